Context: an optimization exercise on an open-source flow, tuned for small area. The choices shown serve that exercise and are no tape-out recipe. In this exercise RTL edits were held to simulation tests only and were not proved equivalent to the original. Order is by start time. A run may have started before the one above it ended, and the first run may already hold edits. Some runs may be left out. An edit can pass the tests and still lose a function that they never use.

==> flow/design.v <==
`timescale 1ns / 1ps
module Clock(
    clkAdj, clkReg, clkFast, clkBlink,
    clk, rst
    );
    output       clkAdj;
    output       clkReg;
    output       clkFast;
    output       clkBlink;
    input        clk;
    input        rst;
    localparam REG_DIV   = 2000;
    localparam ADJ_DIV   = 1000;
    localparam BLINK_DIV = 400;
    localparam FAST_DIV  = 20;
    reg qAdj, qReg, qFast, qBlink;
    integer regCounter;
    integer adjCounter;
    integer blinkCounter;
    integer fastCounter;  
    assign clkReg   = (regCounter == REG_DIV) && !qReg;
    assign clkAdj   = (adjCounter == ADJ_DIV) && !qAdj;
    assign clkBlink = (blinkCounter == BLINK_DIV) && !qBlink;
    assign clkFast  = (fastCounter == FAST_DIV) && !qFast;
    always @ (posedge clk)
        begin
            if (rst)
                begin
                    qReg <= 0;
                    qAdj <= 0;
                    qBlink <= 0;
                    qFast <= 0;
                    regCounter <= 0;
                    adjCounter <= 0;
                    blinkCounter <= 0;
                    fastCounter <= 0;
                end
            else
                begin
                    if (regCounter == REG_DIV)
                        begin
                            qReg <= ~qReg;
                            regCounter <= 1;
                        end
                    else
                        regCounter <= regCounter + 1;
                    if (adjCounter == ADJ_DIV)
                        begin
                            qAdj <= ~qAdj;
                            adjCounter <= 1;
                        end
                    else
                        adjCounter <= adjCounter + 1;
                    if (blinkCounter == BLINK_DIV)
                        begin
                            qBlink <= ~qBlink;
                            blinkCounter <= 1;
                        end
                    else
                        blinkCounter <= blinkCounter + 1;
                    if (fastCounter == FAST_DIV)
                        begin
                            qFast <= ~qFast;
                            fastCounter <= 1;
                        end
                    else
                        fastCounter <= fastCounter + 1;
                end
        end
endmodule
`timescale 1ns / 1ps
module display (
input wire clk,
input wire rst,
input wire btnU, btnL, btnR, btnD, btnP,
output reg hsync, vsync,
output reg [3:0] red, green, blue,
output wire [6:0] seg,
output wire [3:0] an
);
wire clkAdj, clkReg, clkFast, clkBlink;
   Clock clock_ (
          .clkAdj                  (clkAdj), 
          .clkReg                  (clkReg), 
          .clkFast                 (clkFast), 
          .clkBlink                (clkBlink),
          .clk                       (clk),
          .rst                       (rst));
reg [9:0] hcount;
reg [9:0] vcount;
reg [1:0] counter;
reg enable;
wire square_on, maze_on, collision, ghost_on, dots_on;
    reg [3:0]  digit0;    
    reg [3:0]  anode;
    reg [1:0]  index;
    reg [6:0]  segreg;
        reg dot1;  
    reg dot2;
    reg dot3;
    reg pse;
    reg btnP_q;
    assign seg = ~segreg;
    assign an = ~anode;
	function [6:0] segments (input [3:0] digit);
       begin
        case (digit)
            4'b0000 : segments = 7'b0111111;
            4'b0001 : segments = 7'b0000110;
            4'b0010 : segments = 7'b1011011;
            4'b0011 : segments = 7'b1001111;
            4'b0100 : segments = 7'b1100110;
            4'b0101 : segments = 7'b1101101;
            4'b0110 : segments = 7'b1111101;
            4'b0111 : segments = 7'b0000111;
            4'b1000 : segments = 7'b1111111;
            4'b1001 : segments = 7'b1100111;
            default : segments = 7'b1111001;
        endcase
       end
   endfunction
   always @ (posedge clk)
        begin
          if (rst)
            digit0 <= 0;
          else if (clkBlink)
            digit0 <= dot1 + dot2 + dot3;
        end
   always @ (posedge clk)
          begin
            if (rst)
              begin
                index <= 0;
                anode <= 0;
                segreg <= 0;
              end
            else if (clkFast)
              begin
                index <= index + 1;
                anode <= 0;
                anode[index] <= 1;
                segreg <= segments(index == 0 ? digit0 : 4'd0);
              end
         end
always @ (posedge clk)
begin
  if (rst)
  begin
    counter <= 0;
    enable <= 0;
  end
  else if (counter == 3)
  begin
    counter <= 1'b0;
    enable <= 1'b1;
  end
  else
  begin
    counter <= counter + 1'b1;
    enable <= 1'b0;
  end
end
always @(posedge clk)
begin
  if (rst)
  begin
    hcount <= 0;
    vcount <= 0;
    hsync <= 0;
    vsync <= 0;
  end
  else if (enable == 1)
  begin
    if(hcount == 799)
    begin
      hcount <= 0;
      if(vcount == 524)
        vcount <= 0;
      else 
        vcount <= vcount+1'b1;
    end
    else
      hcount <= hcount+1'b1;
  if (vcount >= 490 && vcount < 492) 
    vsync <= 1'b0;
  else
    vsync <= 1'b1;
  if (hcount >= 656 && hcount < 752) 
    hsync <= 1'b0;
  else
    hsync <= 1'b1;
  end
end
    localparam T_W = 50;  
    localparam T_H = 50;  
    reg [9:0] ph;
    reg [9:0] pv;
    reg [9:0] gh;
    reg [9:0] gv;
    localparam WALL_W = 10;
    localparam WALL_H = 400;
    localparam NEW_W = 50 + WALL_W;
    function maze (input [9:0] hcount, vcount);
        begin
         maze = (hcount >= 50) && (hcount < 50 + WALL_W) && (vcount >= 50) && (vcount < 50 + WALL_H) ||
                (hcount >= 50 + WALL_H) && (hcount < 50 + WALL_H + WALL_W) && (vcount >= 50) && (vcount < 50 + WALL_H) ||
                (vcount >= 50) && (vcount <= 50 + WALL_W) && (hcount >= 50) && (hcount <= 50 + WALL_H) ||
                (vcount >= 50 + WALL_H) && (vcount <= 50 + WALL_H + WALL_W) && (hcount >= 50) && (hcount <= 50 + WALL_H + WALL_W) ||
                (hcount >= NEW_W + 60) && (hcount <= NEW_W + 140) && (vcount >= NEW_W + 60) && (vcount <= NEW_W + 60 + WALL_W) ||
                (vcount >= NEW_W + 60) && (vcount <= NEW_W + 140) && (hcount >= NEW_W + 60) && (hcount <= NEW_W + 60 + WALL_W) ||
                (hcount >= NEW_W + 60) && (hcount <= NEW_W +140) && (vcount >= NEW_W + 310) && (vcount <= NEW_W + 310 + WALL_W) ||
                (vcount >= NEW_W + 240) && (vcount <= NEW_W + 320) && (hcount >= NEW_W + 60) && (hcount <= NEW_W + 60 + WALL_W) ||
                (hcount >= NEW_W + 240) && (hcount <= NEW_W + 320) && (vcount >= NEW_W + 60) && (vcount <= NEW_W + 60 + WALL_W) ||
                (vcount >= NEW_W + 60) && (vcount <= NEW_W + 140) && (hcount >= NEW_W + 310) && (hcount <= NEW_W + 310 + WALL_W) ||
                (hcount >= NEW_W + 240) && (hcount <= NEW_W +320) && (vcount >= NEW_W + 310) && (vcount <= NEW_W + 310 + WALL_W) ||
                (vcount >= NEW_W + 240) && (vcount <= NEW_W + 320) && (hcount >= NEW_W + 310) && (hcount <= NEW_W + 310 + WALL_W) ||
                (vcount >= NEW_W + 140) && (vcount <= NEW_W + 240) && (hcount >= NEW_W + 140) && (hcount <= NEW_W + 140 + WALL_W) ||
                (hcount >= NEW_W + 140) && (hcount <= NEW_W + 240) && (vcount >= NEW_W + 230) && (vcount <= NEW_W + 230 + WALL_W) || 
                (vcount >= NEW_W + 140) && (vcount <= NEW_W + 240) && (hcount >= NEW_W + 230) && (hcount <= NEW_W + 230 + WALL_W)                            
        ;
        end
    endfunction
    assign maze_on = maze(hcount, vcount);
    localparam DOT_W = 16;
    assign dots_on = dots(hcount, vcount);
    function dots (input [9:0] hcount, vcount);
    begin
        dots = (hcount >= NEW_W + 22) && (hcount < NEW_W + 22 + DOT_W) && (vcount >= NEW_W + 22) && (vcount < NEW_W + 22 + DOT_W) && !dot1
        || (hcount >= NEW_W + 22) && (hcount <= NEW_W + 22 + DOT_W) && (vcount >= NEW_W + 212) && (vcount <= NEW_W + 212 +  DOT_W)  && !dot2
        || (hcount >= NEW_W + 212) && (hcount <= NEW_W + 212 + DOT_W) && (vcount >= NEW_W + 22) && (vcount <= NEW_W + 22 +  DOT_W) && !dot3
        ;
    end
    endfunction
    function hit (input[9:0] ph, pv, gh, gv, delta);
        begin
            hit = 0;
            if (ph >= gh && ph - gh < delta)
            begin
                if (pv >= gv && pv - gv < delta)
                            hit = 1;
                else if (gv >= pv && gv - pv < delta)
                            hit = 1;
            end
            else if (gh >= ph && gh - ph < delta)
            begin
                    if (pv >= gv && pv - gv < delta)
                        hit = 1;
                    else if (gv >= pv && gv - pv < delta)
                        hit = 1;
            end
            else
                hit = 0;
        end
    endfunction
    function hitDot (input[9:0] ph, pv, gh, gv, delta);
        begin
            hitDot = 0;
            if (ph > gh && ph - gh < delta)
            begin
                if ( gv > pv && gv - pv < T_W)
                    hitDot = 1;
                else if (pv > gv && pv - gv < delta)
                    hitDot = 1;
            end
            else if (gh > ph && gh - ph < T_W)
            begin
                if (pv > gv && pv - gv < delta) 
                    hitDot = 1;  
                else if (gv > pv && gv - pv < T_W)
                    hitDot = 1;
            end
            else if (gv > pv && gv - pv < T_W)
            begin
                if (gh > ph && gh - ph < T_W)
                    hitDot = 1;
                else if (ph > gh && ph - gh < delta)
                    hitDot = 1;
            end
            else if (pv > gv && pv - gv < delta)
            begin
               if (gh > ph && gh - ph < T_W)
                   hitDot = 1;
               else if (ph > gh && ph - gh < delta)
                   hitDot = 1;
            end
            else
                hitDot = 0;
        end
    endfunction
    assign collision = hit(ph, pv, gh, gv, T_W);  
    function pacman (input [9:0] hcount, vcount);
        begin
         pacman = (hcount >= ph) && (hcount < ph + T_W) &&
                           (vcount >= pv) && (vcount < pv + T_H);
        end
    endfunction
    assign square_on = pacman(hcount, vcount);
    function ghost (input [9:0] hcount, vcount);
        begin
         ghost = (hcount >= gh) && (hcount < gh + T_W) &&
                           (vcount >= gv) && (vcount < gv + T_H);
        end
    endfunction
    assign ghost_on = ghost(hcount, vcount);
    localparam LEFT = 2'b10;
    localparam RIGHT = 2'b01;
    localparam UP = 2'b00;
    localparam DOWN = 2'b11;
    reg [1:0] dir_reg, dir_next;
        always @(posedge clk)
        if (rst)
            dir_reg     <= UP;
        else
            dir_reg     <= dir_next;
    always @(posedge clk)
        if (rst)
        begin
            btnP_q <= 0;
            pse <= 0;
        end
        else
        begin
            btnP_q <= btnP;
            if (btnP && !btnP_q)
                pse <= pse + 1;
        end
    always @*
        begin
        dir_next <= dir_reg;    
        if(btnL && !btnR)      
            dir_next <= LEFT;  
        if(btnR && !btnL)      
            dir_next <= RIGHT;
        if (btnU && !btnD)     
            dir_next <= UP;
        if (btnD && !btnU)     
            dir_next <= DOWN;
        end
    integer gcount;  
    always @ (posedge clk)
        if (rst)
        begin
            gcount <= 0;
            gh <= 400;
            gv <= 200;
        end
        else if (clkFast)
        begin
            if (gcount == 15)
            begin
                gcount <= 0;
                if (pse == 0)
                begin
                if (gv < pv && !maze(gh, gv + T_W + 1) && !maze(gh + 10, gv + T_W + 1)&& !maze(gh + 20, gv + T_W + 1) && !maze(gh + 30, gv + T_W + 1) && !maze(gh + 40, gv + T_W + 1) && !maze(gh + 50, gv + T_W + 1))  
                    gv <= gv + 1;
                else if (gh > ph && !maze(gh - 1, gv) && !maze(gh - 1, gv + 10) && !maze(gh - 1, gv + 20) && !maze(gh - 1, gv + 30) && !maze(gh - 1, gv + 40) && !maze(gh - 1, gv + 50))
                    gh <= gh - 1;
                else if (gv > pv && !maze(gh, gv - 1) && !maze(gh + 10, gv - 1)&& !maze(gh + 20, gv - 1) && !maze(gh + 30, gv - 1) && !maze(gh + 40, gv - 1) && !maze(gh + 50, gv - 1))
                    gv <= gv - 1;
                else if (gh < ph && !maze(gh + T_W + 1, gv) && !maze(gh + T_W + 1, gv + 10)&& !maze(gh + T_W + 1, gv + 20) && !maze(gh + T_W + 1, gv + 30) && !maze(gh + T_W + 1, gv + 40)&& !maze(gh + T_W + 1, gv + 50))
                    gh <= gh + 1;
                else if (!maze(gh, gv + T_W + 1) && !maze(gh + 10, gv + T_W + 1)&& !maze(gh + 20, gv + T_W + 1) && !maze(gh + 30, gv + T_W + 1) && !maze(gh + 40, gv + T_W + 1) && !maze(gh + 50, gv + T_W + 1))  
                    gv <= gv + 1;
                else if (!maze(gh - 1, gv) && !maze(gh - 1, gv + 10) && !maze(gh - 1, gv + 20) && !maze(gh - 1, gv + 30) && !maze(gh - 1, gv + 40) && !maze(gh - 1, gv + 50))
                    gh <= gh - 1;
                else if (!maze(gh, gv - 1) && !maze(gh + 10, gv - 1)&& !maze(gh + 20, gv - 1) && !maze(gh + 30, gv - 1) && !maze(gh + 40, gv - 1) && !maze(gh + 50, gv - 1))
                    gv <= gv - 1;
                else if (!maze(gh + T_W + 1, gv) && !maze(gh + T_W + 1, gv + 10)&& !maze(gh + T_W + 1, gv + 20) && !maze(gh + T_W + 1, gv + 30) && !maze(gh + T_W + 1, gv + 40)&& !maze(gh + T_W + 1, gv + 50))
                    gh <= gh + 1;
                end
            end
            else
                gcount <= gcount + 1;
        end
    always @ (posedge clk)
        if (rst)
        begin
            ph <= 300;
            pv <= 300;
            dot1 <= 0;
            dot2 <= 0;
            dot3 <= 0;
        end
        else if (clkFast)
        begin
            case(dir_reg)
                RIGHT: if (pse == 0 && !collision)
                        begin
                            if (!maze(ph + T_W + 1, pv) && !maze(ph + T_W + 1, pv + 10)&& !maze(ph + T_W + 1, pv + 20) && !maze(ph + T_W + 1, pv + 30) && !maze(ph + T_W + 1, pv + 40)&& !maze(ph + T_W + 1, pv + 50))  
                                ph <= ph + 1;
                        end
                LEFT:  if (pse == 0 && !collision)
                        begin
                            if (!maze(ph - 1, pv) && !maze(ph - 1, pv + 10) && !maze(ph - 1, pv + 20) && !maze(ph - 1, pv + 30) && !maze(ph - 1, pv + 40) && !maze(ph - 1, pv + 50))
                                ph <= ph - 1;
                        end
                UP:    if (pse == 0 && !collision) 
                        begin
                            if (!maze(ph, pv - 1) && !maze(ph + 10, pv - 1)&& !maze(ph + 20, pv - 1) && !maze(ph + 30, pv - 1) && !maze(ph + 40, pv - 1) && !maze(ph + 50, pv - 1))
                                pv <= pv - 1;
                        end
                DOWN:  if (pse == 0 && !collision) 
                        begin
                            if (!maze(ph, pv + T_W + 1) && !maze(ph + 10, pv + T_W + 1)&& !maze(ph + 20, pv + T_W + 1) && !maze(ph + 30, pv + T_W + 1) && !maze(ph + 40, pv + T_W + 1) && !maze(ph + 50, pv + T_W + 1))
                                pv <= pv + 1;
                        end
            endcase
            if (hitDot(ph, pv, NEW_W + 22, NEW_W + 22, DOT_W))  
                dot1 <= 1;
            if (hitDot(ph, pv, NEW_W + 22, NEW_W + 212, DOT_W))  
                dot2 <= 1;
            if (hitDot(ph, pv, NEW_W + 212, NEW_W + 22, DOT_W))  
                dot3 <= 1;
        end
always @ (posedge clk)
begin
  if (rst)
  begin
    red <= 0;
    green <= 0;
    blue <= 0;
  end
  else if (enable)
  begin
    if (ghost_on)
    begin
        red <= 0;
        blue <= 3'b111;
        green <= 3'b111;
    end
    else if (square_on && collision)  
    begin
        red <= 3'b111;
        blue <= 0;
        green <= 3'b001;
    end
    else if (square_on)  
        begin
            red <= 3'b111;
            blue <= 3'b000;
            green <= 3'b111;
        end
    else if (maze_on)  
    begin
        red <= 3'b000;
        blue <= 3'b111;
        green <= 3'b000;
    end
    else if (dots_on)  
    begin
        red <= 3'b111;
        green <= 3'b101;
        blue <= 3'b110;
    end
    else 
    begin
      green <= 3'b000;
      blue <= 2'b00; 
      red <= 3'b000;
    end
  end 
end 
endmodule
==> flow/run.sh <==
#!/bin/bash
# synth_recipe.tcl (not shown) runs the flow's synth.tcl, then flattens the netlist and writes it again
# the make line also repeats each setting of config.mk as NAME=value (left out here)
make -C /OpenROAD-flow-scripts/flow DESIGN_CONFIG=/design/flow/config.mk WORK_HOME=/design/flow/orfs CLKGATE_MAP_FILE= SYNTH_SCRIPT=/design/flow/synth_recipe.tcl finish
==> flow/config.mk <==
export PLATFORM = sky130hd
export DESIGN_NAME = display
export DESIGN_NICKNAME = display
export VERILOG_FILES = /design/flow/design.v
export SDC_FILE = /design/flow/constraint.sdc
export NUM_CORES = 4
export LEC_CHECK = 0
export CAP_MARGIN = 20
export CORE_MARGIN = 2
export CORE_UTILIZATION = 40
export SLEW_MARGIN = 20
==> flow/constraint.sdc <==
create_clock -name core_clock -period 10.0 [get_ports {clk}]
set_input_delay 2.0000 -clock core_clock [delete_from_list [all_inputs] [get_ports {clk}]]
set_output_delay 2.0000 -clock core_clock [all_outputs]
set_load 0.01 [all_outputs]
==> results of run 1 <==
## metal layers
| metal | up-vias | routed length [um] | GRT usage, % |
|---|---|---|---|
| met1 | 18800 | 59900 | 40.9 |
| met2 | 2226 | 60600 | 46.3 |
| li1 | 18400 | - | - |
| met3 | 387 | 13100 | 5.35 |
| met4 | 2 | 6290 | 12.9 |
| met5 | - | 18 | 0 |
## through the flow
| step | area (sq um) | util (%) |
|---|---|---|
| after floorplan | 34300 | - |
| after global placement | 35100 | 41.2 |
| after detailed placement | 35100 | 41.2 |
| after CTS | 35700 | 41.9 |
| after global routing | 35700 | 42.0 |
| final | 35700 | 42.0 |
## kinds of logic after synthesis
kind of cell | after synthesis
other | 1
and+or+nand+nor | 2139
buffers and inverters | 475
adders and majority gates | 229
muxes | 53
DFF | 190
xor gates and xnor gates | 324
AOI/OAI and AO/OA | 1560
## Yosys cell counts, drive strengths merged (70+ instances only)
cell | number | area [sq um]
nor3 | 218 | 1130
ha | 224 | 2800
o21ai | 277 | 1390
nand2 | 408 | 1540
dfxtp | 190 | 3800
xnor2 | 221 | 2020
nand3 | 221 | 1110
nor4 | 110 | 703
buf | 156 | 852
or3 | 70 | 443
clkbuf | 176 | 661
a21oi | 316 | 1590
nand4 | 117 | 738
a21o | 87 | 653
xor2 | 103 | 936
inv | 134 | 503
a31oi | 90 | 569
nor2 | 499 | 1880
nand2b | 73 | 457
## worst paths after layout
kind | to | slack, ns | depth (start not counted) | startpoint
worst min register to register | counter[0] | 0.44 | 1 | counter[0]
worst max register to register | gv[0] | 3.34 | 14 | gh[2]
worst min-delay path | counter[0] | 0.44 | 1 | counter[0]
worst max-delay path | gv[0] | 3.34 | 14 | gh[2]
## final cells by class
type	instances	share of cell area [%]
flip-flops and latches	190	10.7
repair buffers	99	2.27
clock inverters	14	0.463
inverters	143	1.50
multi-input cells	4308	79.8
well taps	1144	4.01
clock buffers	18	1.20
==> run_results.csv, run 1 <==
group,metric,value,unit
worst_setup_path,worstPathCellList,"inv_1, ha_1, inv_1, nand2_1, or4_1, and3_1, o221a_2, nor4_1, nand2_1, a41o_1, or3_4, nor3_4, o21ai_0, mux2_2",
clock_tree,clk_latency,0.48,ns
yosys,synth-async-reset-ratio,0,%
worst_setup_path,slowest_delay,0.81,ns
floorplanning,ios,32,
placed_design,place_ws,3.64,ns
yosys,synth-xor-area-share,8.61,%
worst_setup_path,critical_path_class,"reg2reg",
placed_design,gp_congestion,1.05,
hold_path,hp-class,"reg2reg",
detailed_routing,wl,140,mm
layout,area_growth,4.01,%
detailed_routing,routed-via-count,39800,
layout,mostFrequentLayoutCell,"nor2_1",
clock_tree,htreeDepth,4,
yosys,yosys_warnings,2,
worst_setup_path,crit_slowest_cell,"nor3_4",
timing,setup_tns,0,ns
floorplanning,die_x,297,um
detailed_routing,drt-pass1-iter-count,7,
timing,maxSlewHeadroom,25.7,%
floorplanning,initial_core_util,40.3,%
timing,rsz0062_at_grt,"no",
detailed_routing,via_per_inst,6.72,
layout,final_cell_mix,"nor2_1, nand2_1, a21oi_1, o21ai_0, ha_1",
clock_tree,cts_tree,"done",
placed_design,portBuffers,28,
clock_tree,numCtsBuffers,17,
layout,multi_input_area,0.0285,sq mm
detailed_routing,drt_iter0_drc,5044,
floorplanning,dieArea,0.0881,sq mm
floorplanning,die_y,297,um
worst_setup_path,critical_path_arrival,7.03,ns
global_route,grt_pass1_wl,216,mm
worst_setup_path,start_kind,"flop",
yosys,synth_adder_area_share,8.46,%
yosys,synthMuxAreaShare,1.63,%
global_route,grt.total_usage,30.1,%
yosys,avgSynthCellArea,6.90,sq um
timing,finalHoldViolations,0,
yosys,synth_flop_cell,"dfxtp_1",
layout,diodes,0,
layout,top_regs,"clock_.blinkCounter x32, clock_.fastCounter x32, gcount x32",
timing,finalCriticalPeriod,6.66,ns
layout,fillCellCount,8894,
global_route,grt_max_degree,70,
worst_setup_path,cp_num_buf_inv,2,
detailed_routing,ant_nets,0,
detailed_routing,drc,0,
timing,hold_ws,0.439,ns
job,cap_violations,0,
timing,fin_worst_skew,0.0207,ns
layout,seqCellArea,0.00382,sq mm
clock_tree,cts_hold_buf,0,
yosys,yosysUniqueCellTypes,125,
clock_tree,cts_root_buf,"clkbuf_16",
global_route,grt-ovfl-total,0,
floorplanning,core,0.0850,sq mm
layout,finalNonFillerCells,5916,
status,status,"no timing/DRC/antenna violations",
yosys,synthesis.area,0.0343,sq mm
yosys,synth_compound_area_share,31.9,%
placed_design,dpl.hpwl,103,mm
clock_tree,cts_resized,0,
yosys,yosysSeqAreaShare,11.1,%
yosys,synth_top_family_by_area,"simple AND/OR/NAND/NOR gates",
layout,fin_nets,4995,
placed_design,dp.cells,5884,
timing,setup_ws,3.34,ns
timing,setup_viol,0,
yosys,synth_edf_count,0,
yosys,synthCells,4971,
layout,layout-drive-gt1-share,6.41,%
floorplanning,fp-row-count,107,
clock_tree,clk_pin_slew,0.08,ns
global_route,antenna_found_initial,1,
worst_setup_path,required,10.37,ns
clock_tree,post_cts_buffers,0,
worst_setup_path,endpoint_kind,"flop",
clock_tree,clock_path_buffers,2,
yosys,synth-simple-area-share,32.3,%
timing,max_clock_freq,150,MHz
timing,tightest_slew,1.10,ns
worst_setup_path,worstPathMaxFanout,22,
worst_setup_path,critPathTopFamily,"simple AND/OR/NAND/NOR gates",
clock_tree,cts.sinks,190,
detailed_routing,wl_per_cell,23.6,um
yosys,ys_seq_elements,190,
timing,slew_viol_final,0,
global_route,first_global_vias,36400,
timing,period_share,66.6,%
Power of run 1 is not shown: the default activity estimate is doubtful for this run.
==> inputs of run 2 (changes only) <==
==> flow/design.v (replaced) <==
`timescale 1ns / 1ps
module Clock(
    input  wire       clk,
    input  wire       rst,
    output reg        en,
    output wire       fast,
    output wire       blink,
    output reg  [3:0] g16,
    output wire       half
    );
    reg [1:0] cnt;    
    reg [3:0] c10;    
    reg [2:0] g5;     
    assign half  = c10 >= 4'd5;
    assign fast  = en && c10 == 4'd4;
    assign blink = en && c10 == 4'd9 && g16[1:0] == 2'd1 && g5 == 3'd4;
    always @(posedge clk)
        if (rst) begin
            cnt <= 0;
            en  <= 0;
            c10 <= 0;
            g16 <= 0;
            g5  <= 0;
        end else begin
            cnt <= cnt + 1'b1;
            en  <= cnt == 2'd3;
            if (en) begin
                if (c10 == 4'd9) begin
                    c10 <= 0;
                    g16 <= g16 + 1'b1;
                    g5  <= (g5 == 3'd4) ? 3'd0 : g5 + 1'b1;
                end else
                    c10 <= c10 + 1'b1;
            end
        end
endmodule
`timescale 1ns / 1ps
module display (
input wire clk,
input wire rst,
input wire btnU, btnL, btnR, btnD, btnP,
output reg hsync, vsync,
output wire [3:0] red, green, blue,
output wire [6:0] seg,
output wire [3:0] an
);
wire en, fast, blink;
wire [3:0] g16;
wire half;
Clock clock_ (.clk(clk), .rst(rst), .en(en), .fast(fast), .blink(blink), .g16(g16), .half(half));
reg [9:0] hcount;
reg [9:0] vcount;
always @(posedge clk)
  if (rst) begin
    hcount <= 0;
    vcount <= 0;
    hsync <= 0;
    vsync <= 0;
  end else if (en) begin
    if (hcount == 799) begin
      hcount <= 0;
      if (vcount == 524) vcount <= 0;
      else vcount <= vcount + 1'b1;
    end else
      hcount <= hcount + 1'b1;
    vsync <= !(vcount >= 490 && vcount < 492);
    hsync <= !(hcount >= 656 && hcount < 752);
  end
reg [8:0] ph, pv, gh, gv;
reg [1:0] dir_reg;
reg pse, btnP_q;
reg dot1, dot2, dot3;
reg [1:0] digit0;
reg started;
localparam LEFT = 2'b10;
localparam RIGHT = 2'b01;
localparam UP = 2'b00;
localparam DOWN = 2'b11;
    function blkR (input [8:0] x, y);
        blkR = (x >= 9'd399 && x <= 9'd400 && y >= 9'd61 && y <= 9'd399) ||
               (x >= 9'd69 && x <= 9'd149 && y >= 9'd70 && y <= 9'd130) ||
               (x >= 9'd69 && x <= 9'd79 && y >= 9'd70 && y <= 9'd200) ||
               (x >= 9'd69 && x <= 9'd149 && y >= 9'd320 && y <= 9'd380) ||
               (x >= 9'd69 && x <= 9'd79 && y >= 9'd250 && y <= 9'd380) ||
               (x >= 9'd249 && x <= 9'd329 && y >= 9'd70 && y <= 9'd130) ||
               (x >= 9'd319 && x <= 9'd329 && y >= 9'd70 && y <= 9'd200) ||
               (x >= 9'd249 && x <= 9'd329 && y >= 9'd320 && y <= 9'd380) ||
               (x >= 9'd319 && x <= 9'd329 && y >= 9'd250 && y <= 9'd380) ||
               (x >= 9'd149 && x <= 9'd159 && y >= 9'd150 && y <= 9'd300) ||
               (x >= 9'd149 && x <= 9'd249 && y >= 9'd240 && y <= 9'd300) ||
               (x >= 9'd239 && x <= 9'd249 && y >= 9'd150 && y <= 9'd300);
    endfunction
    function blkL (input [8:0] x, y);
        blkL = (x >= 9'd60 && x <= 9'd60 && y >= 9'd61 && y <= 9'd399) ||
               (x >= 9'd121 && x <= 9'd201 && y >= 9'd70 && y <= 9'd130) ||
               (x >= 9'd121 && x <= 9'd131 && y >= 9'd70 && y <= 9'd200) ||
               (x >= 9'd121 && x <= 9'd201 && y >= 9'd320 && y <= 9'd380) ||
               (x >= 9'd121 && x <= 9'd131 && y >= 9'd250 && y <= 9'd380) ||
               (x >= 9'd301 && x <= 9'd381 && y >= 9'd70 && y <= 9'd130) ||
               (x >= 9'd371 && x <= 9'd381 && y >= 9'd70 && y <= 9'd200) ||
               (x >= 9'd301 && x <= 9'd381 && y >= 9'd320 && y <= 9'd380) ||
               (x >= 9'd371 && x <= 9'd381 && y >= 9'd250 && y <= 9'd380) ||
               (x >= 9'd201 && x <= 9'd211 && y >= 9'd150 && y <= 9'd300) ||
               (x >= 9'd201 && x <= 9'd301 && y >= 9'd240 && y <= 9'd300) ||
               (x >= 9'd291 && x <= 9'd301 && y >= 9'd150 && y <= 9'd300);
    endfunction
    function blkU (input [8:0] x, y);
        blkU = (x >= 9'd400 && x <= 9'd400 && y >= 9'd61 && y <= 9'd399) ||
               (x >= 9'd60 && x <= 9'd400 && y >= 9'd61 && y <= 9'd61) ||
               (x >= 9'd70 && x <= 9'd200 && y >= 9'd121 && y <= 9'd131) ||
               (x >= 9'd70 && x <= 9'd130 && y >= 9'd121 && y <= 9'd201) ||
               (x >= 9'd70 && x <= 9'd200 && y >= 9'd371 && y <= 9'd381) ||
               (x >= 9'd70 && x <= 9'd130 && y >= 9'd301 && y <= 9'd381) ||
               (x >= 9'd250 && x <= 9'd380 && y >= 9'd121 && y <= 9'd131) ||
               (x >= 9'd320 && x <= 9'd380 && y >= 9'd121 && y <= 9'd201) ||
               (x >= 9'd250 && x <= 9'd380 && y >= 9'd371 && y <= 9'd381) ||
               (x >= 9'd320 && x <= 9'd380 && y >= 9'd301 && y <= 9'd381) ||
               (x >= 9'd150 && x <= 9'd210 && y >= 9'd201 && y <= 9'd301) ||
               (x >= 9'd150 && x <= 9'd300 && y >= 9'd291 && y <= 9'd301) ||
               (x >= 9'd240 && x <= 9'd300 && y >= 9'd201 && y <= 9'd301);
    endfunction
    function blkD (input [8:0] x, y);
        blkD = (x >= 9'd400 && x <= 9'd400 && y >= 9'd61 && y <= 9'd398) ||
               (x >= 9'd60 && x <= 9'd400 && y >= 9'd399 && y <= 9'd399) ||
               (x >= 9'd70 && x <= 9'd200 && y >= 9'd69 && y <= 9'd79) ||
               (x >= 9'd70 && x <= 9'd130 && y >= 9'd69 && y <= 9'd149) ||
               (x >= 9'd70 && x <= 9'd200 && y >= 9'd319 && y <= 9'd329) ||
               (x >= 9'd70 && x <= 9'd130 && y >= 9'd249 && y <= 9'd329) ||
               (x >= 9'd250 && x <= 9'd380 && y >= 9'd69 && y <= 9'd79) ||
               (x >= 9'd320 && x <= 9'd380 && y >= 9'd69 && y <= 9'd149) ||
               (x >= 9'd250 && x <= 9'd380 && y >= 9'd319 && y <= 9'd329) ||
               (x >= 9'd320 && x <= 9'd380 && y >= 9'd249 && y <= 9'd329) ||
               (x >= 9'd150 && x <= 9'd210 && y >= 9'd149 && y <= 9'd249) ||
               (x >= 9'd150 && x <= 9'd300 && y >= 9'd239 && y <= 9'd249) ||
               (x >= 9'd240 && x <= 9'd300 && y >= 9'd149 && y <= 9'd249);
    endfunction
wire [9:0] dh = {1'b0, ph} - {1'b0, gh};
wire [9:0] dv = {1'b0, pv} - {1'b0, gv};
wire [9:0] dh49 = dh + 10'd49;
wire [9:0] dv49 = dv + 10'd49;
wire collision = dh49 < 10'd99 && dv49 < 10'd99;
wire gh_gt = dh[9];                  
wire gh_lt = !dh[9] && dh != 0;      
wire gv_gt = dv[9];                  
wire gv_lt = !dv[9] && dv != 0;      
function hitDot (input [8:0] x, y, input [9:0] cx, cy);
    hitDot = ((x > cx && x < cx + 16) || (cx > x && cx < x + 50)) &&
             ((y > cy && y < cy + 16) || (cy > y && cy < y + 50));
endfunction
wire [1:0] dir_next = (btnD && !btnU) ? DOWN :
                      (btnU && !btnD) ? UP :
                      (btnR && !btnL) ? RIGHT :
                      (btnL && !btnR) ? LEFT : dir_reg;
always @(posedge clk)
  if (rst) begin
    dir_reg <= UP;
    btnP_q <= 0;
    pse <= 0;
  end else begin
    dir_reg <= dir_next;
    btnP_q <= btnP;
    if (btnP && !btnP_q) pse <= !pse;
  end
always @(posedge clk)
  if (rst) begin
    gh <= 400;
    gv <= 200;
  end else if (fast && g16 == 4'd15 && !pse) begin
    if (gv_lt && !blkD(gh, gv)) gv <= gv + 1'b1;
    else if (gh_gt && !blkL(gh, gv)) gh <= gh - 1'b1;
    else if (gv_gt && !blkU(gh, gv)) gv <= gv - 1'b1;
    else if (gh_lt && !blkR(gh, gv)) gh <= gh + 1'b1;
    else if (!blkD(gh, gv)) gv <= gv + 1'b1;
    else if (!blkL(gh, gv)) gh <= gh - 1'b1;
    else if (!blkU(gh, gv)) gv <= gv - 1'b1;
    else if (!blkR(gh, gv)) gh <= gh + 1'b1;
  end
always @(posedge clk)
  if (rst) begin
    ph <= 300;
    pv <= 300;
    dot1 <= 0;
    dot2 <= 0;
    dot3 <= 0;
  end else if (fast) begin
    if (!pse && !collision)
      case (dir_reg)
        RIGHT: if (!blkR(ph, pv)) ph <= ph + 1'b1;
        LEFT:  if (!blkL(ph, pv)) ph <= ph - 1'b1;
        UP:    if (!blkU(ph, pv)) pv <= pv - 1'b1;
        DOWN:  if (!blkD(ph, pv)) pv <= pv + 1'b1;
      endcase
    if (hitDot(ph, pv, 82, 82)) dot1 <= 1;
    if (hitDot(ph, pv, 82, 272)) dot2 <= 1;
    if (hitDot(ph, pv, 272, 82)) dot3 <= 1;
  end
always @(posedge clk)
  if (rst) digit0 <= 0;
  else if (blink) digit0 <= dot1 + dot2 + dot3;
always @(posedge clk)
  if (rst) started <= 0;
  else if (fast) started <= 1;
wire [1:0] idx = g16[1:0] + {1'b0, half} - 2'd1;
wire [1:0] dsel = (idx == 2'd0) ? digit0 : 2'd0;
reg [6:0] segs;
always @*
  case (dsel)
    2'd0: segs = 7'b0111111;
    2'd1: segs = 7'b0000110;
    2'd2: segs = 7'b1011011;
    default: segs = 7'b1001111;
  endcase
assign seg = started ? ~segs : 7'h7f;
assign an  = started ? ~(4'b0001 << idx) : 4'hf;
function maze (input [9:0] hcount, vcount);
    maze = (hcount >= 50) && (hcount < 60) && (vcount >= 50) && (vcount < 450) ||
           (hcount >= 450) && (hcount < 460) && (vcount >= 50) && (vcount < 450) ||
           (vcount >= 50) && (vcount <= 60) && (hcount >= 50) && (hcount <= 450) ||
           (vcount >= 450) && (vcount <= 460) && (hcount >= 50) && (hcount <= 460) ||
           (hcount >= 120) && (hcount <= 200) && (vcount >= 120) && (vcount <= 130) ||
           (vcount >= 120) && (vcount <= 200) && (hcount >= 120) && (hcount <= 130) ||
           (hcount >= 120) && (hcount <= 200) && (vcount >= 370) && (vcount <= 380) ||
           (vcount >= 300) && (vcount <= 380) && (hcount >= 120) && (hcount <= 130) ||
           (hcount >= 300) && (hcount <= 380) && (vcount >= 120) && (vcount <= 130) ||
           (vcount >= 120) && (vcount <= 200) && (hcount >= 370) && (hcount <= 380) ||
           (hcount >= 300) && (hcount <= 380) && (vcount >= 370) && (vcount <= 380) ||
           (vcount >= 300) && (vcount <= 380) && (hcount >= 370) && (hcount <= 380) ||
           (vcount >= 200) && (vcount <= 300) && (hcount >= 200) && (hcount <= 210) ||
           (hcount >= 200) && (hcount <= 300) && (vcount >= 290) && (vcount <= 300) ||
           (vcount >= 200) && (vcount <= 300) && (hcount >= 290) && (hcount <= 300);
endfunction
wire maze_on = maze(hcount, vcount);
wire dots_on = (hcount >= 82) && (hcount < 98) && (vcount >= 82) && (vcount < 98) && !dot1
            || (hcount >= 82) && (hcount <= 98) && (vcount >= 272) && (vcount <= 288) && !dot2
            || (hcount >= 272) && (hcount <= 288) && (vcount >= 82) && (vcount <= 98) && !dot3;
wire [9:0] hp = hcount - {1'b0, ph};
wire [9:0] vp = vcount - {1'b0, pv};
wire [9:0] hg = hcount - {1'b0, gh};
wire [9:0] vg = vcount - {1'b0, gv};
wire square_on = hp < 50 && vp < 50;
wire ghost_on = hg < 50 && vg < 50;
reg r_on, g0, g1, g2, b0, b12;
always @(posedge clk)
  if (rst) begin
    r_on <= 0; g0 <= 0; g1 <= 0; g2 <= 0; b0 <= 0; b12 <= 0;
  end else if (en) begin
    if (ghost_on) begin
      r_on <= 0; g0 <= 1; g1 <= 1; g2 <= 1; b0 <= 1; b12 <= 1;
    end else if (square_on && collision) begin
      r_on <= 1; g0 <= 1; g1 <= 0; g2 <= 0; b0 <= 0; b12 <= 0;
    end else if (square_on) begin
      r_on <= 1; g0 <= 1; g1 <= 1; g2 <= 1; b0 <= 0; b12 <= 0;
    end else if (maze_on) begin
      r_on <= 0; g0 <= 0; g1 <= 0; g2 <= 0; b0 <= 1; b12 <= 1;
    end else if (dots_on) begin
      r_on <= 1; g0 <= 1; g1 <= 0; g2 <= 1; b0 <= 0; b12 <= 1;
    end else begin
      r_on <= 0; g0 <= 0; g1 <= 0; g2 <= 0; b0 <= 0; b12 <= 0;
    end
  end
assign red   = {1'b0, r_on, r_on, r_on};
assign green = {1'b0, g2, g1, g0};
assign blue  = {1'b0, b12, b12, b0};
endmodule
==> run 2 against run 1 <==
Effect of this change: sequential share of layout area grew 2.7 points; largest cell class unchanged; clock skew is 0.0082 ns lower; still clean on timing, DRC and antenna; count of clock-buffer cells in the layout down 9; highest routed layer is now met4; wire length fell by 71%; final cell count is 64% lower; worst hold slack lost 0.018 ns.
==> run_results.csv, run 2 <==
group,metric,value,unit
yosys,synth_edf_count,0,
yosys,ys_seq_elements,88,
worst_setup_path,regToRegSetupSlack,5.23,ns
worst_setup_path,critical_path_class,"reg2reg",
clock_tree,cts_resized,0,
layout,diodes,0,
floorplanning,fp-row-count,64,
global_route,antenna_found_initial,1,
detailed_routing,drc,0,
timing,hold_ws,0.420,ns
timing,setup_viol,0,
timing,setup_tns,0,ns
layout,mostFrequentLayoutCell,"nor2_1",
timing,rsz0062_at_grt,"no",
yosys,synth.top_cell.area_share,14.0,%
clock_tree,numCtsBuffers,9,
clock_tree,clk_latency,0.36,ns
detailed_routing,drt_iter0_drc,1875,
layout,fin_nets,1829,
detailed_routing,via_per_inst,6.51,
clock_tree,cts_root_buf,"clkbuf_16",
detailed_routing,drt-pass1-iter-count,9,
layout,final_cell_mix,"nor2_1, nand2_1, a21oi_1, o21ai_0, ha_1",
yosys,yosysUniqueCellTypes,97,
yosys,synth_top_area_cell,"dfxtp_1",
worst_setup_path,required,10.21,ns
worst_setup_path,worstPathMaxFanout,20,
detailed_routing,wl,41.2,mm
timing,finalHoldViolations,0,
timing,period_share,47.7,%
timing,tightest_slew,1.21,ns
worst_setup_path,reg2reg_to,"pv[8]",
worst_setup_path,endpoint_kind,"flop",
timing,max_clock_freq,210,MHz
yosys,synthTopCellsByArea,"dfxtp_1, ha_1, nor2_1",
clock_tree,post_cts_buffers,0,
clock_tree,clock_path_buffers,2,
placed_design,gp_congestion,0.940,
global_route,grt_pass1_wl,66.0,mm
global_route,grt_max_degree,63,
floorplanning,initial_core_util,40.9,%
layout,fillCellCount,3139,
global_route,grt-ovfl-total,0,
detailed_routing,ant_nets,0,
timing,setup_ws,5.23,ns
clock_tree,cts.sinks,88,
worst_setup_path,reg2reg_depth,12,
floorplanning,die_x,181,um
worst_setup_path,critical_path_arrival,4.97,ns
layout,top_regs,"hcount x10, vcount x10",
status,status,"no timing/DRC/antenna violations",
yosys,yosysSeqAreaShare,14.0,%
clock_tree,clk_pin_slew,0.08,ns
placed_design,place_ws,5.34,ns
clock_tree,cts_tree,"done",
floorplanning,core,0.0308,sq mm
global_route,grt.total_usage,24.1,%
worst_setup_path,start_kind,"flop",
floorplanning,ios,32,
yosys,synthCells,1800,
layout,area_growth,4.49,%
floorplanning,die_y,181,um
yosys,yosys_warnings,2,
clock_tree,cts_hold_buf,0,
yosys,synth-async-reset-ratio,0,%
placed_design,portBuffers,28,
worst_setup_path,cp-startpoint,"gh[1]",
detailed_routing,routed-via-count,13800,
yosys,avgSynthCellArea,7.00,sq um
yosys,synth_common_cells,"nor2_1, nand2_1, a21oi_1, o21ai_0, ha_1",
job,cap_violations,0,
yosys,synthesis.area,0.0126,sq mm
timing,slew_viol_final,0,
floorplanning,dieArea,0.0329,sq mm
timing,maxSlewHeadroom,17.5,%
worst_setup_path,r2r_start,"gh[1]",
hold_path,hp-class,"reg2reg",
yosys,synth_flop_cell,"dfxtp_1",
clock_tree,htreeDepth,3,
hold_path,hp-start,"clock_.cnt[0]",
detailed_routing,wl_per_cell,19.5,um
layout,layout-drive-gt1-share,4.36,%
timing,finalCriticalPeriod,4.77,ns
hold_path,holdPathEnd,"clock_.cnt[0]",
layout,fin_util,42.7,%
timing,fin_worst_skew,0.0125,ns
placed_design,dpl.hpwl,29.5,mm
yosys,synth_most_common_cell,"nor2_1",
hold_path,min_path_cells,1,
global_route,first_global_vias,12400,
==> run 2: changes by cell type after synthesis, moves of 141 or more <==
cell     change
nand3_1    -145
nor3_1     -141
o21ai_0    -168
xnor2_1    -166
a21oi_1    -188
nor2_1     -309
nand2_1    -263
==> run 2: stage by stage <==
| stage | instances | area, sq um |
|---|---|---|
| after floorplan | 1802 | 12600 |
| after global placement | 2101 | 12800 |
| after detailed placement | 2101 | 12800 |
| after CTS | 2117 | 13200 |
| after global routing | 2117 | 13200 |
| final | 2117 | 13200 |
==> run 2: layer usage <==
layer | share of wire, % | wire, um | GRT usage, %
met5 | 0 | 0 | 0
met4 | 2.5 | 1030 | 7.64
met3 | 7.2 | 2970 | 1.99
met2 | 44 | 18200 | 38.3
met1 | 46 | 19000 | 34.3
==> run 2: cells by family after synthesis <==
group                    share of synthesized area (%)
AO/OA/AOI/OAI                                     31.4
XOR/XNOR                                          5.35
adder cells (fa/ha/maj)                           11.1
buffers and inverters                             7.30
flip-flops                                        14.0
multiplexers                                      2.44
other                                           0.0298
AND/OR/NAND/NOR                                   28.4
==> run 2: how the worst max path moves through the flow <==
| stage | endpoint | slack, ns | cells past startpoint |
|---|---|---|---|
| 3_3_place_gp | gv[2] | 5.47 | 12 |
| 3_5_place_dp | pv[6] | 5.34 | 12 |
| 4_1_cts | pv[8] | 5.30 | 12 |
| 5_1_grt | pv[8] | 4.72 | 12 |
| 2_1_floorplan | gh[6] | 5.92 | 17 |
| 6_report | pv[8] | 5.23 | 12 |
==> run 2: cell type report <==
class                   instances  area (sq um)  share of cell area [%]
flip-flops and latches         88          1760                    13.4
clock buffers                   9           225                    1.71
repair buffers                 39           358                    2.72
inverters                      81           304                    2.31
multi-input cells            1497          9930                    75.4
clock inverters                 7          95.1                   0.722
well taps                     396           495                    3.76
==> run 2: worst max-delay path: stages (launching register included) <==
cell       delay [ns]
dfxtp_1          0.82
inv_1            0.36
ha_1             0.40
nor2b_1          0.20
o2111ai_1        0.23
a31o_2           0.30
a2111oi_0        0.49
o21ai_0          0.15
a32o_1           0.29
a21o_1           0.21
a211oi_2         0.81
and3_1           0.26
o21ai_0          0.07
Power of run 2 is not shown: the default activity estimate is doubtful for this run.
==> inputs of run 3 (changes only) <==
==> flow/design.v (replaced) <==
`timescale 1ns / 1ps
module Clock(
    input  wire       clk,
    input  wire       rst,
    output reg  [1:0] cnt,
    output reg        en
    );
    always @(posedge clk)
        if (rst) begin
            cnt <= 0;
            en  <= 0;
        end else begin
            cnt <= cnt + 1'b1;
            en  <= cnt == 2'd3;
        end
endmodule
`timescale 1ns / 1ps
module display (
input wire clk,
input wire rst,
input wire btnU, btnL, btnR, btnD, btnP,
output reg hsync, vsync,
output wire [3:0] red, green, blue,
output wire [6:0] seg,
output wire [3:0] an
);
wire [1:0] cnt;
wire en;
Clock clock_ (.clk(clk), .rst(rst), .cnt(cnt), .en(en));
reg [6:0] hH;    
reg [3:0] hL;
reg [5:0] vH;    
reg [3:0] vL;
wire [10:0] hc = {hH, hL};
wire [9:0]  vc = {vH, vL};
always @(posedge clk)
  if (rst) begin
    hH <= 0; hL <= 0; vH <= 0; vL <= 0;
    hsync <= 0;
    vsync <= 0;
  end else if (en) begin
    if (hL == 4'd9) begin
      hL <= 0;
      if (hH == 7'd79) begin
        hH <= 0;
        if (vc == ((((524)/10)<<4) | ((524)%10))) begin
          vH <= 0; vL <= 0;
        end else if (vL == 4'd9) begin
          vL <= 0; vH <= vH + 1'b1;
        end else
          vL <= vL + 1'b1;
      end else
        hH <= hH + 1'b1;
    end else
      hL <= hL + 1'b1;
    vsync <= !(vc >= ((((490)/10)<<4) | ((490)%10)) && vc < ((((492)/10)<<4) | ((492)%10)));
    hsync <= !(hc >= ((((656)/10)<<4) | ((656)%10)) && hc < ((((752)/10)<<4) | ((752)%10)));
  end
wire fast  = en && hL == 4'd4;
wire blink = en && hL == 4'd9 && (hH == 7'd9 || hH == 7'd29 || hH == 7'd49 || hH == 7'd69);
wire gstep = hH[3:0] == 4'd15;     
reg [8:0] ph, pv, gh, gv;
reg [1:0] dir_reg;
reg pse, btnP_q;
reg dot1, dot2, dot3;
reg [1:0] digit0;
reg started;
localparam LEFT = 2'b10;
localparam RIGHT = 2'b01;
localparam UP = 2'b00;
localparam DOWN = 2'b11;
    function blkR (input [8:0] x, y);
        blkR = (x >= 9'd399) ||
               (x >= 9'd69 && x <= 9'd127 && y >= 9'd70 && y <= 9'd200) ||
               (x >= 9'd319 && x <= 9'd319 && y >= 9'd256 && y <= 9'd319) ||
               (x >= 9'd239 && x <= 9'd255 && y >= 9'd150 && y <= 9'd255) ||
               (x >= 9'd149 && x <= 9'd191 && y >= 9'd150 && y <= 9'd255) ||
               (x >= 9'd69 && x <= 9'd127 && y >= 9'd250 && y <= 9'd380) ||
               (x >= 9'd319 && x <= 9'd319 && y >= 9'd250 && y <= 9'd255) ||
               (x >= 9'd249 && x <= 9'd255 && y >= 9'd70 && y <= 9'd130) ||
               (x >= 9'd149 && x <= 9'd255 && y >= 9'd256 && y <= 9'd300) ||
               (x >= 9'd249 && x <= 9'd255 && y >= 9'd320 && y <= 9'd380) ||
               (x >= 9'd319 && x <= 9'd319 && y >= 9'd128 && y <= 9'd200);
    endfunction
    function blkL (input [8:0] x, y);
        blkL = (x <= 9'd60) ||
               (x >= 9'd128 && x <= 9'd131 && y >= 9'd256 && y <= 9'd319) ||
               (x >= 9'd320 && x <= 9'd381 && y >= 9'd70 && y <= 9'd200) ||
               (x >= 9'd256 && x <= 9'd301 && y >= 9'd150 && y <= 9'd255) ||
               (x >= 9'd192 && x <= 9'd211 && y >= 9'd150 && y <= 9'd255) ||
               (x >= 9'd320 && x <= 9'd381 && y >= 9'd250 && y <= 9'd380) ||
               (x >= 9'd128 && x <= 9'd131 && y >= 9'd250 && y <= 9'd255) ||
               (x >= 9'd128 && x <= 9'd201 && y >= 9'd70 && y <= 9'd130) ||
               (x >= 9'd256 && x <= 9'd301 && y >= 9'd256 && y <= 9'd300) ||
               (x >= 9'd128 && x <= 9'd131 && y >= 9'd128 && y <= 9'd200) ||
               (x >= 9'd128 && x <= 9'd201 && y >= 9'd320 && y <= 9'd380);
    endfunction
    function blkU (input [8:0] x, y);
        blkU = (y <= 9'd61) ||
               (x >= 9'd256 && x <= 9'd319 && y >= 9'd128 && y <= 9'd131) ||
               (x >= 9'd70 && x <= 9'd200 && y >= 9'd320 && y <= 9'd381) ||
               (x >= 9'd150 && x <= 9'd255 && y >= 9'd256 && y <= 9'd301) ||
               (x >= 9'd250 && x <= 9'd380 && y >= 9'd320 && y <= 9'd381) ||
               (x >= 9'd250 && x <= 9'd255 && y >= 9'd128 && y <= 9'd131) ||
               (x >= 9'd70 && x <= 9'd130 && y >= 9'd128 && y <= 9'd201) ||
               (x >= 9'd400) ||
               (x >= 9'd256 && x <= 9'd300 && y >= 9'd256 && y <= 9'd301) ||
               (x >= 9'd128 && x <= 9'd200 && y >= 9'd128 && y <= 9'd131) ||
               (x >= 9'd320 && x <= 9'd380 && y >= 9'd128 && y <= 9'd201);
    endfunction
    function blkD (input [8:0] x, y);
        blkD = (y >= 9'd399) ||
               (x >= 9'd70 && x <= 9'd200 && y >= 9'd69 && y <= 9'd127) ||
               (x >= 9'd256 && x <= 9'd319 && y >= 9'd319 && y <= 9'd319) ||
               (x >= 9'd240 && x <= 9'd300 && y >= 9'd149 && y <= 9'd255) ||
               (x >= 9'd150 && x <= 9'd210 && y >= 9'd149 && y <= 9'd255) ||
               (x >= 9'd192 && x <= 9'd255 && y >= 9'd239 && y <= 9'd255) ||
               (x >= 9'd250 && x <= 9'd380 && y >= 9'd69 && y <= 9'd127) ||
               (x >= 9'd250 && x <= 9'd255 && y >= 9'd319 && y <= 9'd319) ||
               (x >= 9'd70 && x <= 9'd130 && y >= 9'd249 && y <= 9'd255) ||
               (x >= 9'd400) ||
               (x >= 9'd320 && x <= 9'd380 && y >= 9'd249 && y <= 9'd255) ||
               (x >= 9'd128 && x <= 9'd200 && y >= 9'd319 && y <= 9'd319);
    endfunction
wire [8:0] cx = cnt[0] ? pv : ph;
wire [8:0] cy = cnt[0] ? gv : gh;
wire [9:0] cd = {1'b0, cx} - {1'b0, cy};
wire c_near = cd[9] ? (cd >= 10'd975) : (cd <= 10'd49);
wire c_neg  = cd[9];
wire c_pos  = !cd[9] && cd != 10'd0;
reg  cq_near, cq_neg, cq_pos;
always @(posedge clk) begin
  cq_near <= c_near;
  cq_neg  <= c_neg;
  cq_pos  <= c_pos;
end
wire collision = c_near && cq_near;
wire gh_gt = c_neg;       
wire gh_lt = c_pos;       
wire gv_gt = cq_neg;      
wire gv_lt = cq_pos;      
wire [8:0] wx = fast ? ph : gh;
wire [8:0] wy = fast ? pv : gv;
wire bR = blkR(wx, wy), bL = blkL(wx, wy), bU = blkU(wx, wy), bD = blkD(wx, wy);
reg gbR, gbL, gbU, gbD;
always @(posedge clk)
  if (!fast) begin
    gbR <= bR; gbL <= bL; gbU <= bU; gbD <= bD;
  end
function hitDot (input [8:0] x, y, input [9:0] cx, cy);
    hitDot = ((x > cx && x < cx + 16) || (cx > x && cx < x + 50)) &&
             ((y > cy && y < cy + 16) || (cy > y && cy < y + 50));
endfunction
wire [1:0] dir_next = (btnD && !btnU) ? DOWN :
                      (btnU && !btnD) ? UP :
                      (btnR && !btnL) ? RIGHT :
                      (btnL && !btnR) ? LEFT : dir_reg;
always @(posedge clk)
  if (rst) begin
    dir_reg <= UP;
    btnP_q <= 0;
    pse <= 0;
  end else begin
    dir_reg <= dir_next;
    btnP_q <= btnP;
    if (btnP && !btnP_q) pse <= !pse;
  end
always @(posedge clk)
  if (rst) begin
    gh <= 400;
    gv <= 200;
  end else if (fast && gstep && !pse) begin
    if (gv_lt && !gbD) gv <= gv + 1'b1;
    else if (gh_gt && !gbL) gh <= gh - 1'b1;
    else if (gv_gt && !gbU) gv <= gv - 1'b1;
    else if (gh_lt && !gbR) gh <= gh + 1'b1;
    else if (!gbD) gv <= gv + 1'b1;
    else if (!gbL) gh <= gh - 1'b1;
    else if (!gbU) gv <= gv - 1'b1;
    else if (!gbR) gh <= gh + 1'b1;
  end
always @(posedge clk)
  if (rst) begin
    ph <= 300;
    pv <= 300;
    dot1 <= 0;
    dot2 <= 0;
    dot3 <= 0;
  end else if (fast) begin
    if (!pse && !collision)
      case (dir_reg)
        RIGHT: if (!bR) ph <= ph + 1'b1;
        LEFT:  if (!bL) ph <= ph - 1'b1;
        UP:    if (!bU) pv <= pv - 1'b1;
        DOWN:  if (!bD) pv <= pv + 1'b1;
      endcase
    if (hitDot(ph, pv, 82, 82)) dot1 <= 1;
    if (hitDot(ph, pv, 82, 272)) dot2 <= 1;
    if (hitDot(ph, pv, 272, 82)) dot3 <= 1;
  end
always @(posedge clk)
  if (rst) digit0 <= 0;
  else if (blink) digit0 <= dot1 + dot2 + dot3;
always @(posedge clk)
  if (rst) started <= 0;
  else if (fast) started <= 1;
wire [1:0] idx = hH[1:0] + {1'b0, hL >= 4'd5} - 2'd1;
wire [1:0] dsel = (idx == 2'd0) ? digit0 : 2'd0;
reg [6:0] segs;
always @*
  case (dsel)
    2'd0: segs = 7'b0111111;
    2'd1: segs = 7'b0000110;
    2'd2: segs = 7'b1011011;
    default: segs = 7'b1001111;
  endcase
assign seg = started ? ~segs : 7'h7f;
assign an  = started ? ~(4'b0001 << idx) : 4'hf;
function maze (input [10:0] h, input [9:0] v);
    maze = (h >= ((((50)/10)<<4) | ((50)%10))) && (h < ((((60)/10)<<4) | ((60)%10))) && (v >= ((((50)/10)<<4) | ((50)%10))) && (v < ((((450)/10)<<4) | ((450)%10))) ||
           (h >= ((((450)/10)<<4) | ((450)%10))) && (h < ((((460)/10)<<4) | ((460)%10))) && (v >= ((((50)/10)<<4) | ((50)%10))) && (v < ((((450)/10)<<4) | ((450)%10))) ||
           (v >= ((((50)/10)<<4) | ((50)%10))) && (v <= ((((60)/10)<<4) | ((60)%10))) && (h >= ((((50)/10)<<4) | ((50)%10))) && (h <= ((((450)/10)<<4) | ((450)%10))) ||
           (v >= ((((450)/10)<<4) | ((450)%10))) && (v <= ((((460)/10)<<4) | ((460)%10))) && (h >= ((((50)/10)<<4) | ((50)%10))) && (h <= ((((460)/10)<<4) | ((460)%10))) ||
           (h >= ((((120)/10)<<4) | ((120)%10))) && (h <= ((((200)/10)<<4) | ((200)%10))) && (v >= ((((120)/10)<<4) | ((120)%10))) && (v <= ((((130)/10)<<4) | ((130)%10))) ||
           (v >= ((((120)/10)<<4) | ((120)%10))) && (v <= ((((200)/10)<<4) | ((200)%10))) && (h >= ((((120)/10)<<4) | ((120)%10))) && (h <= ((((130)/10)<<4) | ((130)%10))) ||
           (h >= ((((120)/10)<<4) | ((120)%10))) && (h <= ((((200)/10)<<4) | ((200)%10))) && (v >= ((((370)/10)<<4) | ((370)%10))) && (v <= ((((380)/10)<<4) | ((380)%10))) ||
           (v >= ((((300)/10)<<4) | ((300)%10))) && (v <= ((((380)/10)<<4) | ((380)%10))) && (h >= ((((120)/10)<<4) | ((120)%10))) && (h <= ((((130)/10)<<4) | ((130)%10))) ||
           (h >= ((((300)/10)<<4) | ((300)%10))) && (h <= ((((380)/10)<<4) | ((380)%10))) && (v >= ((((120)/10)<<4) | ((120)%10))) && (v <= ((((130)/10)<<4) | ((130)%10))) ||
           (v >= ((((120)/10)<<4) | ((120)%10))) && (v <= ((((200)/10)<<4) | ((200)%10))) && (h >= ((((370)/10)<<4) | ((370)%10))) && (h <= ((((380)/10)<<4) | ((380)%10))) ||
           (h >= ((((300)/10)<<4) | ((300)%10))) && (h <= ((((380)/10)<<4) | ((380)%10))) && (v >= ((((370)/10)<<4) | ((370)%10))) && (v <= ((((380)/10)<<4) | ((380)%10))) ||
           (v >= ((((300)/10)<<4) | ((300)%10))) && (v <= ((((380)/10)<<4) | ((380)%10))) && (h >= ((((370)/10)<<4) | ((370)%10))) && (h <= ((((380)/10)<<4) | ((380)%10))) ||
           (v >= ((((200)/10)<<4) | ((200)%10))) && (v <= ((((300)/10)<<4) | ((300)%10))) && (h >= ((((200)/10)<<4) | ((200)%10))) && (h <= ((((210)/10)<<4) | ((210)%10))) ||
           (h >= ((((200)/10)<<4) | ((200)%10))) && (h <= ((((300)/10)<<4) | ((300)%10))) && (v >= ((((290)/10)<<4) | ((290)%10))) && (v <= ((((300)/10)<<4) | ((300)%10))) ||
           (v >= ((((200)/10)<<4) | ((200)%10))) && (v <= ((((300)/10)<<4) | ((300)%10))) && (h >= ((((290)/10)<<4) | ((290)%10))) && (h <= ((((300)/10)<<4) | ((300)%10)));
endfunction
wire maze_on = maze(hc, vc);
wire dots_on = (hc >= ((((82)/10)<<4) | ((82)%10))) && (hc < ((((98)/10)<<4) | ((98)%10))) && (vc >= ((((82)/10)<<4) | ((82)%10))) && (vc < ((((98)/10)<<4) | ((98)%10))) && !dot1
            || (hc >= ((((82)/10)<<4) | ((82)%10))) && (hc <= ((((98)/10)<<4) | ((98)%10))) && (vc >= ((((272)/10)<<4) | ((272)%10))) && (vc <= ((((288)/10)<<4) | ((288)%10))) && !dot2
            || (hc >= ((((272)/10)<<4) | ((272)%10))) && (hc <= ((((288)/10)<<4) | ((288)%10))) && (vc >= ((((82)/10)<<4) | ((82)%10))) && (vc <= ((((98)/10)<<4) | ((98)%10))) && !dot3;
wire [10:0] sm = cnt[0] ? hc : {1'b0, vc};
wire [9:0] sa = {sm[10:4], 3'b000} + {sm[10:4], 1'b0} + sm[3:0];    
reg  [8:0] sb;
always @*
  case (cnt)
    2'd1: sb = ph;
    2'd2: sb = pv;
    2'd3: sb = gh;
    default: sb = gv;
  endcase
wire [9:0] sd = sa - {1'b0, sb};
wire s_in = sd < 10'd50;
reg s1, s2, s3;
always @(posedge clk) begin
  s1 <= s_in;
  s2 <= s1;
  s3 <= s2;
end
wire square_on = s3 && s2;
wire ghost_on = s1 && s_in;
reg r_on, g0, g1, g2, b0, b12;
always @(posedge clk)
  if (rst) begin
    r_on <= 0; g0 <= 0; g1 <= 0; g2 <= 0; b0 <= 0; b12 <= 0;
  end else if (en) begin
    if (ghost_on) begin
      r_on <= 0; g0 <= 1; g1 <= 1; g2 <= 1; b0 <= 1; b12 <= 1;
    end else if (square_on && collision) begin
      r_on <= 1; g0 <= 1; g1 <= 0; g2 <= 0; b0 <= 0; b12 <= 0;
    end else if (square_on) begin
      r_on <= 1; g0 <= 1; g1 <= 1; g2 <= 1; b0 <= 0; b12 <= 0;
    end else if (maze_on) begin
      r_on <= 0; g0 <= 0; g1 <= 0; g2 <= 0; b0 <= 1; b12 <= 1;
    end else if (dots_on) begin
      r_on <= 1; g0 <= 1; g1 <= 0; g2 <= 1; b0 <= 0; b12 <= 1;
    end else begin
      r_on <= 0; g0 <= 0; g1 <= 0; g2 <= 0; b0 <= 0; b12 <= 0;
    end
  end
assign red   = {1'b0, r_on, r_on, r_on};
assign green = {1'b0, g2, g1, g0};
assign blue  = {1'b0, b12, b12, b0};
endmodule
--- a/flow/config.mk
+++ b/flow/config.mk
@@ -5,6 +5,7 @@
 export SDC_FILE = /design/flow/constraint.sdc
 export NUM_CORES = 4
 export LEC_CHECK = 0
+export ABC_AREA = 1
 export CAP_MARGIN = 20
 export CORE_MARGIN = 2
 export CORE_UTILIZATION = 40
==> run 3 against run 2 <==
Effect of this change: via count shrank 22%; synthesized cell count shrank 8.7%; sequential share of layout area grew 3.5 points; register-to-register slack lost 0.03 ns; still clean on timing, DRC and antenna; final cell count shrank 7.7%.
==> run_results.csv, run 3 <==
group,metric,value,unit
status,status,"no timing/DRC/antenna violations",
floorplanning,dieArea,0.0262,sq mm
detailed_routing,drc,0,
placed_design,portBuffers,28,
global_route,grt.total_usage,23.6,%
detailed_routing,ant_nets,0,
placed_design,gp_congestion,0.977,
floorplanning,die_x,162,um
worst_setup_path,critical_path_arrival,3.08,ns
global_route,grt-ovfl-total,0,
floorplanning,initial_core_util,40.8,%
yosys,yosysSeqAreaShare,18.1,%
timing,setup_viol,0,
timing,setup_tns,0,ns
layout,mostFrequentLayoutCell,"nand2_1",
clock_tree,htreeDepth,3,
clock_tree,cts_hold_buf,0,
detailed_routing,routed-via-count,10800,
worst_setup_path,r2r_start,"clock_.cnt[0]",
floorplanning,fp-row-count,57,
yosys,synth.top_cell.area_share,16.9,%
layout,layout-drive-gt1-share,4.60,%
placed_design,dpl.hpwl,23.8,mm
yosys,synth-async-reset-ratio,0,%
timing,period_share,50.8,%
yosys,synthTopCellsByArea,"dfxtp_1, nand2_1, ha_1",
clock_tree,clk_latency,0.36,ns
clock_tree,numCtsBuffers,9,
worst_setup_path,critical_path_class,"reg2out",
yosys,ys_seq_elements,88,
worst_setup_path,critPathTopFamily,"simple AND/OR/NAND/NOR gates",
detailed_routing,drt_iter0_drc,1143,
timing,maxSlewHeadroom,48.3,%
layout,multi_input_area,0.00703,sq mm
timing,slew_viol_final,0,
clock_tree,cts.sinks,88,
timing,fin_worst_skew,0.0128,ns
yosys,synthesis.area,0.00996,sq mm
hold_path,holdPathEnd,"s3",
yosys,avgSynthCellArea,6.06,sq um
yosys,synthCells,1643,
yosys,synth_edf_count,4,
worst_setup_path,reg2reg_depth,23,
global_route,first_global_vias,9634,
floorplanning,core,0.0244,sq mm
worst_setup_path,crit_slowest_cell,"clkdlybuf4s50_1",
yosys,synth_common_cells,"nand2_1, nor2_1, inv_1, o21ai_0, nand3_1",
yosys,synth_flop_cell,"dfxtp_1",
clock_tree,cts_tree,"done",
detailed_routing,via_per_inst,5.53,
global_route,grt_pass1_wl,50.1,mm
worst_setup_path,worstPathCellList,"nor2_4, nor2_1, nor2_1, ha_1, nand2_1, nand2_1, inv_1, nor2_1, nand2_1, o21ai_0, clkdlybuf4s50_1",
yosys,yosys_warnings,2,
timing,finalHoldViolations,0,
layout,area_growth,6.94,%
layout,fin_nets,1712,
floorplanning,ios,32,
global_route,antenna_found_initial,0,
yosys,synth_top_area_cell,"dfxtp_1",
worst_setup_path,regToRegSetupSlack,5.20,ns
timing,max_clock_freq,197,MHz
layout,fillCellCount,2627,
clock_tree,cts_root_buf,"clkbuf_16",
detailed_routing,wl,30.9,mm
yosys,synth_most_common_cell,"nand2_1",
timing,rsz0062_at_grt,"no",
floorplanning,die_y,162,um
hold_path,hp-class,"reg2reg",
layout,diodes,0,
worst_setup_path,required,8.00,ns
timing,finalCriticalPeriod,5.08,ns
detailed_routing,wl_per_cell,15.8,um
worst_setup_path,worstPathMaxFanout,28,
clock_tree,cts_resized,0,
worst_setup_path,slowest_delay,0.58,ns
detailed_routing,drt-pass1-iter-count,6,
global_route,grt_max_degree,62,
clock_tree,clock_path_buffers,2,
layout,seqCellArea,0.00180,sq mm
hold_path,min_path_cells,0,
worst_setup_path,endpoint_kind,"output port",
worst_setup_path,cp_num_buf_inv,2,
clock_tree,clk_pin_slew,0.07,ns
hold_path,hp-start,"s2",
worst_setup_path,reg2reg_to,"g2",
clock_tree,post_cts_buffers,0,
job,cap_violations,0,
layout,final_cell_mix,"nand2_1, nor2_1, inv_1, o21ai_0, nand3_1",
timing,tightest_slew,0.773,ns
worst_setup_path,start_kind,"flop",
yosys,yosysUniqueCellTypes,60,
-- run 3: final cells by class --
cell class	instances	share of cell area, %
multi-input combinational	1286	66.1
timing repair buffer	33	2.98
inverter	206	7.26
tap	324	3.81
clock buffer	10	2.24
sequential	88	16.9
clock inverter	6	0.717
-- run 3: cell families (layout without fill, tap and decap cells) --
group                      Yosys count  count (layout)  share of synthesized area (%)
and+or+nand+nor                    868             868                           38.5
AOI/OAI and AO/OA                  283             283                           16.4
buffers and inverters              271             255                           11.3
DFF                                 88              88                           18.1
adders and majority gates           81              81                           11.2
xor gates and xnor gates            51              51                           4.49
other                                1               3                         0.0377
-- run 3: stage by stage --
stage / setup WS [ns] / area [sq um] / hold WS [ns] / instances / utilization, %
6_report: 4.92 / 10600 / 0.353 / 1953 / 43.7
3_5_place_dp: 5.25 / 10300 / 0.344 / 1937 / 42.4
4_1_cts: 4.95 / 10600 / 0.354 / 1953 / 43.7
2_1_floorplan: 5.69 / 9960 / 0.331 / 1645 / -
5_1_grt: 4.68 / 10600 / 0.369 / 1953 / 43.7
3_3_place_gp: 5.39 / 10300 / 0.343 / 1937 / 42.4
-- run 3: routing by layer --
metal / vias up / global-route usage [%] / share of wire [%]
met5: - / 0 / 0
met4: 0 / 5.55 / 1.7
met3: 49 / 3.12 / 7.7
met2: 432 / 34.8 / 42
met1: 4907 / 36.0 / 49
li1: 5413 / - / -
-- run 3: how the worst max path moves through the flow --
stage	start	to	slack, ns	cells past startpoint
2_1_floorplan	clock_.cnt[0]	g2	5.69	24
3_3_place_gp	clock_.cnt[0]	g2	5.39	23
3_5_place_dp	clock_.cnt[0]	g2	5.25	23
4_1_cts	hL[0]	seg[0]	4.95	11
5_1_grt	hL[0]	seg[0]	4.68	11
6_report	hL[1]	seg[0]	4.92	11
Power of run 3 is not shown: the default activity estimate is doubtful for this run.
==> inputs of run 4 (changes only) <==
==> flow/flow/run.sh (new file) <==
#!/bin/bash
# Own layout flow: the standard synthesis, then the combinational logic
# between the registers is mapped again by ABC for area (the registers, their
# names and cell types are kept as the standard synthesis gave them), then
# the standard layout from the floorplan on.
set -euo pipefail
HERE=$(pwd)
RES=$HERE/orfs/results/$FLOW_PLATFORM/display/base
LIB=$FLOW_HOME/platforms/$FLOW_PLATFORM/lib/sky130_fd_sc_hd__tt_025C_1v80.lib
YOSYS=$(command -v yosys || echo /OpenROAD-flow-scripts/tools/install/yosys/bin/yosys)
[ -x "$YOSYS" ] || YOSYS=$FLOW_HOME/../tools/install/yosys/bin/yosys

bash standard.sh synth > synth.log 2>&1

DU=""
for c in $(sed -n '/DONT_USE_CELLS += /,/^$/p' $FLOW_HOME/platforms/$FLOW_PLATFORM/config.mk | grep -o 'sky130_fd_sc_hd__[a-z0-9_]*'); do
  DU="$DU -dont_use $c"
done

cp $RES/1_2_yosys.v $HERE/1_2_yosys_standard.v
cat > $HERE/reopt.ys <<EOS
read_liberty -ignore_miss_func $LIB
read_verilog $HERE/1_2_yosys_standard.v
hierarchy -top $FLOW_TOP
blackbox sky130_fd_sc_hd__*df* sky130_fd_sc_hd__conb*
flatten
opt -purge
abc -liberty $LIB $DU -script $HERE/flow/area.abc
setundef -zero
splitnets
opt_clean -purge
hilomap -singleton -hicell sky130_fd_sc_hd__conb_1 HI -locell sky130_fd_sc_hd__conb_1 LO
insbuf -buf sky130_fd_sc_hd__buf_4 A X
opt_clean -purge
stat -liberty $LIB
check
write_verilog -noattr -nohex -nodec $HERE/1_2_yosys_area.v
EOS
$YOSYS -s $HERE/reopt.ys > reopt.log 2>&1

# Prove the new netlist equal to the standard one (registers paired by name);
# keep the standard netlist if the proof does not go through.
cat > $HERE/equiv.ys <<EOS
read_liberty -ignore_miss_func $LIB
read_verilog $HERE/1_2_yosys_standard.v
rename $FLOW_TOP gold
read_verilog $HERE/1_2_yosys_area.v
rename $FLOW_TOP gate
hierarchy -check
flatten gold gate
opt_clean
equiv_make gold gate eq
hierarchy -top eq
equiv_simple -undef
equiv_induct -undef
equiv_status -assert
EOS
if $YOSYS -s $HERE/equiv.ys > equiv.log 2>&1; then
  cp $HERE/1_2_yosys_area.v $RES/1_2_yosys.v
else
  echo "equivalence proof failed; keeping the standard netlist" >> equiv.log
fi
rm -f $RES/1_synth.odb $RES/1_synth.sdc

bash standard.sh finish > finish.log 2>&1
==> flow/flow/area.abc (new file) <==
strash
&get -n
&deepsyn -T 60
&put
balance -l; resub -K 6 -l; rewrite -l; resub -K 6 -N 2 -l; refactor -l; resub -K 8 -l; balance -l; resub -K 8 -N 2 -l; rewrite -l; resub -K 10 -l; rewrite -z -l; resub -K 10 -N 2 -l; balance -l; resub -K 12 -l; refactor -z -l; resub -K 12 -N 2 -l; rewrite -z -l; balance -l
dch -f
amap
topo
==> flow/standard.sh (new file) <==
#!/bin/bash
# synth_recipe.tcl (not shown) runs the flow's synth.tcl, then flattens the netlist and writes it again
# the make line also repeats each setting of config.mk as NAME=value (left out here)
make -C /OpenROAD-flow-scripts/flow DESIGN_CONFIG=/design/flow/config.mk WORK_HOME=/design/flow/orfs CLKGATE_MAP_FILE= SYNTH_SCRIPT=/design/flow/synth_recipe.tcl "${@:-finish}"
removed: flow/run.sh
==> run 4 against run 3 <==
Effect of this change: via count fell by 31%; critical endpoint is now gh[8]; flip-flop and latch count stayed put; highest routed layer unchanged; synthesized area down 36%; core utilization is 1.9 points higher; maximum frequency down 25%.
==> run_results.csv, run 4 <==
group,metric,value,unit
layout,area_growth,12.4,%
global_route,first_global_vias,6292,
timing,slew_viol_final,0,
layout,fin_nets,1028,
yosys,avgSynthCellArea,6.46,sq um
detailed_routing,via_per_inst,5.97,
yosys,synthesis.area,0.00639,sq mm
worst_setup_path,crit_slowest_cell,"clkinv_1",
global_route,grt_max_degree,55,
placed_design,place_ws,3.45,ns
clock_tree,clk_latency,0.35,ns
worst_setup_path,worstPathMaxFanout,29,
worst_setup_path,critical_path_class,"reg2reg",
clock_tree,clk_pin_slew,0.07,ns
worst_setup_path,slowest_delay,0.88,ns
placed_design,gp_congestion,0.941,
timing,period_share,67.4,%
clock_tree,cts_resized,0,
worst_setup_path,start_kind,"flop",
clock_tree,cts_hold_buf,0,
floorplanning,die_x,130,um
clock_tree,cts_root_buf,"clkbuf_16",
global_route,grt-ovfl-total,0,
timing,fin_worst_skew,0.00864,ns
layout,diodes,0,
detailed_routing,drt_iter0_drc,752,
detailed_routing,drc,0,
global_route,grt_pass1_wl,33.5,mm
worst_setup_path,cpMostUsedCell,"nor2_1",
job,cap_violations,0,
floorplanning,die_y,130,um
floorplanning,ios,32,
timing,tightest_slew,0.837,ns
layout,final_area,0.00718,sq mm
timing,finalCriticalPeriod,6.74,ns
detailed_routing,routed-via-count,7419,
floorplanning,dieArea,0.0170,sq mm
yosys,synthCells,990,
timing,rsz0062_at_grt,"no",
detailed_routing,ant_nets,0,
layout,final_cell_mix,"nor2_1, clkinv_1, nand2_1, dfxtp_1, a21oi_1",
hold_path,hp-class,"reg2reg",
worst_setup_path,required,10.24,ns
detailed_routing,drt-pass1-iter-count,6,
layout,layout-drive-gt1-share,2.05,%
timing,setup_viol,0,
global_route,antenna_found_initial,0,
yosys,yosys_warnings,2,
timing,finalHoldViolations,0,
timing,max_clock_freq,148,MHz
floorplanning,initial_core_util,40.5,%
global_route,grt.total_usage,25.5,%
clock_tree,htreeDepth,3,
timing,setup_ws,3.26,ns
worst_setup_path,critical_path_arrival,6.97,ns
timing,maxSlewHeadroom,43.4,%
floorplanning,core,0.0158,sq mm
placed_design,portBuffers,28,
timing,setup_tns,0,ns
clock_tree,clock_path_buffers,2,
floorplanning,fp-row-count,46,
layout,mostFrequentLayoutCell,"nor2_1",
layout,fin_util,45.5,%
clock_tree,cts.sinks,88,
clock_tree,numCtsBuffers,9,
placed_design,dpl.hpwl,16.2,mm
detailed_routing,wl_per_cell,17.1,um
detailed_routing,wl,21.2,mm
worst_setup_path,endpoint_kind,"flop",
clock_tree,post_cts_buffers,0,
placed_design,postPlaceCellArea,0.00688,sq mm
clock_tree,cts_tree,"done",
status,status,"no timing/DRC/antenna violations",
## run 4: cell type report
class	count	area (sq um)
fill	1678	8590
multi-input combinational	766	4040
sequential	88	1800
inverter	125	469
timing repair buffer	31	298
tap	216	270
clock buffer	10	239
clock inverter	6	67.6
## run 4: metrics by stage
step	cells	hold slack, ns
finish	1242	0.357
global route	1242	0.368
CTS	1242	0.355
detailed placement	1226	0.341
global placement	1226	0.335
floorplan	992	0.324
## run 4: layer usage
layer / vias to the layer above / share of wire [%] / global-route usage, %
li1: 3679 / - / -
met1: 3357 / 47 / 37.2
met2: 358 / 41 / 37.0
met3: 25 / 9.9 / 5.90
met4: 0 / 1.8 / 8.01
met5: - / 0 / 0
## run 4: critical path, delay by kind of cell, from the launching register on
kind                   cells  cell delay (ns)
DFF                        1             0.82
buffers and inverters      1             0.88
and+or+nand+nor           15             2.14
AOI/OAI and AO/OA         15             2.80
## run 4: path summary, 6_finish.rpt
check                           cells past startpoint    end          start  slack, ns
worst max register to register                     31  gh[8]  clock_.cnt[0]       3.26
worst min register to register                      0     s2             s1       0.36
worst min-delay path                                0     s2             s1       0.36
worst max-delay path                               31  gh[8]  clock_.cnt[0]       3.26
Power of run 4 is not shown: the default activity estimate is doubtful for this run.
==> inputs of run 5 (changes only) <==
--- a/flow/design.v
+++ b/flow/design.v
@@ -19,7 +19,7 @@
 input wire clk,
 input wire rst,
 input wire btnU, btnL, btnR, btnD, btnP,
-output reg hsync, vsync,
+output wire hsync, vsync,
 output wire [3:0] red, green, blue,
 output wire [6:0] seg,
 output wire [3:0] an
@@ -32,12 +32,11 @@
 reg [5:0] vH;    
 reg [3:0] vL;
 wire [10:0] hc = {hH, hL};
+reg started;    
 wire [9:0]  vc = {vH, vL};
 always @(posedge clk)
   if (rst) begin
     hH <= 0; hL <= 0; vH <= 0; vL <= 0;
-    hsync <= 0;
-    vsync <= 0;
   end else if (en) begin
     if (hL == 4'd9) begin
       hL <= 0;
@@ -53,10 +52,12 @@
         hH <= hH + 1'b1;
     end else
       hL <= hL + 1'b1;
-    vsync <= !(vc >= ((((490)/10)<<4) | ((490)%10)) && vc < ((((492)/10)<<4) | ((492)%10)));
-    hsync <= !(hc >= ((((656)/10)<<4) | ((656)%10)) && hc < ((((752)/10)<<4) | ((752)%10)));
   end
 wire fast  = en && hL == 4'd4;
+wire first = hc == 0 && vc == 0 && !started;
+assign hsync = !first && !(hc >= ((((657)/10)<<4) | ((657)%10)) && hc <= ((((752)/10)<<4) | ((752)%10)));
+assign vsync = !first && !(hL == 0 && hH == 0 ? (vH == 6'd49 && (vL == 4'd1 || vL == 4'd2))
+                                                : (vH == 6'd49 && vL <= 4'd1));
 wire blink = en && hL == 4'd9 && (hH == 7'd9 || hH == 7'd29 || hH == 7'd49 || hH == 7'd69);
 wire gstep = hH[3:0] == 4'd15;     
 reg [8:0] ph, pv, gh, gv;
@@ -64,7 +65,6 @@
 reg pse, btnP_q;
 reg dot1, dot2, dot3;
 reg [1:0] digit0;
-reg started;
 localparam LEFT = 2'b10;
 localparam RIGHT = 2'b01;
 localparam UP = 2'b00;
@@ -148,8 +148,8 @@
     gbR <= bR; gbL <= bL; gbU <= bU; gbD <= bD;
   end
 function hitDot (input [8:0] x, y, input [9:0] cx, cy);
-    hitDot = ((x > cx && x < cx + 16) || (cx > x && cx < x + 50)) &&
-             ((y > cy && y < cy + 16) || (cy > y && cy < y + 50));
+    hitDot = (x < cx + 16) && (x != cx) && (cx < 100 || x > cx - 50) &&
+             (y < cy + 16) && (y != cy) && (cy < 100 || y > cy - 50);
 endfunction
 wire [1:0] dir_next = (btnD && !btnU) ? DOWN :
                       (btnU && !btnD) ? UP :
--- a/flow/flow/run.sh
+++ b/flow/flow/run.sh
@@ -62,4 +62,8 @@
 fi
 rm -f $RES/1_synth.odb $RES/1_synth.sdc
 
+# Port buffers: the standard flow buffers every input and output port; use
+# the smallest buffer cell for them (the ports' loads are small).
+printf '\nexport BUFFER_PORTS_ARGS = -buffer_cell sky130_fd_sc_hd__buf_1\n' >> $HERE/config.mk
+
 bash standard.sh finish > finish.log 2>&1
--- a/flow/config.mk
+++ b/flow/config.mk
@@ -8,5 +8,7 @@
 export ABC_AREA = 1
 export CAP_MARGIN = 20
 export CORE_MARGIN = 2
-export CORE_UTILIZATION = 40
+export CORE_UTILIZATION = 70
 export SLEW_MARGIN = 20
+
+export BUFFER_PORTS_ARGS = -buffer_cell sky130_fd_sc_hd__buf_1
==> run 5 against run 4 <==
Effect of this change: still clean; core utilization is 31 points higher; flip-flop and latch count fell by 2; die area down 42%; critical path depth down 1; first-iteration DRC count up 37%; global-route usage increased by 16 points; synthesized area down 0.41%; non-clock buffer count is the same; synthesized cell count shrank 1.3%; register-to-register slack worse by 0.68 ns; critical path type unchanged; highest routed layer unchanged.
==> run_results.csv, run 5 <==
group,metric,value,unit
global_route,grt-ovfl-total,0,
worst_setup_path,required,10.26,ns
clock_tree,cts_hold_buf,0,
worst_setup_path,regToRegSetupSlack,2.58,ns
clock_tree,cts_root_buf,"clkbuf_8",
timing,fin_worst_skew,0.0135,ns
worst_setup_path,slowest_delay,0.83,ns
detailed_routing,via_per_inst,7.04,
worst_setup_path,critPathTopFamily,"compound AO/OA/AOI/OAI gates",
clock_tree,cts_resized,0,
worst_setup_path,crit_slowest_cell,"dfxtp_1",
status,status,"no timing/DRC/antenna violations",
global_route,antenna_found_initial,0,
detailed_routing,drt-pass1-iter-count,9,
timing,setup_viol,0,
worst_setup_path,start_kind,"flop",
worst_setup_path,r2r_start,"clock_.cnt[0]",
job,cap_violations,0,
clock_tree,clk_pin_slew,0.10,ns
clock_tree,clk_latency,0.38,ns
clock_tree,htreeDepth,3,
detailed_routing,wl,20.8,mm
yosys,synthCells,977,
yosys,yosys_warnings,2,
global_route,grt_max_degree,55,
worst_setup_path,critical_path_arrival,7.67,ns
worst_setup_path,reg2reg_depth,30,
worst_setup_path,endpoint_kind,"flop",
floorplanning,core,0.00876,sq mm
detailed_routing,wl_per_cell,18.6,um
timing,rsz0062_at_grt,"no",
worst_setup_path,worstPathMaxFanout,25,
global_route,grt_pass1_wl,33.7,mm
worst_setup_path,cp-startpoint,"clock_.cnt[0]",
timing,period_share,74.2,%
timing,finalCriticalPeriod,7.42,ns
clock_tree,post_cts_buffers,0,
yosys,avgSynthCellArea,6.52,sq um
placed_design,gp_congestion,1.05,
detailed_routing,drc,0,
layout,diodes,0,
floorplanning,fp-row-count,34,
timing,max_clock_freq,135,MHz
clock_tree,numCtsBuffers,9,
hold_path,hp-class,"reg2reg",
yosys,synthesis.area,0.00637,sq mm
floorplanning,initial_core_util,72.6,%
clock_tree,cts.sinks,86,
worst_setup_path,crit_path_end,"gh[8]",
global_route,first_global_vias,7180,
placed_design,portBuffers,28,
placed_design,dpl.hpwl,15.3,mm
detailed_routing,drt_iter0_drc,1030,
layout,fin_nets,1015,
timing,tightest_slew,1.19,ns
floorplanning,die_y,99.4,um
floorplanning,die_x,99.4,um
timing,setup_tns,0,ns
worst_setup_path,cp_num_buf_inv,4,
worst_setup_path,critical_path_class,"reg2reg",
timing,slew_viol_final,0,
floorplanning,dieArea,0.00987,sq mm
clock_tree,clock_path_buffers,2,
detailed_routing,routed-via-count,7891,
worst_setup_path,crit_cells,30,
clock_tree,cts_tree,"done",
layout,area_growth,5.92,%
layout,mostFrequentLayoutCell,"nor2_1",
global_route,grt.total_usage,41.9,%
timing,maxSlewHeadroom,19.7,%
detailed_routing,ant_nets,0,
layout,layout-drive-gt1-share,2.07,%
timing,finalHoldViolations,0,
worst_setup_path,reg2reg_to,"gh[8]",
floorplanning,ios,32,
layout,final_cell_mix,"nor2_1, clkinv_1, nand2_1, dfxtp_1, o21ai_0",
==> run 5: worst min path at each step <==
stage | from | endpoint | slack [ns] | cells past startpoint
after detailed placement | s1 | s2 | 0.34 | 0
after CTS | s1 | s2 | 0.36 | 0
after global placement | s2 | s3 | 0.34 | 0
after global routing | s1 | s2 | 0.37 | 0
after floorplan | s1 | s2 | 0.33 | 0
final | s1 | s2 | 0.36 | 0
==> run 5: layer usage <==
| metal | share of wire (%) | wire, um | track usage, % |
|---|---|---|---|
| met4 | 8.0 | 1670 | 29.4 |
| met5 | 0 | 0 | 0 |
| met2 | 45 | 9450 | 69.2 |
| met3 | 10 | 2150 | 7.10 |
| met1 | 36 | 7570 | 49.5 |
==> run 5: layout make-up <==
class                           count  area [sq um]
Timing Repair Buffer               31           129
Clock buffer                        9           124
Sequential cell                    86          1760
Multi-Input combinational cell    751          4040
Fill cell                         664          2020
Clock inverter                      7          73.8
Tap cell                          108           135
Inverter                          129           484
==> run 5: worst reg2reg max path: cells and delay by family (launching register included) <==
kind                   cells  cell delay, ns
AND/OR/NAND/NOR           10            2.05
buffers and inverters      4            1.23
flip-flops                 1            0.83
AO/OA/AOI/OAI             16            3.18
==> run 5: per-stage QoR <==
stage | setup slack, ns | cells | hold WS, ns | utilization [%] | instance area, sq um
after floorplan | 3.69 | 979 | 0.331 | - | 6370
after global placement | 3.36 | 1105 | 0.335 | 74.7 | 6550
after detailed placement | 2.95 | 1105 | 0.337 | 74.7 | 6550
after CTS | 2.88 | 1121 | 0.357 | 76.9 | 6740
after global routing | 1.94 | 1121 | 0.370 | 76.9 | 6740
final | 2.58 | 1121 | 0.357 | 76.9 | 6740
Power of run 5 is not shown: the default activity estimate is doubtful for this run.
==> inputs of run 6 (changes only) <==
--- a/flow/design.v
+++ b/flow/design.v
@@ -143,10 +143,9 @@
 wire [8:0] wy = fast ? pv : gv;
 wire bR = blkR(wx, wy), bL = blkL(wx, wy), bU = blkU(wx, wy), bD = blkD(wx, wy);
 reg gbR, gbL, gbU, gbD;
-always @(posedge clk)
-  if (!fast) begin
-    gbR <= bR; gbL <= bL; gbU <= bU; gbD <= bD;
-  end
+always @(posedge clk) begin
+  gbR <= bR; gbL <= bL; gbU <= bU; gbD <= bD;
+end
 function hitDot (input [8:0] x, y, input [9:0] cx, cy);
     hitDot = (x < cx + 16) && (x != cx) && (cx < 100 || x > cx - 50) &&
              (y < cy + 16) && (y != cy) && (cy < 100 || y > cy - 50);
@@ -257,26 +256,27 @@
 end
 wire square_on = s3 && s2;
 wire ghost_on = s1 && s_in;
-reg r_on, g0, g1, g2, b0, b12;
-always @(posedge clk)
-  if (rst) begin
-    r_on <= 0; g0 <= 0; g1 <= 0; g2 <= 0; b0 <= 0; b12 <= 0;
-  end else if (en) begin
-    if (ghost_on) begin
-      r_on <= 0; g0 <= 1; g1 <= 1; g2 <= 1; b0 <= 1; b12 <= 1;
-    end else if (square_on && collision) begin
-      r_on <= 1; g0 <= 1; g1 <= 0; g2 <= 0; b0 <= 0; b12 <= 0;
-    end else if (square_on) begin
-      r_on <= 1; g0 <= 1; g1 <= 1; g2 <= 1; b0 <= 0; b12 <= 0;
-    end else if (maze_on) begin
-      r_on <= 0; g0 <= 0; g1 <= 0; g2 <= 0; b0 <= 1; b12 <= 1;
-    end else if (dots_on) begin
-      r_on <= 1; g0 <= 1; g1 <= 0; g2 <= 1; b0 <= 0; b12 <= 1;
-    end else begin
-      r_on <= 0; g0 <= 0; g1 <= 0; g2 <= 0; b0 <= 0; b12 <= 0;
-    end
-  end
-assign red   = {1'b0, r_on, r_on, r_on};
-assign green = {1'b0, g2, g1, g0};
-assign blue  = {1'b0, b12, b12, b0};
+localparam C_BLACK = 3'd0, C_GHOST = 3'd1, C_HIT = 3'd2, C_PAC = 3'd3, C_MAZE = 3'd4, C_DOT = 3'd5;
+reg [2:0] col;
+always @(posedge clk)
+  if (rst) col <= C_BLACK;
+  else if (en)
+    col <= ghost_on ? C_GHOST :
+           (square_on && collision) ? C_HIT :
+           square_on ? C_PAC :
+           maze_on ? C_MAZE :
+           dots_on ? C_DOT : C_BLACK;
+reg [2:0] r3, g3, b3;
+always @*
+  case (col)
+    C_GHOST: begin r3 = 3'd0; g3 = 3'd7; b3 = 3'd7; end
+    C_HIT:   begin r3 = 3'd7; g3 = 3'd1; b3 = 3'd0; end
+    C_PAC:   begin r3 = 3'd7; g3 = 3'd7; b3 = 3'd0; end
+    C_MAZE:  begin r3 = 3'd0; g3 = 3'd0; b3 = 3'd7; end
+    C_DOT:   begin r3 = 3'd7; g3 = 3'd5; b3 = 3'd6; end
+    default: begin r3 = 3'd0; g3 = 3'd0; b3 = 3'd0; end
+  endcase
+assign red   = {1'b0, r3};
+assign green = {1'b0, g3};
+assign blue  = {1'b0, b3};
 endmodule
--- a/flow/flow/run.sh
+++ b/flow/flow/run.sh
@@ -18,25 +18,42 @@
 done
 
 cp $RES/1_2_yosys.v $HERE/1_2_yosys_standard.v
-cat > $HERE/reopt.ys <<EOS
+
+# Map the logic again with ABC's deep synthesis under several random seeds
+# (four at a time) and keep the smallest result.
+C2="balance -l; resub -K 6 -l; rewrite -l; resub -K 6 -N 2 -l; refactor -l; resub -K 8 -l; balance -l; resub -K 8 -N 2 -l; rewrite -l; resub -K 10 -l; rewrite -z -l; resub -K 10 -N 2 -l; balance -l; resub -K 12 -l; refactor -z -l; resub -K 12 -N 2 -l; rewrite -z -l; balance -l"
+reopt () {
+  local n=$1
+  printf 'strash\n&get -n\n&deepsyn -T 60 -S %s\n&put\n%s\ndch -f\namap\nstrash\ndch -f\namap\ntopo\n' $n "$C2" > $HERE/area_$n.abc
+  cat > $HERE/reopt_$n.ys <<EOS
 read_liberty -ignore_miss_func $LIB
 read_verilog $HERE/1_2_yosys_standard.v
 hierarchy -top $FLOW_TOP
 blackbox sky130_fd_sc_hd__*df* sky130_fd_sc_hd__conb*
 flatten
 opt -purge
-abc -liberty $LIB $DU -script $HERE/flow/area.abc
+abc -liberty $LIB $DU -script $HERE/area_$n.abc
 setundef -zero
 splitnets
 opt_clean -purge
 hilomap -singleton -hicell sky130_fd_sc_hd__conb_1 HI -locell sky130_fd_sc_hd__conb_1 LO
 insbuf -buf sky130_fd_sc_hd__buf_4 A X
 opt_clean -purge
-stat -liberty $LIB
-check
-write_verilog -noattr -nohex -nodec $HERE/1_2_yosys_area.v
+tee -o $HERE/stat_$n.txt stat -liberty $LIB
+write_verilog -noattr -nohex -nodec $HERE/1_2_yosys_area_$n.v
 EOS
-$YOSYS -s $HERE/reopt.ys > reopt.log 2>&1
+  $YOSYS -s $HERE/reopt_$n.ys > reopt_$n.log 2>&1 || true
+}
+for n in 1 2 3 4; do reopt $n & done; wait
+for n in 5 6 7 8; do reopt $n & done; wait
+best=""; bestarea=""
+for n in 1 2 3 4 5 6 7 8; do
+  a=$(grep -o "Chip area for module .*: [0-9.]*" $HERE/stat_$n.txt 2>/dev/null | awk '{print $NF}' || true)
+  [ -n "$a" ] || continue
+  if [ -z "$best" ] || awk "BEGIN{exit !($a < $bestarea)}"; then best=$n; bestarea=$a; fi
+done
+echo "best seed $best area $bestarea" > reopt.log
+if [ -n "$best" ]; then cp $HERE/1_2_yosys_area_$best.v $HERE/1_2_yosys_area.v; else cp $HERE/1_2_yosys_standard.v $HERE/1_2_yosys_area.v; fi
 
 # Prove the new netlist equal to the standard one (registers paired by name);
 # keep the standard netlist if the proof does not go through.
--- a/flow/config.mk
+++ b/flow/config.mk
@@ -8,7 +8,7 @@
 export ABC_AREA = 1
 export CAP_MARGIN = 20
 export CORE_MARGIN = 2
-export CORE_UTILIZATION = 70
+export CORE_UTILIZATION = 60
 export SLEW_MARGIN = 20
 
 export BUFFER_PORTS_ARGS = -buffer_cell sky130_fd_sc_hd__buf_1
removed: flow/flow/area.abc
==> run 6 against run 5 <==
Effect of this change: still clean on timing, DRC and antenna; flip-flop and latch count is 3 lower; sequential share of layout area decreased by 1.0 points; synthesized area shrank 3.0%; synthesized cell count shrank 1.6%; final cell count is 1.5% higher; largest cell class unchanged; highest routed layer unchanged.
==> run_results.csv, run 6 <==
group,metric,value,unit
floorplanning,core,0.0101,sq mm
global_route,antenna_found_initial,0,
timing,setup_tns,0,ns
detailed_routing,via_per_inst,6.74,
detailed_routing,wl,22.1,mm
clock_tree,cts_hold_buf,0,
detailed_routing,wl_per_cell,19.4,um
worst_setup_path,start_kind,"flop",
clock_tree,cts_root_buf,"clkbuf_8",
timing,max_clock_freq,145,MHz
placed_design,gp_congestion,1.06,
detailed_routing,ant_nets,0,
timing,finalCriticalPeriod,6.91,ns
clock_tree,numCtsBuffers,9,
global_route,first_global_vias,6923,
layout,final_cell_mix,"nor2_1, clkinv_1, o21ai_0, dfxtp_1, a21oi_1",
floorplanning,die_y,105,um
detailed_routing,drt_iter0_drc,991,
clock_tree,clk_latency,0.38,ns
global_route,grt_pass1_wl,35.1,mm
yosys,synthesis.area,0.00617,sq mm
placed_design,dpl.hpwl,17.0,mm
worst_setup_path,worstPathMaxFanout,22,
floorplanning,dieArea,0.0111,sq mm
worst_setup_path,endpoint_kind,"flop",
layout,diodes,0,
layout,mostFrequentLayoutCell,"nor2_1",
placed_design,portBuffers,28,
hold_path,hp-class,"reg2reg",
floorplanning,ios,32,
timing,maxSlewHeadroom,30.9,%
status,status,"no timing/DRC/antenna violations",
layout,area_growth,7.19,%
yosys,synthCells,961,
detailed_routing,drt-pass1-iter-count,8,
timing,tightest_slew,1.03,ns
hold_path,min_path_cells,0,
job,cap_violations,0,
worst_setup_path,reg2reg_depth,27,
clock_tree,clk_pin_slew,0.09,ns
detailed_routing,routed-via-count,7674,
timing,fin_worst_skew,0.0125,ns
clock_tree,htreeDepth,3,
timing,finalHoldViolations,0,
detailed_routing,drc,0,
floorplanning,initial_core_util,60.9,%
yosys,avgSynthCellArea,6.43,sq um
clock_tree,cts_tree,"done",
clock_tree,cts.sinks,83,
layout,fin_nets,1004,
global_route,grt-ovfl-total,0,
timing,period_share,69.1,%
global_route,grt_max_degree,56,
worst_setup_path,critical_path_class,"reg2reg",
timing,rsz0062_at_grt,"no",
worst_setup_path,required,10.30,ns
timing,setup_viol,0,
floorplanning,fp-row-count,37,
clock_tree,post_cts_buffers,0,
global_route,grt.total_usage,39.8,%
clock_tree,clock_path_buffers,2,
clock_tree,cts_resized,0,
layout,layout-drive-gt1-share,1.90,%
floorplanning,die_x,105,um
timing,slew_viol_final,0,
yosys,yosys_warnings,2,
worst_setup_path,critical_path_arrival,7.22,ns
[run 6: worst max-delay path, stage by stage, from the launching register on]
cell	delay [ns]
dfxtp_1	0.77
clkinv_1	0.70
a21oi_1	0.38
o21a_1	0.17
nor2_1	0.06
o22a_1	0.24
o22ai_1	0.23
nor2_1	0.09
nor2_1	0.14
nor2_1	0.08
nor2_1	0.14
nor2_1	0.09
nor3_1	0.26
o32a_1	0.24
nor2_1	0.06
a21oi_1	0.14
o211ai_1	0.14
o41ai_1	0.42
nor2_1	0.11
a222oi_1	0.25
a21oi_1	0.10
nor4_1	0.43
o221ai_1	0.31
a221oi_1	0.54
clkinv_1	0.23
nor2_1	0.23
nor2_1	0.06
a211oi_1	0.20
[run 6: cell type report]
| cell class | count | area (sq um) |
|---|---|---|
| flip-flops and latches | 83 | 1660 |
| inverters | 137 | 514 |
| clock buffers | 10 | 128 |
| well taps | 136 | 170 |
| fillers | 900 | 3520 |
| clock inverters | 6 | 65.1 |
| multi-input cells | 736 | 3960 |
| repair buffers | 30 | 121 |
[run 6: routing by layer]
layer | wire [um] | vias to the layer above | track usage, %
met5 | 0 | - | 0
met4 | 1330 | 0 | 22.8
met3 | 2010 | 106 | 8.91
met2 | 10500 | 459 | 67.4
met1 | 8310 | 3505 | 46.0
li1 | - | 3604 | -
[run 6: metrics by stage]
stage	setup slack (ns)	hold WS, ns	instance area (sq um)	std cells	util, %
finish	3.09	0.369	6620	1138	65.3
global route	2.30	0.374	6620	1138	65.3
CTS	3.34	0.367	6620	1138	65.3
detailed placement	3.38	0.358	6430	1122	63.4
global placement	3.77	0.341	6430	1122	63.4
floorplan	4.07	0.331	6180	963	-
[run 6: worst paths after layout]
| path | start | endpoint | slack (ns) |
|---|---|---|---|
| hold reg to reg | s1 | s2 | 0.37 |
| setup reg to reg | clock_.cnt[0] | gv[4] | 3.09 |
| hold / removal | s1 | s2 | 0.37 |
| setup / recovery | clock_.cnt[0] | gv[4] | 3.09 |
Power of run 6 is not shown: the default activity estimate is doubtful for this run.
==> inputs of run 7 (changes only) <==
--- a/flow/flow/run.sh
+++ b/flow/flow/run.sh
@@ -20,11 +20,16 @@
 cp $RES/1_2_yosys.v $HERE/1_2_yosys_standard.v
 
 # Map the logic again with ABC's deep synthesis under several random seeds
-# (four at a time) and keep the smallest result.
+# and two finishing scripts (four runs at a time) and keep the smallest result.
 C2="balance -l; resub -K 6 -l; rewrite -l; resub -K 6 -N 2 -l; refactor -l; resub -K 8 -l; balance -l; resub -K 8 -N 2 -l; rewrite -l; resub -K 10 -l; rewrite -z -l; resub -K 10 -N 2 -l; balance -l; resub -K 12 -l; refactor -z -l; resub -K 12 -N 2 -l; rewrite -z -l; balance -l"
 reopt () {
   local n=$1
-  printf 'strash\n&get -n\n&deepsyn -T 60 -S %s\n&put\n%s\ndch -f\namap\nstrash\ndch -f\namap\ntopo\n' $n "$C2" > $HERE/area_$n.abc
+  local seed=$(( (n + 1) / 2 ))
+  if (( n % 2 )); then
+    printf 'strash\n&get -n\n&deepsyn -T 60 -S %s\n&put\n%s\ndch -f\namap\nstrash\ndch -f\namap\ntopo\n' $seed "$C2" > $HERE/area_$n.abc
+  else
+    printf 'strash\n&get -n\n&deepsyn -T 60 -S %s\n&put\n%s\ndch -f\namap\ntopo\n' $seed "$C2" > $HERE/area_$n.abc
+  fi
   cat > $HERE/reopt_$n.ys <<EOS
 read_liberty -ignore_miss_func $LIB
 read_verilog $HERE/1_2_yosys_standard.v
@@ -44,10 +49,11 @@
 EOS
   $YOSYS -s $HERE/reopt_$n.ys > reopt_$n.log 2>&1 || true
 }
-for n in 1 2 3 4; do reopt $n & done; wait
-for n in 5 6 7 8; do reopt $n & done; wait
+for b in 0 4 8 12; do
+  for n in 1 2 3 4; do reopt $((b + n)) & done; wait
+done
 best=""; bestarea=""
-for n in 1 2 3 4 5 6 7 8; do
+for n in $(seq 1 16); do
   a=$(grep -o "Chip area for module .*: [0-9.]*" $HERE/stat_$n.txt 2>/dev/null | awk '{print $NF}' || true)
   [ -n "$a" ] || continue
   if [ -z "$best" ] || awk "BEGIN{exit !($a < $bestarea)}"; then best=$n; bestarea=$a; fi
--- a/flow/config.mk
+++ b/flow/config.mk
@@ -8,7 +8,7 @@
 export ABC_AREA = 1
 export CAP_MARGIN = 20
 export CORE_MARGIN = 2
-export CORE_UTILIZATION = 60
+export CORE_UTILIZATION = 65
 export SLEW_MARGIN = 20
 
 export BUFFER_PORTS_ARGS = -buffer_cell sky130_fd_sc_hd__buf_1
==> run 7 against run 6 <==
Effect of this change: worst hold slack got worse by 0.0075 ns; count of clock-buffer cells in the layout decreased by 1; clock skew decreased by 0.0054 ns; synthesized cell count increased by 0.21%; final cell count decreased by 2.1%; maximum frequency decreased by 1.5%; core utilization increased by 6.0 points; die area decreased by 7.8%; largest cell class unchanged; highest routed layer unchanged.
==> run_results.csv, run 7 <==
group,metric,value,unit
status,status,"no timing/DRC/antenna violations",
layout,mostFrequentLayoutCell,"nor2_1",
clock_tree,cts_hold_buf,0,
timing,fin_worst_skew,0.00703,ns
worst_setup_path,required,10.28,ns
layout,diodes,0,
clock_tree,htreeDepth,3,
layout,fin_util,71.3,%
worst_setup_path,worstPathMaxFanout,22,
timing,rsz0062_at_grt,"no",
floorplanning,die_x,101,um
job,cap_violations,0,
worst_setup_path,slowest_delay,0.84,ns
timing,hold_ws,0.362,ns
clock_tree,cts_root_buf,"clkbuf_8",
floorplanning,die_y,101,um
placed_design,dp.cells,1098,
timing,setup_viol,0,
clock_tree,clock_path_buffers,2,
yosys,yosys_warnings,2,
placed_design,gp_congestion,1.20,
clock_tree,clk_latency,0.36,ns
timing,finalHoldViolations,0,
layout,fillCellCount,795,
timing,finalCriticalPeriod,7.01,ns
floorplanning,dieArea,0.0102,sq mm
worst_setup_path,critical_path_arrival,7.29,ns
timing,setup_tns,0,ns
yosys,synthesis.area,0.00614,sq mm
clock_tree,numCtsBuffers,9,
floorplanning,core,0.00920,sq mm
placed_design,dpl.hpwl,16.0,mm
layout,fin_nets,1005,
detailed_routing,drt_iter0_drc,1007,
layout,finalNonFillerCells,1114,
placed_design,portBuffers,28,
global_route,antenna_found_initial,0,
timing,tightest_slew,0.854,ns
floorplanning,initial_core_util,66.8,%
worst_setup_path,start_kind,"flop",
detailed_routing,wl,21.4,mm
clock_tree,cts.sinks,83,
detailed_routing,ant_nets,0,
timing,maxSlewHeadroom,42.7,%
floorplanning,fp-row-count,35,
clock_tree,clk_pin_slew,0.09,ns
global_route,grt-ovfl-total,0,
clock_tree,cts_tree,"done",
detailed_routing,via_per_inst,7.02,
global_route,first_global_vias,7069,
timing,max_clock_freq,143,MHz
global_route,grt_pass1_wl,34.1,mm
yosys,synthCells,963,
worst_setup_path,cpMostUsedCell,"nor2_1",
detailed_routing,routed-via-count,7816,
clock_tree,post_cts_buffers,0,
global_route,grt.total_usage,41.6,%
detailed_routing,wl_per_cell,19.2,um
detailed_routing,drc,0,
worst_setup_path,crit_slowest_cell,"dfxtp_1",
worst_setup_path,critical_path_class,"reg2reg",
worst_setup_path,endpoint_kind,"flop",
layout,area_growth,6.64,%
layout,layout-drive-gt1-share,1.79,%
layout,final_cell_mix,"nor2_1, clkinv_1, dfxtp_1, o21ai_0, nand2_1",
timing,slew_viol_final,0,
floorplanning,ios,32,
global_route,grt_max_degree,55,
hold_path,hp-class,"reg2reg",
detailed_routing,drt-pass1-iter-count,6,
clock_tree,cts_resized,0,
timing,period_share,70.1,%
yosys,avgSynthCellArea,6.38,sq um
run 7: final cells by class:
cell class                 count  area, sq um  share of cell area [%]
timing repair buffer          29          114                    1.74
clock inverter                 7         76.3                    1.16
multi-input combinational    744         3950                    60.2
sequential                    83         1660                    25.4
inverter                     131          492                    7.50
tap                          111          139                    2.12
clock buffer                   9          124                    1.89
run 7: worst max-delay path: cells and delay by family, from the launching register on:
kind                   cells  cell delay [ns]
AO/OA/AOI/OAI             17             3.91
AND/OR/NAND/NOR            7             0.97
buffers and inverters      5             1.19
flip-flops                 1             0.84
run 7: path summary, 6_finish.rpt:
path | cells past startpoint | slack (ns) | to | startpoint
setup / recovery | 29 | 2.99 | gh[8] | clock_.cnt[0]
hold / removal | 0 | 0.36 | s2 | s1
setup reg to reg | 29 | 2.99 | gh[8] | clock_.cnt[0]
hold reg to reg | 0 | 0.36 | s2 | s1
run 7: routing by layer:
| layer | GRT usage (%) | vias to the layer above | wire length (um) |
|---|---|---|---|
| met2 | 70.2 | 639 | 9800 |
| li1 | - | 3592 | - |
| met3 | 6.21 | 146 | 2290 |
| met1 | 49.7 | 3439 | 7790 |
| met4 | 25.7 | 0 | 1510 |
| met5 | 0 | - | 0 |
run 7: through the flow:
step,setup WS (ns),instance area (sq um)
after floorplan,4.89,6150
after global placement,3.66,6350
after detailed placement,3.45,6350
after CTS,3.34,6550
after global routing,2.47,6550
final,2.99,6550
Power of run 7 is not shown: the default activity estimate is doubtful for this run.

## afterwards: timing with drivers on the ports
How much do the figures lean on ideal ports? The routed layouts below were timed once more, with nothing changed but the port constraints.
Step 1 sets driving cells, clkbuf_16 on the clock port and buf_2 on the other inputs (assumed; they add their load-dependent delay and slew).
Step 2, shift: input delay + t, output delay - t, t = (earliest + latest rising clock arrival at the registers) / 2. This alone moves slack from input paths to output paths.
Three values: ideal ports, drivers, drivers and shift; two values: the first two.
| run | t (ns) | setup WS [ns] | pins driven straight from the clock port |
|---|---|---|---|
| run 1 | 0.532 | 3.341 / 3.341 / 3.341 | 1 |
| run 2 | 0.402 | 5.234 / 5.234 / 5.234 | 1 |
| run 3 | 0.403 | 4.916 / 4.869 / 5.200 | 1 |
| run 4 | 0.395 | 3.264 / 3.264 / 3.264 | 1 |
| run 5 | 0.404 | 2.583 / 2.583 / 2.583 | 1 |
| run 6 | 0.412 | 3.089 / 3.089 / 3.089 | 1 |
| run 7 | 0.397 | 2.986 / 2.986 / 2.986 | 1 |
After both steps every run listed still meets setup and hold.
